Source: an optimization exercise on an open RTL-to-GDS flow (aim: small area). Production flows keep margins and buffers that such runs may drop. The RTL was checked by simulation tests, not by an equivalence proof against the original design. Order is by start time. A run may have started before the one above it ended, and the first run may already hold edits. Some runs may be left out. An edit can pass the tests and still lose a function that they never use. The clock cells of runs 6 to 11 come from the design's own scripts or RTL, not from TritonCTS. The clock port is modelled as an ideal driver, which makes a skipped or thinned clock tree look cheaper than it is; a real chip needs a root buffer or a tree.

[design/flow/design.v]
`timescale 1ns / 1ps
module XMLDecoder(
    input CLOCK,
    input rst,           
    input inValid,
    input inEop,
    input [7:0] in,
    output reg outValid,
    output reg outEop,
    output reg [7:0] out,
    output isData,
    output isTag,
    output reg isTagName,
    output reg isTagKey,
    output reg isTagValue,
    output reg isComment,
    output reg [3:0] tagDepth,
    output reg depthPush,
    output reg depthPop,
    output [7:0] s0,
    output [7:0] s1,
    output [7:0] s2,
    output [7:0] s3,
    output [7:0] s4,
    output [7:0] s5,
    output [7:0] s6,
    output [7:0] s7
    );
	reg eopn;
	reg eopnn;
	reg eopnnn;
	reg vnnn;
 	reg vnn;
	reg vn;
	reg [7:0] snnn;
	reg [7:0] snn;
	reg [7:0] sn;
	reg [7:0] sp;
	reg [7:0] spp;
	reg isClosingTag;
	reg isSelfClosingTag;
	reg intag;   
	reg [7:0] tagno [0:7];   
	wire onTagStartNext = sn == "<" && !(snn=="!" && snnn=="-");   
	wire onTagClose = (out == ">");		    
	wire onSelfCloseTag = (out =="/" || out == "?") && sn == ">";    
	wire onCloseThenData = onTagClose && sn != "<";
	wire isOpeningTag = intag && !isSelfClosingTag && !isClosingTag;
	wire _isData = outValid && !intag && !isComment;
	wire _isTag  = intag && !isComment;
	assign s0 = tagno[0];
	assign s1 = tagno[1];
	assign s2 = tagno[2];
	assign s3 = tagno[3];
	assign s4 = tagno[4];
	assign s5 = tagno[5];
	assign s6 = tagno[6];
	assign s7 = tagno[7];
	always @(posedge CLOCK) begin
		if (rst) begin
			eopnnn <= 1; eopnn <= 1; eopn <= 1; outEop <= 0;
			vnnn <= 0; vnn <= 0; vn <= 0; outValid <= 0;
			snnn <= 0; snn <= 0; sn <= 0; out <= 0; sp <= 0; spp <= 0;
			intag <= 0; isClosingTag <= 0; isSelfClosingTag <= 0;
			isTagName <= 0; isTagKey <= 0; isTagValue <= 0; isComment <= 0;
			tagDepth <= 0; depthPush <= 0; depthPop <= 0;
			tagno[0] <= 0; tagno[1] <= 0; tagno[2] <= 0; tagno[3] <= 0;
			tagno[4] <= 0; tagno[5] <= 0; tagno[6] <= 0; tagno[7] <= 0;
		end else begin
		eopnnn    <= inEop;
		eopnn     <= eopnnn;
		eopn      <= eopnn;
		outEop    <= eopn;
		if (inValid || eopn || eopnn || eopnnn || inEop) begin
			vnnn      <= inValid;
			vnn       <= vnnn;
			vn        <= vnn;
			outValid  <= vn;
			snnn      <= in;
			snn       <= snnn;
			sn        <= snn;
			out       <= sn;
			sp        <= out;
			spp       <= sp;
		end else begin
			outValid  <= 0;
		end
		if (outEop) begin	 
			tagDepth 		<= 0;
			tagno[0]		<= 0;
			tagno[1]		<= 0;
			tagno[2]		<= 0;
			tagno[3]		<= 0;
			tagno[4]		<= 0;
			tagno[5] 		<= 0;
			tagno[6] 		<= 0;
			intag            <= 0;
			isClosingTag     <= 0;
			isSelfClosingTag <= 0;
			isTagName        <= 0;
			isTagKey         <= 0;
			isTagValue       <= 0;
			isComment        <= 0;
			depthPush        <= 0;
			depthPop         <= 0;
		end else if (vn || eopn || eopnn || eopnnn) begin	 
			isComment <=  (( (sn == "<" && !eopn) && (snn == "!" && !eopnn) && (snnn == "-" && !eopnnn) && (in == "-" && !inEop)) || isComment )
						&& !(out == ">" && sp == "-" && spp == "-");
			if (!isComment) begin
				intag <= (intag || onTagStartNext) && !(onTagClose && !onTagStartNext);
				isTagName <= ((out == "<" && sn != "/") || (out=="/" && sp == "<") || isTagName)
				               && !(sn == " " || sn == ">");
				isTagKey <= (intag && out==" " || isTagKey) && sn!="=";
				isTagValue <= (intag && out=="=" || isTagValue) && !(sn == " " || sn == ">");
				isClosingTag <= (out != ">" && isClosingTag) || (out == "<" && sn == "/");
				isSelfClosingTag <= (isSelfClosingTag || onSelfCloseTag) && !onTagStartNext;
				if (onTagClose && isOpeningTag) begin
					tagDepth <= tagDepth + 8'h1;
				end else if (onTagClose && isClosingTag) begin
					tagDepth <= tagDepth - 8'h1;
				end else begin
					tagDepth <= tagDepth;
				end
				depthPush <= onTagClose && isOpeningTag;
				depthPop  <= onTagClose && isClosingTag;
				if (onTagClose) begin
					if (isClosingTag || isSelfClosingTag) begin
						if (tagDepth < 4'd8)
							tagno[tagDepth[2:0]] <= tagno[tagDepth[2:0]] + 8'h1;
						if (tagDepth < 4'd7)
							tagno[tagDepth[2:0] + 3'd1] <= 0;
					end
				end
			end
		end
		end  
	end
	assign isTag      = _isTag;
	assign isData     = _isData;
endmodule
[design/flow/run.sh]
#!/bin/bash
# synth_recipe.tcl (not shown) runs the flow's synth.tcl, then flattens the netlist and writes it again
# the make line also repeats each setting of config.mk as NAME=value (left out here)
make -C /OpenROAD-flow-scripts/flow DESIGN_CONFIG=/design/flow/config.mk WORK_HOME=/design/flow/orfs CLKGATE_MAP_FILE= SYNTH_SCRIPT=/design/flow/synth_recipe.tcl finish
[design/flow/config.mk]
export PLATFORM = sky130hd
export DESIGN_NAME = XMLDecoder
export DESIGN_NICKNAME = XMLDecoder
export VERILOG_FILES = /design/flow/design.v
export SDC_FILE = /design/flow/constraint.sdc
export NUM_CORES = 4
export LEC_CHECK = 0
export CAP_MARGIN = 20
export CORE_MARGIN = 2
export CORE_UTILIZATION = 40
export SLEW_MARGIN = 20
[design/flow/constraint.sdc]
create_clock -name core_clock -period 5.0 [get_ports {CLOCK}]
set_input_delay 1.0000 -clock core_clock [delete_from_list [all_inputs] [get_ports {CLOCK}]]
set_output_delay 1.0000 -clock core_clock [all_outputs]
set_load 0.01 [all_outputs]
==> results of run 1 <==
-- sequential cells by signal (all words and copies together), names as in the netlist, 4 cells and up, named ones only --
register / count
tagDepth: 4
spp: 8
out: 8
snnn: 8
snn: 8
sn: 8
tagno: 64
sp: 8
-- final cells by class --
class	count	area [sq um]
Sequential cell	136	2720
Multi-Input combinational cell	517	3140
Clock inverter	13	178
Fill cell	1428	7270
Inverter	4	15.0
Tap cell	188	235
Timing Repair Buffer	106	1030
Clock buffer	19	443
-- tightest hold or removal path, stage by stage (launching register included) --
cell and delay (ns):
dfxtp_1 0.31, nand2_1 0.05, a21oi_1 0.05
-- stage by stage --
step / std cells / worst slack (ns)
2_1_floorplan: 703 / 2.07
3_3_place_gp: 951 / 1.60
3_5_place_dp: 951 / 1.54
4_1_cts: 983 / 1.75
5_1_grt: 983 / 1.52
6_report: 983 / 1.74
-- cell families (layout without fill, tap and decap cells) --
group           after synthesis  count (layout)  share of synthesized area, %
mux                          26              26                          7.64
buf+inv                      50             142                          3.69
xor+xnor                      9               9                          1.54
fa+ha+maj                     5               5                          1.15
flops                       136             136                          44.8
compound gates              141             141                          13.7
simple gates                336             336                          27.4
-- cells in the mapped netlist, types with 3 or more instances --
cell type,instances
a31oi_1,15
xnor2_1,5
a21oi_1,84
nor2_1,66
mux4_2,16
nor4_1,13
or2_2,4
dfxtp_1,136
mux2_2,3
o2bb2ai_1,3
nor3_1,10
nor3b_1,5
nand3_1,28
nand4b_1,9
nand4_1,17
nand2b_1,4
o21ai_0,13
buf_2,8
a22o_1,9
and3_1,17
or3_1,7
ha_1,4
mux2i_1,7
nor4b_1,4
o31ai_1,3
or4_1,3
nand2_1,124
nand3b_1,3
a311oi_1,3
clkbuf_1,33
nor2b_1,8
inv_1,4
-- worst min-delay path by stage --
stage                  end  slack (ns)  cells past startpoint
floorplan           spp[1]        0.43                      2
global placement    spp[7]        0.43                      2
detailed placement     vnn        0.45                      2
CTS                    vnn        0.46                      2
global route        spp[1]        0.47                      2
finish              spp[5]        0.45                      2
-- cells in the final DEF, fill, tap and decap left out, types with 10 or more instances in the layout --
master and n:
a21oi_1 84, clkdlybuf4s50_1 96, nor2_1 65, and3_1 17, dfxtp_1 136, clkbuf_16 17, nand2_1 124, o21ai_0 13
nand3_1 28, nor3_1 10, nor4_1 12, nand4_1 17, a31oi_1 15, mux4_2 16
-- routing by layer --
layer	vias up	wire length, um	share of wire [%]	GRT usage, %
met5	-	0	0	0
met4	0	422	2.2	9.18
met3	31	1200	6.3	4.86
met2	218	8780	46	37.4
met1	2809	8640	45	33.6
li1	2698	-	-	-
==> reports/results.tsv, run 1 <==
stage	metric	value	unit
floorplanning	chip width	127	um
clock_network	# clock sinks	136	
sta	Tightest Pin Transition	1.05	ns
sta	crit share post-route	65.1	%
setup_path	critical path type	reg2reg	
setup_path	Crit. path cell count	8	
logic_synthesis	Synthesis Warnings	1	
finish	Layout Utilization	51.7	%
global_routing	GR Overflow Total	0	
placed_design	Port Buffers	97	
floorplanning	Core Region	0.0150	sq mm
floorplanning	initial core utilization	40.4	%
floorplanning	die height	127	um
global_routing	largest net degree at the start of global routing	57	
clock_network	CTS root buf	clkbuf_16	
sta	Setup TNS	0	ns
setup_path	crit path to	tagno[7][4]	
finish	nets@finish	799	
worst_hold_path	worst hold path type	reg2reg	
logic_synthesis	syn avg cell area	8.64	sq um
detailed_routing	1st-pass router iterations	5	
clock_network	Setup Buffers After CTS	0	
sta	Slew HR	29.8	%
detailed_routing	post-route ant nets	0	
logic_synthesis	Cells after Synth	703	
clock_network	PostCTS Resize Cnt	0	
clock_network	Num CTS Buffers	17	
setup_path	r2r worst-path depth	8	
sta	clk_skew	0.00659	ns
global_routing	number of global-route vias before repair	5468	
logic_synthesis	Netlist cell types	59	
sta	final slew viol count	0	
placed_design	placed cell area	0.00715	sq mm
outcome	status	timing/DRC/antenna clean	
setup_path	crit path cell chain	mux4_2 -> mux2_2 -> ha_1 -> inv_1 -> nor3_1 -> xor2_1 -> nor2_1 -> o21ba_2	
clock_network	CTS tree	yes	
logic_synthesis	Mapped Area	0.00607	sq mm
finish	share of layout cells above drive strength 1	9.81	%
clock_network	hold buffer count at CTS	0	
setup_path	Worst R2R End	tagno[7][4]	
logic_synthesis	Primary FF master, synth	dfxtp_1	
setup_path	Worst setup SP type	register	
setup_path	endpoint class of the critical path	register	
sta	f_max	0.307	GHz
clock_network	clock slew at the register clock pins of the worst setup and hold paths	0.06	ns
worst_hold_path	Hold Startpoint	spp[5]	
finish	Layout area overhead	27.8	%
logic_synthesis	register area share after synthesis	44.8	%
setup_path	Req. time, crit path	5.31	ns
finish	final instance area	0.00777	sq mm
global_routing	initial antenna violation count	0	
clock_network	Clock Tree Buf Depth	2	
setup_path	Critical-path top delay cell	dfxtp_1	
logic_synthesis	Post-synth EDFFs	0	
detailed_routing	Routed WL per cell	19.4	um
setup_path	Arr. time, crit path	3.57	ns
setup_path	CP delay by family, top	multiplexers	
global_routing	Total Routing Usage GR	24.2	%
detailed_routing	DRC Markers	0	
placed_design	RePlAce Congestion	0.878	
sta	RSZ-0062 raised after global routing	false	
clock_network	clk latency of the worst-skew pair	0.42	ns
floorplanning	row cnt	45	
setup_path	slowest stage delay, CP	0.69	ns
setup_path	r2r setup slk	1.74	ns
logic_synthesis	Synth async-reset ratio	0	%
logic_synthesis	Mapped Nets	720	
logic_synthesis	most area-hungry cell type in the Yosys netlist	dfxtp_1	
sta	Final Hold Fails	0	
sta	clock period minus worst slack	3.26	ns
floorplanning	Boundary Pins	98	
sta	final setup violation count	0	
flow_run	Max Cap Viol	0	
logic_synthesis	post-synth top area share	44.8	%
detailed_routing	Routed WL	19000	um
logic_synthesis	Synth area leaders	dfxtp_1 45%, nand2_1 7.7%, a21oi_1 6.9%	
detailed_routing	Avg Vias per Cell	5.86	
floorplanning	DIE AREA	0.0162	sq mm
global_routing	first-pass GRT wire length	30600	um
finish	ANT cells	0	
sta	Fin Hold WS	0.455	ns
clock_network	Max H-tree Level	4	
detailed_routing	1st-iter DRT viols	424	
setup_path	Buf+Inv Stages, Crit Path	1	
detailed_routing	via count	5756	
setup_path	critical path fanouts, max	9	
logic_synthesis	Synth Register Bits	136	
placed_design	post-DP HPWL	13900	um
Power of run 1 is not shown: the default activity estimate is doubtful for this run.
==> run 2, diff against run 1 <==
==> design/flow/design.v (replaced) <==
`timescale 1ns / 1ps
module XMLDecoder(
    input CLOCK,
    input rst,           
    input inValid,
    input inEop,
    input [7:0] in,
    output reg outValid,
    output reg outEop,
    output reg [7:0] out,
    output isData,
    output isTag,
    output reg isTagName,
    output reg isTagKey,
    output reg isTagValue,
    output reg isComment,
    output reg [3:0] tagDepth,
    output reg depthPush,
    output reg depthPop,
    output [7:0] s0,
    output [7:0] s1,
    output [7:0] s2,
    output [7:0] s3,
    output [7:0] s4,
    output [7:0] s5,
    output [7:0] s6,
    output [7:0] s7
    );
	reg eopn, eopnn, eopnnn;
	reg vnnn, vnn, vn;
	reg [7:0] snnn, snn, sn;
	reg spLt, spDash, spDash2;
	reg isClosingTag;
	reg isSelfClosingTag;
	reg intag;
	reg [7:0] tagno [0:7];
	wire outLt   = out == "<";
	wire outGt   = out == ">";
	wire outDash = out == "-";
	wire outSl   = out == "/";
	wire snLt    = sn == "<";
	wire snGt    = sn == ">";
	wire snSp    = sn == " ";
	wire onTagStartNext = snLt && !(snn == "!" && snnn == "-");
	wire onSelfCloseTag = (outSl || out == "?") && snGt;
	wire isOpeningTag   = intag && !isSelfClosingTag && !isClosingTag;
	wire eopAny = eopn || eopnn || eopnnn;
	wire shift  = inValid || inEop || eopAny;
	wire step   = !outEop && (vn || eopAny) && !isComment;
	wire bump   = step && outGt && (isClosingTag || isSelfClosingTag);
	assign s0 = tagno[0];
	assign s1 = tagno[1];
	assign s2 = tagno[2];
	assign s3 = tagno[3];
	assign s4 = tagno[4];
	assign s5 = tagno[5];
	assign s6 = tagno[6];
	assign s7 = tagno[7];
	assign isTag  = intag && !isComment;
	assign isData = outValid && !intag && !isComment;
	always @(posedge CLOCK) begin
		if (rst) begin
			eopnnn <= 1; eopnn <= 1; eopn <= 1; outEop <= 0;
		end else begin
			eopnnn <= inEop;
			eopnn  <= eopnnn;
			eopn   <= eopnn;
			outEop <= eopn;
		end
	end
	always @(posedge CLOCK) begin
		if (rst) begin
			vnnn <= 0; vnn <= 0; vn <= 0; outValid <= 0;
			snnn <= 0; snn <= 0; sn <= 0; out <= 0;
			spLt <= 0; spDash <= 0; spDash2 <= 0;
		end else if (shift) begin
			vnnn <= inValid; vnn <= vnnn; vn <= vnn; outValid <= vn;
			snnn <= in; snn <= snnn; sn <= snn; out <= sn;
			spLt <= outLt; spDash <= outDash; spDash2 <= outDash && spDash;
		end else begin
			outValid <= 0;
		end
	end
	always @(posedge CLOCK) begin
		if (rst || outEop) begin
			isComment <= 0;
		end else if (vn || eopAny) begin
			isComment <= ((snLt && !eopn) && (snn == "!" && !eopnn) && (snnn == "-" && !eopnnn) && (in == "-" && !inEop) || isComment)
			             && !(outGt && spDash2);
		end
	end
	always @(posedge CLOCK) begin
		if (rst || outEop) begin
			intag <= 0; isClosingTag <= 0; isSelfClosingTag <= 0;
			isTagName <= 0; isTagKey <= 0; isTagValue <= 0;
			tagDepth <= 0; depthPush <= 0; depthPop <= 0;
		end else if (step) begin
			intag <= (intag || onTagStartNext) && !(outGt && !onTagStartNext);
			isTagName <= ((outLt && sn != "/") || (outSl && spLt) || isTagName) && !(snSp || snGt);
			isTagKey <= (intag && out == " " || isTagKey) && sn != "=";
			isTagValue <= (intag && out == "=" || isTagValue) && !(snSp || snGt);
			isClosingTag <= (!outGt && isClosingTag) || (outLt && sn == "/");
			isSelfClosingTag <= (isSelfClosingTag || onSelfCloseTag) && !onTagStartNext;
			if (outGt && isOpeningTag)
				tagDepth <= tagDepth + 4'd1;
			else if (outGt && isClosingTag)
				tagDepth <= tagDepth - 4'd1;
			depthPush <= outGt && isOpeningTag;
			depthPop  <= outGt && isClosingTag;
		end
	end
	wire [7:0] cur = tagno[tagDepth[2:0]];
	wire [7:0] nxt = cur + 8'd1;
	wire live = !rst && !outEop;
	wire [7:0] busEven = (live && !tagDepth[0]) ? nxt : 8'd0;
	wire [7:0] busOdd  = (live &&  tagDepth[0]) ? nxt : 8'd0;
	genvar i;
	generate for (i = 0; i < 8; i = i + 1) begin : g_tag
		wire load = rst || (outEop && i != 7) || (bump && (tagDepth == i || (i != 0 && tagDepth == i - 1)));
		always @(posedge CLOCK)
			if (load) tagno[i] <= (i % 2) ? busOdd : busEven;
	end endgenerate
endmodule
==> run 2 against run 1 <==
  * Die area shrank 16%
  * Flip-flop and latch count shrank 16
  * Cell count decreased by 23%
  * Worst hold slack gained 0.0011 ns
  * Global-route usage shrank 2.9 points
  * Critical path depth grew 2
  * Clock skew rose by 0.0014 ns
  * Synthesized cell count down 32%
  * Routed wire length decreased by 25%
  * Design area decreased by 12%
  * Critical endpoint is now tagno[6][6]
  * Largest cell class is now flip-flops and latches
==> reports/results.tsv, run 2 <==
stage	metric	value	unit	change
outcome	status	timing/DRC/antenna clean		unchanged
clock_network	# clock sinks	120		was 136
logic_synthesis	Post-synth top cells	88 x nand2_1, 64 x edfxtp_1, 56 x dfxtp_1		was 136 x dfxtp_1, 124 x nand2_1, 84 x a21oi_1
clock_network	Setup Buffers After CTS	0		unchanged
clock_network	clock slew at the register clock pins of the worst setup and hold paths	0.05	ns	was 0.06 ns
detailed_routing	Met3 Wirelength	701	um	was 1200 um
finish	share of layout cells above drive strength 1	10.5	%	was 9.81%
detailed_routing	1st-iter DRT viols	255		was 424
detailed_routing	met2 wire length	7200	um	was 8780 um
setup_path	Arr. time, crit path	3.53	ns	was 3.57 ns
clock_network	Clock Tree Buf Depth	2		unchanged
logic_synthesis	Synth Register Bits	120		was 136
finish	ANT cells	0		unchanged
detailed_routing	uppermost layer routed	met4		unchanged
detailed_routing	post-route ant nets	0		unchanged
worst_hold_path	worst hold path type	reg2reg		unchanged
finish	nets@finish	596		was 799
global_routing	largest net degree at the start of global routing	47		was 57
flow_run	Max Cap Viol	0		unchanged
sta	crit share post-route	67.9	%	was 65.1%
logic_synthesis	Post-synth EDFFs	64		was 0
logic_synthesis	post-synth top area share	37.7	%	was 44.8%
clock_network	hold buffer count at CTS	0		unchanged
floorplanning	Boundary Pins	98		unchanged
floorplanning	chip width	117	um	was 127 um
setup_path	endpoint class of the critical path	register		unchanged
clock_network	CTS root buf	clkbuf_16		unchanged
clock_network	PostCTS Resize Cnt	0		unchanged
setup_path	critical path fanouts, max	12		was 9
clock_network	CTS tree	yes		unchanged
logic_synthesis	Mapped Nets	497		was 720
sta	f_max	0.294	GHz	was 0.307 GHz
detailed_routing	Avg Vias per Cell	5.35		was 5.86
detailed_routing	DRC Markers	0		unchanged
logic_synthesis	Mapped Area	0.00509	sq mm	was 0.00607 sq mm
placed_design	Port Buffers	97		unchanged
global_routing	initial antenna violation count	0		unchanged
logic_synthesis	Synth async-reset ratio	0	%	unchanged
sta	Setup TNS	0	ns	unchanged
logic_synthesis	syn avg cell area	10.7	sq um	was 8.64 sq um
finish	Largest Register	tagno		unchanged
global_routing	number of global-route vias before repair	3972		was 5,468
detailed_routing	Routed WL	14200	um	was 19,000 um
sta	Tightest Pin Transition	0.987	ns	was 1.05 ns
logic_synthesis	Netlist cell types	61		was 59
finish	Layout area overhead	33.7	%	was 27.8%
setup_path	critical path type	reg2reg		unchanged
logic_synthesis	register area share after synthesis	59.8	%	was 44.8%
placed_design	post-DP HPWL	10100	um	was 13,900 um
floorplanning	initial core utilization	40.7	%	was 40.4%
setup_path	Req. time, crit path	5.13	ns	was 5.31 ns
global_routing	first-pass GRT wire length	21600	um	was 30,600 um
logic_synthesis	Primary FF master, synth	edfxtp_1		was dfxtp_1
sta	Final Hold Fails	0		unchanged
setup_path	Worst setup SP type	register		unchanged
clock_network	clk latency of the worst-skew pair	0.41	ns	was 0.42 ns
finish	commonest non-fill, non-tap cell in the layout	clkdlybuf4s50_1		was dfxtp_1
clock_network	Max H-tree Level	4		unchanged
placed_design	RePlAce Congestion	0.879		was 0.878
detailed_routing	wl on met1	6040	um	was 8640 um
detailed_routing	Routed WL per cell	18.7	um	was 19.4 um
floorplanning	row cnt	41		was 45
logic_synthesis	Synth area leaders	edfxtp_1 38%, dfxtp_1 22%, nand2_1 6.5%		was dfxtp_1 45%, nand2_1 7.7%, a21oi_1 6.9%
sta	clock period minus worst slack	3.40	ns	was 3.26 ns
global_routing	GR Overflow Total	0		unchanged
logic_synthesis	Cells after Synth	477		was 703
floorplanning	Core Region	0.0125	sq mm	was 0.0150 sq mm
clock_network	Num CTS Buffers	17		unchanged
sta	clk_skew	0.00800	ns	was 0.00659 ns
finish	most frequent cells in the layout	97 x clkdlybuf4s50_1, 88 x nand2_1, 64 x edfxtp_1		was 136 x dfxtp_1, 124 x nand2_1, 96 x clkdlybuf4s50_1
sta	final setup violation count	0		unchanged
sta	RSZ-0062 raised after global routing	false		unchanged
floorplanning	die height	117	um	was 127 um
logic_synthesis	Synthesis Warnings	2		was 1
floorplanning	DIE AREA	0.0136	sq mm	was 0.0162 sq mm
detailed_routing	via count	4068		was 5,756
sta	Slew HR	34.1	%	was 29.8%
detailed_routing	1st-pass router iterations	5		unchanged
logic_synthesis	most area-hungry cell type in the Yosys netlist	edfxtp_1		was dfxtp_1
global_routing	Total Routing Usage GR	21.3	%	was 24.2%
finish	Largest register FFs	64		unchanged
sta	final slew viol count	0		unchanged
logic_synthesis	most numerous cell in the Yosys netlist	nand2_1		was dfxtp_1
-- run 2: final timing paths --
| path | from | end | slack [ns] | depth (start not counted) |
|---|---|---|---|---|
| worst max-delay path | tagDepth[0] | tagno[6][6] | 1.60 | 10 |
| worst max register to register | tagDepth[0] | tagno[6][6] | 1.60 | 10 |
| worst min-delay path | spLt | spLt | 0.46 | 2 |
| worst min register to register | spLt | spLt | 0.46 | 2 |
-- run 2: cell type report --
cell class	instances	area [sq um]
multi-input combinational	323	1880
timing repair buffer	106	1040
sequential	120	3040
fill	1180	5710
inverter	8	30.0
clock inverter	9	85.1
tap	172	215
clock buffer	23	519
-- run 2: worst max-delay path: stages, from the launching register on --
cell      delay (ns)
dfxtp_1         0.44
inv_1           0.17
ha_1            0.41
a211o_4         0.44
or2_4           0.29
a31oi_2         0.33
ha_1            0.29
o221ai_1        0.13
nor4_1          0.25
xnor2_1         0.22
nor2_1          0.13
-- run 2: layer usage --
metal  GRT usage, %  up-vias
met5              0        -
met4           6.90        0
met3           5.05       27
met2           36.6      136
met1           26.6     1963
li1               -     1942
-- run 2: kinds of logic (layout without fill, tap and decap cells) --
| family | Yosys count | in the layout | share of synthesized area [%] |
|---|---|---|---|
| fa+ha+maj | 8 | 8 | 1.97 |
| simple gates | 194 | 194 | 18.3 |
| xor+xnor | 7 | 7 | 1.20 |
| mux | 6 | 6 | 1.30 |
| compound gates | 108 | 108 | 14.1 |
| buf+inv | 34 | 146 | 3.42 |
| flops | 120 | 120 | 59.8 |
-- run 2: metrics by stage --
step	cells	cell area [sq um]	worst slack, ns	hold WS (ns)	util (%)
after floorplan	477	5090	1.85	0.427	-
after global placement	729	6200	1.77	0.437	49.6
after detailed placement	729	6200	1.65	0.449	49.6
after CTS	761	6810	1.63	0.456	54.4
after global routing	761	6810	1.36	0.480	54.4
final	761	6810	1.60	0.456	54.4
Power of run 2 is not shown: the default activity estimate is doubtful for this run.
==> run 3, diff against run 2 <==
==> design/flow/flow/run.sh (new file) <==
#!/bin/bash
# Own layout flow: the standard ORFS flow (standard.sh) with
#  - an area-oriented abc script in synthesis (flow/synth.tcl, flow/area.abc),
#  - the smallest buffer (buf_1) on every input and output port,
#  - CTS without dummy load cells, using small clock buffers.
# The full make output goes to run.log in the work folder; each ORFS tool's log
# is under orfs/logs/.
set -euo pipefail
WORK=$(pwd)
export FLOW_SYNTH_TCL=$WORK/synth_recipe.tcl
export AREA_ABC_SCRIPT=$WORK/flow/area.abc
bash standard.sh \
  "SYNTH_SCRIPT=$WORK/flow/synth.tcl" \
  "BUFFER_PORTS_ARGS=-buffer_cell sky130_fd_sc_hd__buf_1" \
  "CTS_ARGS=-sink_clustering_enable -repair_clock_nets -dont_use_dummy_load -buf_list sky130_fd_sc_hd__clkbuf_4" \
  finish > "$WORK/run.log" 2>&1
==> design/flow/flow/area.abc (new file) <==
&get -n
&st
&dc2
&dch
&nf -R 1000 -p -a -C 32
&put
==> design/flow/flow/synth.tcl (new file) <==
# The standard synthesis (synth_recipe.tcl) with one change: the combinational
# mapping step (abc) runs an area-oriented script, flow/area.abc, in place of the
# ORFS speed script. Flip-flop mapping and register names are untouched.
proc abc {args} {
  set i [lsearch -exact $args -script]
  if { $i >= 0 } { lset args [expr {$i + 1}] $::env(AREA_ABC_SCRIPT) }
  yosys abc {*}$args
}
source $::env(FLOW_SYNTH_TCL)
==> design/flow/standard.sh (new file) <==
#!/bin/bash
# synth_recipe.tcl (not shown) runs the flow's synth.tcl, then flattens the netlist and writes it again
# the make line also repeats each setting of config.mk as NAME=value (left out here)
make -C /OpenROAD-flow-scripts/flow DESIGN_CONFIG=/design/flow/config.mk WORK_HOME=/design/flow/orfs CLKGATE_MAP_FILE= SYNTH_SCRIPT=/design/flow/synth_recipe.tcl "${@:-finish}"
--- a/design/flow/config.mk
+++ b/design/flow/config.mk
@@ -8,4 +8,4 @@
 export CAP_MARGIN = 20
 export CORE_MARGIN = 2
-export CORE_UTILIZATION = 40
+export CORE_UTILIZATION = 30
 export SLEW_MARGIN = 20
removed: design/flow/run.sh
==> run 3 against run 2 <==
  * Global-route usage down 5.3 points
  * Synthesized area down 6.6%
  * Die area up 24%
  * Cell count up 0.92%
  * Largest cell class unchanged
==> reports/results.tsv, run 3 <==
stage	metric	value	unit	change
sta	final setup violation count	0		unchanged
sta	worst setup margin	1.35	ns	was 1.60 ns
logic_synthesis	Primary FF master, synth	edfxtp_1		unchanged
setup_path	Arr. time, crit path	3.88	ns	was 3.53 ns
sta	clk_skew	0.0477	ns	was 0.00800 ns
global_routing	number of global-route vias before repair	3716		was 3,972
floorplanning	chip width	130	um	was 117 um
sta	RSZ-0062 raised after global routing	false		unchanged
global_routing	grt peak-use layer	met2		unchanged
logic_synthesis	Synth async-reset ratio	0	%	unchanged
finish	fillcell total	1622		was 1,180
logic_synthesis	Synthesis Warnings	2		unchanged
logic_synthesis	Mapped Area	0.00476	sq mm	was 0.00509 sq mm
detailed_routing	DRC Markers	0		unchanged
setup_path	critical path type	reg2reg		unchanged
clock_network	Setup Buffers After CTS	0		unchanged
worst_hold_path	Hold Startpoint	depthPop		was spLt
finish	Largest register FFs	64		unchanged
clock_network	CTS root buf	clkbuf_4		was clkbuf_16
global_routing	largest net degree at the start of global routing	45		was 47
finish	commonest non-fill, non-tap cell in the layout	nor2_1		was clkdlybuf4s50_1
logic_synthesis	register area share after synthesis	64.0	%	was 59.8%
worst_hold_path	worst hold path type	reg2reg		unchanged
floorplanning	die height	130	um	was 117 um
floorplanning	row cnt	46		was 41
floorplanning	Boundary Pins	98		unchanged
setup_path	Setup crit start	tagDepth[0]		unchanged
logic_synthesis	Cells after Synth	432		was 477
setup_path	endpoint class of the critical path	register		unchanged
clock_network	Max H-tree Level	4		unchanged
clock_network	Clock Tree Buf Depth	2		unchanged
logic_synthesis	most area-hungry cell type in the Yosys netlist	edfxtp_1		unchanged
logic_synthesis	Synth Register Bits	120		unchanged
detailed_routing	1st-iter DRT viols	478		was 255
finish	share of layout cells above drive strength 1	4.53	%	was 10.5%
floorplanning	DIE AREA	0.0169	sq mm	was 0.0136 sq mm
finish	ANT cells	0		unchanged
detailed_routing	Routed WL	13200	um	was 14,200 um
global_routing	first-pass GRT wire length	20400	um	was 21,600 um
detailed_routing	1st-pass router iterations	9		was 5
global_routing	M1 GR Usage	20.2	%	was 26.6%
sta	f_max	0.274	GHz	was 0.294 GHz
clock_network	PostCTS Resize Cnt	0		unchanged
logic_synthesis	Post-synth top cells	103 x nor2_1, 64 x edfxtp_1, 56 x dfxtp_1		was 88 x nand2_1, 64 x edfxtp_1, 56 x dfxtp_1
clock_network	clock slew at the register clock pins of the worst setup and hold paths	0.09	ns	was 0.05 ns
sta	Final Hold Fails	0		unchanged
logic_synthesis	Netlist cell types	38		was 61
detailed_routing	Routed WL per cell	17.2	um	was 18.7 um
flow_run	Max Cap Viol	0		unchanged
placed_design	worst slack at placement	1.39	ns	was 1.65 ns
detailed_routing	via count	3962		was 4,068
finish	Layout area overhead	17.0	%	was 33.7%
sta	Setup TNS	0	ns	unchanged
outcome	status	timing/DRC/antenna clean		unchanged
placed_design	Port Buffers	97		unchanged
setup_path	Req. time, crit path	5.23	ns	was 5.13 ns
detailed_routing	post-route ant nets	0		unchanged
clock_network	CTS tree	yes		unchanged
logic_synthesis	Mapped Nets	452		was 497
detailed_routing	Avg Vias per Cell	5.16		was 5.35
global_routing	Total Routing Usage GR	16.0	%	was 21.3%
setup_path	Worst setup SP type	register		unchanged
sta	final slew viol count	0		unchanged
global_routing	met2 Use GR	26.6	%	was 36.6%
floorplanning	initial core utilization	30.3	%	was 40.7%
logic_synthesis	most numerous cell in the Yosys netlist	nor2_1		was nand2_1
sta	Slew HR	36.1	%	was 34.1%
logic_synthesis	syn avg cell area	11.0	sq um	was 10.7 sq um
clock_network	hold buffer count at CTS	0		unchanged
placed_design	RePlAce Congestion	0.892		was 0.879
placed_design	post-DP HPWL	9460	um	was 10,100 um
finish	most frequent cells in the layout	103 x nor2_1, 96 x buf_1, 64 x edfxtp_1		was 97 x clkdlybuf4s50_1, 88 x nand2_1, 64 x edfxtp_1
global_routing	initial antenna violation count	0		unchanged
finish	Largest Register	tagno		unchanged
logic_synthesis	Synth area leaders	edfxtp_1 40%, dfxtp_1 24%, nor2_1 8.1%		was edfxtp_1 38%, dfxtp_1 22%, nand2_1 6.5%
floorplanning	Core Region	0.0157	sq mm	was 0.0125 sq mm
clock_network	clk latency of the worst-skew pair	0.52	ns	was 0.41 ns
finish	nets@finish	574		was 596
logic_synthesis	post-synth top area share	40.4	%	was 37.7%
setup_path	critical path fanouts, max	16		was 12
clock_network	# clock sinks	120		unchanged
setup_path	reg2reg start	tagDepth[0]		unchanged
logic_synthesis	Post-synth EDFFs	64		unchanged
sta	Tightest Pin Transition	0.951	ns	was 0.987 ns
sta	clock period minus worst slack	3.65	ns	was 3.40 ns
global_routing	routing usage on met3	4.51	%	was 5.05%
global_routing	GR Overflow Total	0		unchanged
clock_network	Num CTS Buffers	17		unchanged
sta	crit share post-route	73.1	%	was 67.9%
==> run 3: area by class of cell <==
type / instances / area (sq um) / share of cell area [%]
sequential: 120 / 3040 / 54.7
timing repair buffer: 103 / 410 / 7.37
inverter: 4 / 15.0 / 0.270
tap: 216 / 270 / 4.86
clock buffer: 17 / 128 / 2.29
multi-input combinational: 308 / 1700 / 30.5
==> run 3: cells by family after synthesis <==
| kind of cell | after synthesis | synth area share [%] |
|---|---|---|
| fa+ha+maj | 8 | 2.10 |
| compound gates | 61 | 9.02 |
| simple gates | 231 | 23.1 |
| xor+xnor | 8 | 1.47 |
| flops | 120 | 64.0 |
| buf+inv | 4 | 0.316 |
==> run 3: per-layer routing <==
layer | vias up | part of all wire (%) | wire length [um]
met5 | - | 0 | 0
met4 | 0 | 1.4 | 186
met3 | 21 | 9.1 | 1210
met2 | 223 | 48 | 6340
met1 | 1856 | 42 | 5510
li1 | 1862 | - | -
==> run 3: through the flow <==
| stage | cells | utilization (%) | hold slack, ns | cell area [sq um] |
|---|---|---|---|---|
| floorplan | 432 | - | 0.423 | 4760 |
| global placement | 750 | 34.6 | 0.447 | 5430 |
| detailed placement | 750 | 34.6 | 0.441 | 5430 |
| CTS | 767 | 35.4 | 0.459 | 5560 |
| global route | 768 | 35.4 | 0.476 | 5570 |
| finish | 768 | 35.4 | 0.457 | 5570 |
==> run 3: worst max-delay path, cell delays in order, from the launching register on <==
cell and delay, ns:
dfxtp_1 0.52, clkinv_1 0.24, ha_1 0.28, and2_0 0.42, nor3_1 0.25, nand2_1 0.33, a31oi_1 0.41, nand3_1 0.20
nor4_1 0.39, xor2_1 0.24, nor2_1 0.10
==> run 3: worst paths after layout <==
path                  to  slack, ns  depth (start not counted)
max reg2reg  tagno[2][7]       1.35                         10
max          tagno[2][7]       1.35                         10
min reg2reg     depthPop       0.46                          2
min             depthPop       0.46                          2
Power of run 3 is not shown: the default activity estimate is doubtful for this run.
==> run 4, diff against run 3 <==
--- a/design/flow/design.v
+++ b/design/flow/design.v
@@ -110,5 +110,8 @@
 		end
 	end
-	wire [7:0] cur = tagno[tagDepth[2:0]];
+	wire [7:0] cur = ({8{tagDepth[2:0]==3'd0}} & tagno[0]) | ({8{tagDepth[2:0]==3'd1}} & tagno[1])
+	                | ({8{tagDepth[2:0]==3'd2}} & tagno[2]) | ({8{tagDepth[2:0]==3'd3}} & tagno[3])
+	                | ({8{tagDepth[2:0]==3'd4}} & tagno[4]) | ({8{tagDepth[2:0]==3'd5}} & tagno[5])
+	                | ({8{tagDepth[2:0]==3'd6}} & tagno[6]) | ({8{tagDepth[2:0]==3'd7}} & tagno[7]);
 	wire [7:0] nxt = cur + 8'd1;
 	wire live = !rst && !outEop;
==> design/flow/flow/area.abc (replaced) <==
&get -n
&st
&deepsyn -T 60
&dch
&nf -R 1000 -p -a -C 32
&put
==> design/flow/flow/synth.tcl (replaced) <==
# The standard synthesis (synth_recipe.tcl) with one change: the combinational
# mapping step (abc) runs an area-oriented script, flow/area.abc (a 60 s
# &deepsyn restructuring, then area-recovering &nf mapping), in place of the
# ORFS speed script. Flip-flop mapping and register names are untouched.
proc abc {args} {
  set i [lsearch -exact $args -script]
  if { $i >= 0 } { lset args [expr {$i + 1}] $::env(AREA_ABC_SCRIPT) }
  yosys abc {*}$args
}
source $::env(FLOW_SYNTH_TCL)
==> run 4 against run 3 <==
  * Maximum frequency grew 6.9%
  * Global-route usage shrank 0.28 points
  * Non-clock buffer count is the same
  * Critical endpoint is now tagno[1][7]
  * Routed wire length shrank 3.4%
  * First-iteration DRC count shrank 26%
  * Largest cell class unchanged
==> reports/results.tsv, run 4 <==
stage	metric	value	unit	change
outcome	status	timing/DRC/antenna clean		unchanged
setup_path	slowest stage delay, CP	0.56	ns	was 0.52 ns
sta	final slew viol count	0		unchanged
logic_synthesis	most area-hungry cell type in the Yosys netlist	edfxtp_1		unchanged
placed_design	RePlAce Congestion	0.870		was 0.892
floorplanning	DIE AREA	0.0163	sq mm	was 0.0169 sq mm
sta	Tightest Pin Transition	0.904	ns	was 0.951 ns
global_routing	largest net degree at the start of global routing	38		was 45
global_routing	GR Overflow Total	0		unchanged
clock_network	Num CTS Buffers	17		unchanged
logic_synthesis	Post-synth EDFFs	64		unchanged
global_routing	initial antenna violation count	0		unchanged
detailed_routing	via count	3635		was 3,962
clock_network	hold buffer count at CTS	0		unchanged
detailed_routing	post-route ant nets	0		unchanged
detailed_routing	wl on met1	5520	um	was 5510 um
finish	ANT cells	0		unchanged
setup_path	endpoint class of the critical path	register		unchanged
setup_path	reg2reg start	out[5]		was tagDepth[0]
global_routing	number of global-route vias before repair	3447		was 3,716
logic_synthesis	syn avg cell area	13.2	sq um	was 11.0 sq um
sta	crit share post-route	68.3	%	was 73.1%
detailed_routing	Avg Vias per Cell	5.53		was 5.16
setup_path	critical path fanouts, max	9		was 16
setup_path	Setup crit start	out[5]		was tagDepth[0]
clock_network	CTS root buf	clkbuf_4		unchanged
finish	most frequent cells in the layout	97 x buf_1, 64 x edfxtp_1, 56 x dfxtp_1		was 103 x nor2_1, 96 x buf_1, 64 x edfxtp_1
detailed_routing	Routed WL per cell	19.5	um	was 17.2 um
logic_synthesis	Primary FF master, synth	edfxtp_1		unchanged
clock_network	Setup Buffers After CTS	0		unchanged
setup_path	Worst setup SP type	register		unchanged
clock_network	clk latency of the worst-skew pair	0.52	ns	about the same
flow_run	Max Cap Viol	0		unchanged
finish	Layout area overhead	17.0	%	about the same
worst_hold_path	worst hold path type	reg2reg		unchanged
logic_synthesis	post-synth top area share	41.9	%	was 40.4%
sta	Slew HR	39.3	%	was 36.1%
detailed_routing	Routed WL	12800	um	was 13,200 um
clock_network	clock slew at the register clock pins of the worst setup and hold paths	0.08	ns	was 0.09 ns
placed_design	worst slack at placement	1.67	ns	was 1.39 ns
floorplanning	Core Region	0.0151	sq mm	was 0.0157 sq mm
placed_design	Port Buffers	97		unchanged
sta	worst setup margin	1.58	ns	was 1.35 ns
setup_path	critical path type	reg2reg		unchanged
detailed_routing	uppermost layer routed	met4		unchanged
clock_network	# clock sinks	120		unchanged
finish	share of layout cells above drive strength 1	5.33	%	was 4.53%
detailed_routing	Met3 Wirelength	1010	um	was 1210 um
setup_path	most used cell, CP	nand2_1		
detailed_routing	met2 wire length	6070	um	was 6340 um
setup_path	Req. time, crit path	5.13	ns	was 5.23 ns
logic_synthesis	Cells after Synth	349		was 432
finish	nets@finish	491		was 574
floorplanning	initial core utilization	30.4	%	was 30.3%
sta	final setup violation count	0		unchanged
finish	Largest register FFs	64		unchanged
clock_network	Clock Tree Buf Depth	2		unchanged
worst_hold_path	Hold Startpoint	eopnn		was depthPop
finish	fillcell total	1523		was 1,622
setup_path	crit path cell chain	nor3b_1 -> nor2b_1 -> nand4_1 -> nor2_1 -> nand2_1 -> nor3_1 -> nand2_1 -> nand2_1 -> a21o_1		was clkinv_1 -> ha_1 -> and2_0 -> nor3_1 -> nand2_1 -> a31oi_1 -> nand3_1 -> nor4_1 -> xor2_1 -> nor2_1
finish	Largest Register	tagno		unchanged
clock_network	PostCTS Resize Cnt	0		unchanged
logic_synthesis	most numerous cell in the Yosys netlist	edfxtp_1		was nor2_1
detailed_routing	DRC Markers	0		unchanged
sta	Final Hold Fails	0		unchanged
clock_network	Max H-tree Level	4		unchanged
logic_synthesis	Netlist cell types	38		unchanged
detailed_routing	1st-iter DRT viols	354		was 478
logic_synthesis	Mapped Nets	369		was 452
logic_synthesis	Synth Register Bits	120		unchanged
logic_synthesis	Synthesis Warnings	2		unchanged
logic_synthesis	Synth async-reset ratio	0	%	unchanged
finish	Layout Utilization	35.6	%	was 35.4%
floorplanning	Boundary Pins	98		unchanged
logic_synthesis	register area share after synthesis	66.3	%	was 64.0%
global_routing	first-pass GRT wire length	19200	um	was 20,400 um
global_routing	Total Routing Usage GR	15.7	%	was 16.0%
setup_path	Arr. time, crit path	3.55	ns	was 3.88 ns
floorplanning	row cnt	45		was 46
logic_synthesis	Mapped Area	0.00459	sq mm	was 0.00476 sq mm
sta	Setup TNS	0	ns	unchanged
floorplanning	die height	128	um	was 130 um
floorplanning	chip width	128	um	was 130 um
sta	f_max	0.293	GHz	was 0.274 GHz
detailed_routing	1st-pass router iterations	5		was 9
placed_design	post-DP HPWL	9170	um	was 9460 um
sta	clk_skew	0.0479	ns	was 0.0477 ns
setup_path	Critical-path top delay cell	nor3_1		was dfxtp_1
logic_synthesis	Synth area leaders	edfxtp_1 42%, dfxtp_1 24%, a22o_1 6.7%		was edfxtp_1 40%, dfxtp_1 24%, nor2_1 8.1%
sta	clock period minus worst slack	3.42	ns	was 3.65 ns
logic_synthesis	Post-synth top cells	64 x edfxtp_1, 56 x dfxtp_1, 35 x a22o_1		was 103 x nor2_1, 64 x edfxtp_1, 56 x dfxtp_1
clock_network	CTS tree	yes		unchanged
finish	commonest non-fill, non-tap cell in the layout	buf_1		was nor2_1
sta	RSZ-0062 raised after global routing	false		unchanged
run 4: changes by cell type after synthesis, moves of 3 or more:
cell / before / now
nor2_1: 103 / 32
nor3_1: 42 / 8
a22o_1: 4 / 35
a222oi_1: 8 / 16
a21oi_1: 14 / 7
nand2_1: 25 / 19
nand3_1: 9 / 5
nor4_1: 9 / 5
a22oi_1: 9 / 6
and3_1: 4 / 7
nor2b_1: 6 / 9
nor3b_1: 3 / 6
run 4: critical path: cells and delay by family, from the launching register on:
kind | cells | cell delay (ns)
simple gates | 8 | 2.25
compound gates | 1 | 0.45
flops | 1 | 0.36
run 4: cell type report:
type	instances	area (sq um)	area share [%]
inverter	6	22.5	0.419
tap	188	235	4.38
sequential	120	3040	56.7
multi-input combinational	223	1530	28.5
timing repair buffer	103	409	7.62
clock buffer	17	128	2.38
run 4: cell families after synthesis:
family	count (synthesis)	share of synthesized area (%)
compound gates	85	15.0
xor+xnor	6	1.15
fa+ha+maj	8	2.18
buf+inv	6	0.491
flops	120	66.3
mux	2	0.436
simple gates	122	14.4
run 4: stage by stage:
| step | hold slack [ns] | cells | instance area [sq um] |
|---|---|---|---|
| after floorplan | 0.419 | 349 | 4590 |
| after global placement | 0.438 | 638 | 5230 |
| after detailed placement | 0.443 | 640 | 5240 |
| after CTS | 0.455 | 657 | 5370 |
| after global routing | 0.483 | 657 | 5370 |
| final | 0.454 | 657 | 5370 |
run 4: final timing paths:
check,end,slack (ns),cells after the start
setup / recovery,tagno[1][7],1.58,9
hold / removal,eopn,0.45,1
setup reg to reg,tagno[1][7],1.58,9
hold reg to reg,eopn,0.45,1
run 4: per-layer routing:
layer / up-vias / track usage (%)
li1: 1637 / -
met1: 1780 / 20.3
met2: 201 / 25.2
met3: 17 / 4.59
met4: 0 / 5.88
met5: - / 0
Power of run 4 is not shown: the default activity estimate is doubtful for this run.
==> run 5, diff against run 4 <==
--- a/design/flow/design.v
+++ b/design/flow/design.v
@@ -115,12 +115,11 @@
 	                | ({8{tagDepth[2:0]==3'd6}} & tagno[6]) | ({8{tagDepth[2:0]==3'd7}} & tagno[7]);
 	wire [7:0] nxt = cur + 8'd1;
-	wire live = !rst && !outEop;
-	wire [7:0] busEven = (live && !tagDepth[0]) ? nxt : 8'd0;
-	wire [7:0] busOdd  = (live &&  tagDepth[0]) ? nxt : 8'd0;
 	genvar i;
 	generate for (i = 0; i < 8; i = i + 1) begin : g_tag
-		wire load = rst || (outEop && i != 7) || (bump && (tagDepth == i || (i != 0 && tagDepth == i - 1)));
+		wire clr  = rst || (outEop && i != 7);
+		wire inc  = !rst && bump && tagDepth == i;
+		wire keep = !clr && !(bump && (tagDepth == i || (i != 0 && tagDepth == i - 1)));
 		always @(posedge CLOCK)
-			if (load) tagno[i] <= (i % 2) ? busOdd : busEven;
+			tagno[i] <= ({8{inc}} & nxt) | ({8{keep}} & tagno[i]);
 	end endgenerate
 endmodule
==> run 5 against run 4 <==
  * Register-to-register slack worse by 0.58 ns
  * Clock-buffer cell count unchanged
  * Via count grew 18%
  * Flip-flop and latch count did not move
  * Critical endpoint is now tagno[1][4]
  * Largest cell class unchanged
  * Utilization grew 0.41 points
  * Highest routed layer unchanged
  * Still clean on timing, DRC and antenna
  * First-iteration DRC count is 15% higher
==> reports/results.tsv, run 5 <==
stage	metric	value	unit	change
clock_network	Clock Tree Buf Depth	2		unchanged
logic_synthesis	Synth Register Bits	120		unchanged
clock_network	Num CTS Buffers	17		unchanged
floorplanning	die height	127	um	was 128 um
sta	RSZ-0062 raised after global routing	false		unchanged
logic_synthesis	Post-synth EDFFs	0		was 64
sta	Setup TNS	0	ns	unchanged
finish	most frequent cells in the layout	120 x dfxtp_1, 97 x buf_1, 70 x a22o_1		was 97 x buf_1, 64 x edfxtp_1, 56 x dfxtp_1
clock_network	# clock sinks	120		unchanged
setup_path	Arr. time, crit path	4.43	ns	was 3.55 ns
logic_synthesis	Netlist cell types	33		was 38
floorplanning	Boundary Pins	98		unchanged
placed_design	Port Buffers	97		unchanged
sta	Tightest Pin Transition	1.08	ns	was 0.904 ns
clock_network	hold buffer count at CTS	0		unchanged
sta	Slew HR	27.8	%	was 39.3%
sta	clock period minus worst slack	4.00	ns	was 3.42 ns
detailed_routing	Routed WL per cell	19.2	um	was 19.5 um
logic_synthesis	register area share after synthesis	53.2	%	was 66.3%
placed_design	post-DP HPWL	10300	um	was 9170 um
floorplanning	row cnt	44		was 45
logic_synthesis	post-synth top area share	53.2	%	was 41.9%
sta	final setup violation count	0		unchanged
logic_synthesis	Cells after Synth	446		was 349
setup_path	critical path type	reg2reg		unchanged
logic_synthesis	syn avg cell area	10.1	sq um	was 13.2 sq um
logic_synthesis	Primary FF master, synth	dfxtp_1		was edfxtp_1
detailed_routing	post-route ant nets	0		unchanged
worst_hold_path	worst hold path type	reg2reg		unchanged
finish	Largest register FFs	64		unchanged
detailed_routing	via count	4275		was 3,635
global_routing	largest net degree at the start of global routing	22		was 38
global_routing	first-pass GRT wire length	22600	um	was 19,200 um
finish	commonest non-fill, non-tap cell in the layout	dfxtp_1		was buf_1
clock_network	clk latency of the worst-skew pair	0.53	ns	was 0.52 ns
setup_path	critical path fanouts, max	12		was 9
logic_synthesis	most area-hungry cell type in the Yosys netlist	dfxtp_1		was edfxtp_1
setup_path	Req. time, crit path	5.44	ns	was 5.13 ns
outcome	status	timing/DRC/antenna clean		unchanged
floorplanning	initial core utilization	30.8	%	was 30.4%
floorplanning	chip width	127	um	was 128 um
flow_run	Max Cap Viol	0		unchanged
logic_synthesis	most numerous cell in the Yosys netlist	dfxtp_1		was edfxtp_1
logic_synthesis	Synthesis Warnings	2		unchanged
global_routing	Total Routing Usage GR	18.1	%	was 15.7%
sta	clk_skew	0.0381	ns	was 0.0479 ns
sta	Final Hold Fails	0		unchanged
sta	final slew viol count	0		unchanged
finish	nets@finish	584		was 491
placed_design	RePlAce Congestion	0.925		was 0.870
finish	Largest Register	tagno		unchanged
sta	crit share post-route	80.0	%	was 68.3%
clock_network	CTS root buf	clkbuf_4		unchanged
clock_network	clock slew at the register clock pins of the worst setup and hold paths	0.09	ns	was 0.08 ns
global_routing	number of global-route vias before repair	4158		was 3,447
finish	fillcell total	1540		was 1,523
finish	Layout area overhead	16.7	%	was 17.0%
logic_synthesis	Synth area leaders	dfxtp_1 53%, a22o_1 14%, nand2_1 4.2%		was edfxtp_1 42%, dfxtp_1 24%, a22o_1 6.7%
detailed_routing	DRC Markers	0		unchanged
detailed_routing	Avg Vias per Cell	5.72		was 5.53
detailed_routing	Routed WL	14300	um	was 12,800 um
clock_network	Setup Buffers After CTS	0		unchanged
global_routing	GR Overflow Total	0		unchanged
detailed_routing	1st-pass router iterations	5		unchanged
floorplanning	DIE AREA	0.0161	sq mm	was 0.0163 sq mm
logic_synthesis	Post-synth top cells	120 x dfxtp_1, 70 x a22o_1, 51 x nand2_1		was 64 x edfxtp_1, 56 x dfxtp_1, 35 x a22o_1
clock_network	CTS tree	yes		unchanged
setup_path	Worst setup SP type	register		unchanged
logic_synthesis	Synth async-reset ratio	0	%	unchanged
finish	share of layout cells above drive strength 1	3.74	%	was 5.33%
logic_synthesis	Mapped Nets	466		was 369
global_routing	initial antenna violation count	0		unchanged
floorplanning	Core Region	0.0146	sq mm	was 0.0151 sq mm
setup_path	endpoint class of the critical path	register		unchanged
clock_network	Max H-tree Level	4		unchanged
detailed_routing	1st-iter DRT viols	408		was 354
sta	f_max	0.250	GHz	was 0.293 GHz
logic_synthesis	Mapped Area	0.00452	sq mm	was 0.00459 sq mm
clock_network	PostCTS Resize Cnt	0		unchanged
[run 5: cell types whose count changed after synthesis, moves of 9 or more]
cell,previous run,this run
edfxtp_1,64,0
dfxtp_1,56,120
nand2_1,19,51
o21ai_0,8,36
nor2_1,32,23
a22o_1,35,70
[run 5: worst max-delay path: stages (launching register included)]
cell	delay [ns]
dfxtp_1	0.53
clkinv_1	0.29
ha_1	0.44
a222oi_1	0.32
nand2_1	0.10
a211oi_1	0.51
clkinv_1	0.32
ha_1	0.33
nor3b_1	0.17
xnor2_1	0.50
clkinv_1	0.23
o21ai_0	0.21
[run 5: layout make-up]
class                   instances  area [sq um]  area share [%]
well taps                     184           230            4.37
repair buffers                 99           379            7.19
diodes                          1          2.50          0.0475
inverters                       9          33.8           0.641
clock buffers                  17           128            2.42
flip-flops and latches        120          2400            45.6
multi-input cells             317          2090            39.7
[run 5: layer usage]
| metal | vias up | global-route usage (%) | part of all wire, % |
|---|---|---|---|
| met5 | - | 0 | 0 |
| met4 | 0 | 6.66 | 2.3 |
| met3 | 34 | 6.41 | 9.7 |
| met2 | 250 | 29.3 | 46 |
| met1 | 2027 | 22.3 | 42 |
| li1 | 1964 | - | - |
[run 5: final timing paths]
| path | start | end | slack (ns) | cells after the start |
|---|---|---|---|---|
| setup / recovery | tagDepth[2] | tagno[1][4] | 1.00 | 11 |
| hold / removal | eopnn | eopn | 0.45 | 1 |
| setup reg to reg | tagDepth[2] | tagno[1][4] | 1.00 | 11 |
| hold reg to reg | eopnn | eopn | 0.45 | 1 |
[run 5: logic make-up after synthesis]
| family | after synthesis | share of synthesized area [%] |
|---|---|---|
| compound gates | 152 | 25.5 |
| simple gates | 148 | 16.6 |
| flops | 120 | 53.2 |
| xor+xnor | 9 | 1.75 |
| buf+inv | 9 | 0.748 |
| fa+ha+maj | 8 | 2.22 |
[run 5: metrics by stage]
stage               instance area (sq um)  hold WS [ns]  instances  setup WS [ns]  utilization, %
global placement                     5130         0.435        729           1.40            35.1
global route                         5270         0.470        746          0.573            36.0
floorplan                            4520         0.427        446           1.12               -
detailed placement                   5130         0.444        729           1.09            35.1
finish                               5270         0.451        747           1.00            36.0
CTS                                  5260         0.450        746           1.09            35.9
Power of run 5 is not shown: the default activity estimate is doubtful for this run.
==> run 6, diff against run 5 <==
==> design/flow/flow/run.sh (replaced) <==
#!/bin/bash
# Own layout flow: the standard ORFS flow (standard.sh) with
#  - an area-oriented abc script in synthesis (flow/synth.tcl, flow/area.abc),
#  - the smallest buffer (buf_1) on every input and output port,
#  - a hand-built two-level clock tree in place of TritonCTS (flow/cts_hook.tcl,
#    flow/manual_cts.tcl): CLOCK -> clkinv_8 -> 10 clkinv_4 -> flip-flops.
# The full make output goes to run.log in the work folder; each ORFS tool's log
# is under orfs/logs/.
set -euo pipefail
WORK=$(pwd)
export FLOW_SYNTH_TCL=$WORK/synth_recipe.tcl
export AREA_ABC_SCRIPT=$WORK/flow/area.abc
export MCTS_ROOT=sky130_fd_sc_hd__clkinv_8
export MCTS_LEAF=sky130_fd_sc_hd__clkinv_4
export MCTS_NLEAF=10
bash standard.sh \
  "SYNTH_SCRIPT=$WORK/flow/synth.tcl" \
  "BUFFER_PORTS_ARGS=-buffer_cell sky130_fd_sc_hd__buf_1" \
  "PRE_CTS_TCL=$WORK/flow/cts_hook.tcl" \
  finish > "$WORK/run.log" 2>&1
==> design/flow/flow/cts_hook.tcl (new file) <==
# PRE_CTS_TCL hook: ORFS's cts.tcl calls clock_tree_synthesis right after this
# file is sourced; this replaces that call with the two-level clock tree of
# manual_cts.tcl (inverter root, inverter leaves). Everything else in cts.tcl
# (placement legalisation, timing repair) runs as usual.
source [file join [file dirname [info script]] manual_cts.tcl]
proc clock_tree_synthesis {args} {
  manual_clock_tree $::env(MCTS_ROOT) $::env(MCTS_LEAF) $::env(MCTS_NLEAF)
  set_propagated_clock [all_clocks]
}
==> design/flow/flow/manual_cts.tcl (new file) <==
# Two-level clock tree built by hand: CLOCK -> one root cell -> NLEAF leaf cells
# -> flip-flops. Sinks are split into NLEAF clusters of (nearly) equal size by
# a capacity-limited k-means on their placed locations; each leaf sits at its
# cluster's centroid and the root at the centroid of the leaves. Root and leaf
# cells are both buffers or both inverters, so the flip-flops see CLOCK's own
# polarity.
proc mcts_out_iterm {inst} {
  foreach it [$inst getITerms] {
    if {[$it isOutputSignal]} { return $it }
  }
  error "no output on [$inst getName]"
}
proc mcts_in_iterm {inst} {
  foreach it [$inst getITerms] {
    if {[$it isInputSignal]} { return $it }
  }
  error "no input on [$inst getName]"
}
proc manual_clock_tree {root_cell leaf_cell nleaf} {
  set db [ord::get_db]
  set block [ord::get_db_block]
  set clknet [$block findNet CLOCK]
  set sinks {}
  set pts {}
  foreach it [$clknet getITerms] {
    lappend sinks $it
    set bb [[$it getInst] getBBox]
    lappend pts [list [expr {([$bb xMin] + [$bb xMax]) / 2.0}] [expr {([$bb yMin] + [$bb yMax]) / 2.0}]]
  }
  set n [llength $sinks]
  set cap [expr {int(ceil(double($n) / $nleaf))}]
  # initial centres: spread along x then y
  set order [lsort -real -index 0 $pts]
  set cents {}
  for {set k 0} {$k < $nleaf} {incr k} {
    lappend cents [lindex $order [expr {int(($k + 0.5) * $n / $nleaf)}]]
  }
  for {set iter 0} {$iter < 40} {incr iter} {
    # all (distance, sink, centre) pairs, nearest first; fill each centre up to cap
    set pairs {}
    for {set s 0} {$s < $n} {incr s} {
      set p [lindex $pts $s]
      for {set k 0} {$k < $nleaf} {incr k} {
        set c [lindex $cents $k]
        lappend pairs [list [expr {abs([lindex $p 0] - [lindex $c 0]) + abs([lindex $p 1] - [lindex $c 1])}] $s $k]
      }
    }
    set pairs [lsort -real -index 0 $pairs]
    set assign [lrepeat $n -1]
    set fill [lrepeat $nleaf 0]
    foreach pr $pairs {
      lassign $pr d s k
      if {[lindex $assign $s] >= 0 || [lindex $fill $k] >= $cap} continue
      lset assign $s $k
      lset fill $k [expr {[lindex $fill $k] + 1}]
    }
    set newc {}
    for {set k 0} {$k < $nleaf} {incr k} {
      set sx 0.0; set sy 0.0; set cnt 0
      foreach p $pts a $assign {
        if {$a == $k} { set sx [expr {$sx + [lindex $p 0]}]; set sy [expr {$sy + [lindex $p 1]}]; incr cnt }
      }
      if {$cnt > 0} { lappend newc [list [expr {$sx / $cnt}] [expr {$sy / $cnt}]] } else { lappend newc [lindex $cents $k] }
    }
    set cents $newc
  }
  set sx 0.0; set sy 0.0
  foreach c $cents { set sx [expr {$sx + [lindex $c 0]}]; set sy [expr {$sy + [lindex $c 1]}] }
  foreach it $sinks { $it disconnect }
  set root [odb::dbInst_create $block [$db findMaster $root_cell] clkroot_CLOCK]
  $root setLocation [expr {int($sx / $nleaf)}] [expr {int($sy / $nleaf)}]
  $root setPlacementStatus PLACED
  set rnet [odb::dbNet_create $block clknet_root_CLOCK]
  $rnet setSigType CLOCK
  [mcts_in_iterm $root] connect $clknet
  [mcts_out_iterm $root] connect $rnet
  set leafm [$db findMaster $leaf_cell]
  for {set k 0} {$k < $nleaf} {incr k} {
    set c [lindex $cents $k]
    set leaf [odb::dbInst_create $block $leafm clkleaf_${k}_CLOCK]
    $leaf setLocation [expr {int([lindex $c 0])}] [expr {int([lindex $c 1])}]
    $leaf setPlacementStatus PLACED
    set lnet [odb::dbNet_create $block clknet_leaf_${k}_CLOCK]
    $lnet setSigType CLOCK
    [mcts_in_iterm $leaf] connect $rnet
    [mcts_out_iterm $leaf] connect $lnet
    foreach it $sinks a $assign { if {$a == $k} { $it connect $lnet } }
  }
  global_connect
}
==> run 6 against run 5 <==
  * Routed wire length up 0.46%
  * Design area down 0.50%
  * Utilization down 0.18 points
  * Critical path depth unchanged
  * First-iteration DRC count up 1.5%
  * Critical path type unchanged
  * Critical endpoint unchanged
  * Largest cell class unchanged
  * Highest routed layer unchanged
==> reports/results.tsv, run 6 <==
stage	metric	value	unit	change
outcome	status	timing/DRC/antenna clean		unchanged
sta	f_max	0.246	GHz	was 0.250 GHz
finish	share of layout cells above drive strength 1	2.70	%	was 3.74%
sta	crit share post-route	81.2	%	was 80.0%
setup_path	critical path type	reg2reg		unchanged
clock_network	PostCTS Resize Cnt	0		unchanged
finish	Largest Register	tagno		unchanged
finish	ANT cells	0		was 1
detailed_routing	1st-pass router iterations	9		was 5
floorplanning	Core Region	0.0146	sq mm	unchanged
detailed_routing	via count	4211		was 4,275
logic_synthesis	most area-hungry cell type in the Yosys netlist	dfxtp_1		unchanged
logic_synthesis	Synth area leaders	dfxtp_1 53%, a22o_1 14%, nand2_1 4.2%		unchanged
logic_synthesis	Post-synth top cells	120 x dfxtp_1, 70 x a22o_1, 51 x nand2_1		unchanged
worst_hold_path	worst hold path type	reg2reg		unchanged
global_routing	largest net degree at the start of global routing	22		unchanged
global_routing	number of global-route vias before repair	4115		was 4,158
logic_synthesis	Netlist cell types	33		unchanged
clock_network	clock slew at the register clock pins of the worst setup and hold paths	0.09	ns	about the same
setup_path	crit path cell chain	clkinv_1 -> ha_1 -> a222oi_1 -> nand2_1 -> a211oi_1 -> clkinv_1 -> ha_1 -> nor3b_1 -> xnor2_1 -> clkinv_1 -> o21ai_0		unchanged
detailed_routing	Routed WL	14400	um	was 14,300 um
logic_synthesis	syn avg cell area	10.1	sq um	unchanged
setup_path	Req. time, crit path	5.18	ns	was 5.44 ns
placed_design	RePlAce Congestion	0.925		unchanged
logic_synthesis	Synthesis Warnings	2		unchanged
sta	Slew HR	28.3	%	was 27.8%
floorplanning	initial core utilization	30.8	%	unchanged
global_routing	GR Overflow Total	0		unchanged
setup_path	endpoint class of the critical path	register		unchanged
global_routing	initial antenna violation count	0		unchanged
sta	final setup violation count	0		unchanged
detailed_routing	Avg Vias per Cell	5.69		was 5.72
sta	Tightest Pin Transition	1.07	ns	was 1.08 ns
logic_synthesis	Mapped Area	0.00452	sq mm	unchanged
clock_network	Setup Buffers After CTS	0		unchanged
sta	final slew viol count	0		unchanged
detailed_routing	Routed WL per cell	19.5	um	was 19.2 um
finish	Largest register FFs	64		unchanged
finish	commonest non-fill, non-tap cell in the layout	dfxtp_1		unchanged
setup_path	slowest stage delay, CP	0.54	ns	was 0.53 ns
floorplanning	die height	127	um	unchanged
global_routing	first-pass GRT wire length	22700	um	was 22,600 um
finish	nets@finish	578		was 584
clock_network	clk latency of the worst-skew pair	0.27	ns	was 0.53 ns
logic_synthesis	post-synth top area share	53.2	%	unchanged
floorplanning	DIE AREA	0.0161	sq mm	unchanged
sta	clock period minus worst slack	4.06	ns	was 4.00 ns
logic_synthesis	Primary FF master, synth	dfxtp_1		unchanged
global_routing	Total Routing Usage GR	17.3	%	was 18.1%
floorplanning	chip width	127	um	unchanged
logic_synthesis	Mapped Nets	466		unchanged
finish	most frequent cells in the layout	120 x dfxtp_1, 97 x buf_1, 70 x a22o_1		unchanged
setup_path	Buf+Inv Stages, Crit Path	3		unchanged
logic_synthesis	Synth async-reset ratio	0	%	unchanged
sta	RSZ-0062 raised after global routing	false		unchanged
detailed_routing	post-route ant nets	0		unchanged
clock_network	hold buffer count at CTS	0		unchanged
logic_synthesis	most numerous cell in the Yosys netlist	dfxtp_1		unchanged
placed_design	Port Buffers	97		unchanged
floorplanning	Boundary Pins	98		unchanged
setup_path	Worst setup SP type	register		unchanged
sta	clk_skew	0.0216	ns	was 0.0381 ns
setup_path	most used cell, CP	clkinv_1		unchanged
flow_run	Max Cap Viol	0		unchanged
detailed_routing	1st-iter DRT viols	414		was 408
placed_design	post-DP HPWL	10300	um	unchanged
sta	Setup TNS	0	ns	unchanged
detailed_routing	DRC Markers	0		unchanged
floorplanning	row cnt	44		unchanged
logic_synthesis	Synth Register Bits	120		unchanged
setup_path	Arr. time, crit path	4.24	ns	was 4.43 ns
sta	Final Hold Fails	0		unchanged
finish	Layout area overhead	16.1	%	was 16.7%
setup_path	Critical-path top delay cell	dfxtp_1		unchanged
logic_synthesis	Post-synth EDFFs	0		unchanged
logic_synthesis	Cells after Synth	446		unchanged
logic_synthesis	register area share after synthesis	53.2	%	unchanged
setup_path	CP delay by family, top	compound AO/OA/AOI/OAI gates		unchanged
setup_path	critical path fanouts, max	12		unchanged
==> run 6: cell counts after synthesis <==
Identical to the previous run, type by type.
==> run 6: worst paths after layout <==
path / startpoint / end / slack, ns / cells after the start
setup / recovery: tagDepth[2] / tagno[1][4] / 0.94 / 11
hold reg to reg: spDash / spDash / 0.46 / 1
hold / removal: spDash / spDash / 0.46 / 1
setup reg to reg: tagDepth[2] / tagno[1][4] / 0.94 / 11
==> run 6: worst reg2reg max path, cell delays in order (launching register included) <==
cell and delay, ns:
dfxtp_1 0.54, clkinv_1 0.29, ha_1 0.44, a222oi_1 0.32, nand2_1 0.09, a211oi_1 0.52, clkinv_1 0.32, ha_1 0.33
nor3b_1 0.17, xnor2_1 0.51, clkinv_1 0.23, o21ai_0 0.21
==> run 6: cell families after synthesis <==
| kind of cell | count (synthesis) | share of synthesized area [%] |
|---|---|---|
| compound gates | 152 | 25.5 |
| xor+xnor | 9 | 1.75 |
| fa+ha+maj | 8 | 2.22 |
| buf+inv | 9 | 0.748 |
| flops | 120 | 53.2 |
| simple gates | 148 | 16.6 |
==> run 6: layer usage <==
layer | global-route usage (%) | vias up | share of wire [%]
li1 | - | 1950 | -
met2 | 29.5 | 214 | 46
met3 | 3.54 | 26 | 9.2
met5 | 0 | - | 0
met4 | 3.75 | 0 | 2.0
met1 | 22.6 | 2021 | 42
==> run 6: layout make-up <==
| type | instances | area, sq um |
|---|---|---|
| Sequential cell | 120 | 2400 |
| Tap cell | 184 | 230 |
| Fill cell | 1538 | 9400 |
| Multi-Input combinational cell | 317 | 2090 |
| Timing Repair Buffer | 99 | 379 |
| Inverter | 20 | 138 |
==> run 6: metrics by stage <==
stage / worst slack [ns] / util (%) / hold slack (ns) / area, sq um / std cells
global placement: 1.40 / 35.1 / 0.435 / 5130 / 729
detailed placement: 1.09 / 35.1 / 0.444 / 5130 / 729
global route: 0.521 / 35.8 / 0.499 / 5240 / 740
floorplan: 1.12 / - / 0.427 / 4520 / 446
finish: 0.938 / 35.8 / 0.465 / 5240 / 740
CTS: 1.05 / 35.8 / 0.465 / 5240 / 740
Power of run 6 is not shown: the default activity estimate is doubtful for this run.
==> run 7, diff against run 6 <==
--- a/design/flow/flow/run.sh
+++ b/design/flow/flow/run.sh
@@ -2,4 +2,5 @@
 # Own layout flow: the standard ORFS flow (standard.sh) with
 #  - an area-oriented abc script in synthesis (flow/synth.tcl, flow/area.abc),
+#    run with four &deepsyn seeds, keeping the smallest netlist,
 #  - the smallest buffer (buf_1) on every input and output port,
 #  - a hand-built two-level clock tree in place of TritonCTS (flow/cts_hook.tcl,
@@ -14,4 +15,5 @@
 export MCTS_LEAF=sky130_fd_sc_hd__clkinv_4
 export MCTS_NLEAF=10
+export AREA_ABC_SEEDS="1 2 3 4"
 bash standard.sh \
   "SYNTH_SCRIPT=$WORK/flow/synth.tcl" \
==> design/flow/flow/area.abc (replaced) <==
&get -n
&st
&deepsyn -T 40 -S @SEED@
&dch
&nf -R 1000 -p -a -C 32
&put
==> design/flow/flow/synth.tcl (replaced) <==
# The standard synthesis (synth_recipe.tcl) with one change: the combinational
# mapping step (abc) runs an area-oriented script in place of the ORFS speed
# script: a time-limited &deepsyn restructuring then area-recovering &nf
# mapping. It is run with several deepsyn seeds and the smallest result kept.
# Flip-flop mapping and register names are untouched.
proc abc {args} {
  set i [lsearch -exact $args -script]
  if { $i < 0 } { yosys abc {*}$args; return }
  set libs {}
  foreach lib $::env(LIB_FILES) { lappend libs -liberty $lib }
  yosys design -save pre_abc
  set best_area 1e30
  set best_seed -1
  foreach seed $::env(AREA_ABC_SEEDS) {
    yosys design -load pre_abc
    set script $::env(OBJECTS_DIR)/area_abc_$seed.script
    set f [open $script w]
    puts $f [string map [list @SEED@ $seed] [read [set g [open $::env(AREA_ABC_SCRIPT)]]]]
    close $g
    close $f
    lset args [expr {$i + 1}] $script
    yosys abc {*}$args
    yosys tee -q -o $::env(OBJECTS_DIR)/area_abc_$seed.stat stat {*}$libs
    set fh [open $::env(OBJECTS_DIR)/area_abc_$seed.stat]
    set txt [read $fh]
    close $fh
    regexp {Chip area for module[^:]*:\s*([0-9.]+)} $txt -> area
    puts "area_abc seed $seed: chip area $area"
    if { $area < $best_area } {
      set best_area $area
      set best_seed $seed
      yosys design -save abc_best
    }
  }
  puts "area_abc: keeping seed $best_seed, chip area $best_area"
  yosys design -load abc_best
}
source $::env(FLOW_SYNTH_TCL)
==> run 7 against run 6 <==
  * Still clean on timing, DRC and antenna
  * Setup slack improved by 0.47 ns
  * Design area down 1.5%
  * Cell count up 2.2%
  * Critical path type is now in2reg
  * Worst hold slack worse by 0.0027 ns
==> reports/results.tsv, run 7 <==
stage	metric	value	unit	change
finish	nets@finish	594		was 578
setup_path	Req. time, crit path	5.20	ns	was 5.18 ns
finish	commonest non-fill, non-tap cell in the layout	dfxtp_1		unchanged
finish	Largest register FFs	64		unchanged
floorplanning	DIE AREA	0.0158	sq mm	was 0.0161 sq mm
worst_hold_path	worst hold path type	reg2reg		unchanged
placed_design	RePlAce Congestion	0.939		was 0.925
finish	most frequent cells in the layout	120 x dfxtp_1, 97 x buf_1, 83 x nand2_1		was 120 x dfxtp_1, 97 x buf_1, 70 x a22o_1
finish	Largest Register	tagno		unchanged
outcome	status	timing/DRC/antenna clean		unchanged
global_routing	initial antenna violation count	0		unchanged
logic_synthesis	syn avg cell area	9.63	sq um	was 10.1 sq um
setup_path	crit path cell chain	buf_1 -> or2_0 -> nor4_1 -> buf_4 -> a21oi_1 -> and2_0 -> nand2_1 -> o21ai_0		was clkinv_1 -> ha_1 -> a222oi_1 -> nand2_1 -> a211oi_1 -> clkinv_1 -> ha_1 -> nor3b_1 -> xnor2_1 -> clkinv_1 -> o21ai_0
sta	Fin Hold WS	0.462	ns	was 0.465 ns
sta	Setup TNS	0	ns	unchanged
global_routing	GR Overflow Total	0		unchanged
sta	Tightest Pin Transition	0.928	ns	was 1.07 ns
finish	share of layout cells above drive strength 1	2.97	%	was 2.70%
setup_path	Worst setup SP type	input port		was register
detailed_routing	met2 wire length	6400	um	was 6670 um
placed_design	Port Buffers	97		unchanged
logic_synthesis	Synth area leaders	dfxtp_1 54%, o21ai_0 7.7%, a22o_1 7.1%		was dfxtp_1 53%, a22o_1 14%, nand2_1 4.2%
finish	Layout area overhead	16.6	%	was 16.1%
detailed_routing	via count	4239		was 4,211
logic_synthesis	Mapped Nets	480		was 466
floorplanning	Core Region	0.0145	sq mm	was 0.0146 sq mm
sta	clk_skew	0.0179	ns	was 0.0216 ns
logic_synthesis	register area share after synthesis	54.2	%	was 53.2%
global_routing	first-pass GRT wire length	21400	um	was 22,700 um
logic_synthesis	Synthesis Warnings	2		unchanged
setup_path	Critical-path top delay cell	a21oi_1		was dfxtp_1
detailed_routing	Avg Vias per Cell	5.61		was 5.69
logic_synthesis	Synth async-reset ratio	0	%	unchanged
detailed_routing	uppermost layer routed	met4		unchanged
logic_synthesis	Synth Register Bits	120		unchanged
global_routing	number of global-route vias before repair	3968		was 4,115
detailed_routing	post-route ant nets	0		unchanged
placed_design	post-DP HPWL	9780	um	was 10,300 um
floorplanning	die height	126	um	was 127 um
setup_path	critical path type	in2reg		was reg2reg
setup_path	Arr. time, crit path	3.79	ns	was 4.24 ns
floorplanning	initial core utilization	30.6	%	was 30.8%
detailed_routing	1st-pass router iterations	6		was 9
detailed_routing	1st-iter DRT viols	544		was 414
detailed_routing	Routed WL per cell	18.1	um	was 19.5 um
setup_path	critical path fanouts, max	11		was 12
setup_path	slowest stage delay, CP	0.74	ns	was 0.54 ns
sta	final setup violation count	0		unchanged
clock_network	PostCTS Resize Cnt	0		unchanged
logic_synthesis	Post-synth EDFFs	0		unchanged
sta	Final Hold Fails	0		unchanged
finish	ANT cells	0		unchanged
clock_network	clk latency of the worst-skew pair	0.27	ns	about the same
detailed_routing	Met3 Wirelength	1220	um	was 1320 um
detailed_routing	wl on met1	5690	um	was 6120 um
setup_path	r2r worst-path depth	10		was 11
logic_synthesis	most numerous cell in the Yosys netlist	dfxtp_1		unchanged
logic_synthesis	post-synth top area share	54.2	%	was 53.2%
logic_synthesis	Mapped Area	0.00443	sq mm	was 0.00452 sq mm
clock_network	hold buffer count at CTS	0		unchanged
floorplanning	Boundary Pins	98		unchanged
detailed_routing	DRC Markers	0		unchanged
sta	f_max	0.278	GHz	was 0.246 GHz
logic_synthesis	Netlist cell types	40		was 33
clock_network	Setup Buffers After CTS	0		unchanged
detailed_routing	Routed WL	13700	um	was 14,400 um
global_routing	Total Routing Usage GR	16.2	%	was 17.3%
sta	RSZ-0062 raised after global routing	false		unchanged
logic_synthesis	Post-synth top cells	120 x dfxtp_1, 83 x nand2_1, 68 x o21ai_0		was 120 x dfxtp_1, 70 x a22o_1, 51 x nand2_1
finish	fillcell total	1538		unchanged
sta	final slew viol count	0		unchanged
setup_path	endpoint class of the critical path	register		unchanged
floorplanning	row cnt	44		unchanged
sta	clock period minus worst slack	3.60	ns	was 4.06 ns
floorplanning	chip width	126	um	was 127 um
logic_synthesis	Cells after Synth	460		was 446
logic_synthesis	Primary FF master, synth	dfxtp_1		unchanged
sta	Slew HR	38.1	%	was 28.3%
logic_synthesis	most area-hungry cell type in the Yosys netlist	dfxtp_1		unchanged
sta	crit share post-route	71.9	%	was 81.2%
global_routing	largest net degree at the start of global routing	38		was 22
clock_network	clock slew at the register clock pins of the worst setup and hold paths	0.10	ns	was 0.09 ns
worst_hold_path	Hold Path Cell Cnt	2		was 1
flow_run	Max Cap Viol	0		unchanged
[run 7: cell count changes in the layout (fill, tap and decap cells not counted), moves of 4 or more]
cell and change:
a22o_1 -34, nor2_1 -7, nand2_1 +32, nor3_1 -9, o21ai_0 +32, nand3_1 +4
[run 7: routing by layer]
metal / up-vias / track usage, %
met5: - / 0
met4: 0 / 5.16
met3: 30 / 2.18
met2: 210 / 26.9
met1: 2026 / 22.0
li1: 1973 / -
[run 7: worst paths after layout]
kind	startpoint	endpoint	slack, ns
worst max-delay path	rst	tagno[1][6]	1.40
worst min-delay path	depthPop	depthPop	0.46
worst max register to register	tagDepth[0]	tagno[3][6]	1.62
worst min register to register	depthPop	depthPop	0.46
[run 7: stage by stage]
| stage | util (%) | instance area [sq um] | worst slack, ns | std cells |
|---|---|---|---|---|
| after floorplan | - | 4430 | 1.12 | 460 |
| after global placement | 35.0 | 5060 | 1.17 | 745 |
| after detailed placement | 35.0 | 5060 | 1.15 | 745 |
| after CTS | 35.7 | 5170 | 1.44 | 756 |
| after global routing | 35.7 | 5170 | 1.19 | 756 |
| final | 35.7 | 5170 | 1.40 | 756 |
[run 7: worst max-delay path: cells and delay by family]
kind                   cells  cell delay [ns]
buffers and inverters      2             0.54
AOI/OAI and AO/OA          2             0.82
and+or+nand+nor            4             1.42
[run 7: cell type report]
| cell class | count | area [sq um] | area share (%) |
|---|---|---|---|
| Inverter | 17 | 126 | 2.45 |
| Timing Repair Buffer | 101 | 394 | 7.63 |
| Multi-Input combinational cell | 334 | 2010 | 39.0 |
| Tap cell | 184 | 230 | 4.46 |
| Sequential cell | 120 | 2400 | 46.5 |
[run 7: cells by family (layout without fill, tap and decap cells)]
| logic type | after synthesis | count (layout) | synth area share, % |
|---|---|---|---|
| fa+ha+maj | 8 | 8 | 2.26 |
| buf+inv | 6 | 118 | 0.508 |
| compound gates | 148 | 148 | 22.7 |
| simple gates | 172 | 172 | 19.1 |
| flops | 120 | 120 | 54.2 |
| xor+xnor | 6 | 6 | 1.19 |
Power of run 7 is not shown: the default activity estimate is doubtful for this run.
==> run 8, diff against run 7 <==
--- a/design/flow/flow/run.sh
+++ b/design/flow/flow/run.sh
@@ -2,5 +2,5 @@
 # Own layout flow: the standard ORFS flow (standard.sh) with
 #  - an area-oriented abc script in synthesis (flow/synth.tcl, flow/area.abc),
-#    run with four &deepsyn seeds, keeping the smallest netlist,
+#    run with eight &deepsyn seeds, keeping the smallest netlist,
 #  - the smallest buffer (buf_1) on every input and output port,
 #  - a hand-built two-level clock tree in place of TritonCTS (flow/cts_hook.tcl,
@@ -15,5 +15,5 @@
 export MCTS_LEAF=sky130_fd_sc_hd__clkinv_4
 export MCTS_NLEAF=10
-export AREA_ABC_SEEDS="1 2 3 4"
+export AREA_ABC_SEEDS="1 2 3 4 5 6 7 8"
 bash standard.sh \
   "SYNTH_SCRIPT=$WORK/flow/synth.tcl" \
==> design/flow/flow/area.abc (replaced) <==
&get -n
&st
&deepsyn -T 30 -S @SEED@
&dch
&nf -R 1000 -p -a -C 32
&put
==> run 8 against run 7 <==
  * Worst hold slack unchanged
  * Synthesized area unchanged
  * Design area unchanged
  * Via count unchanged
  * Largest cell class unchanged
==> reports/results.tsv, run 8 <==
stage	metric	value	unit	change
floorplanning	DIE AREA	0.0158	sq mm	unchanged
logic_synthesis	Synthesis Warnings	2		unchanged
setup_path	Arr. time, crit path	3.79	ns	about the same
finish	nets@finish	594		unchanged
global_routing	grt peak-use layer	met2		unchanged
clock_network	PostCTS Resize Cnt	0		unchanged
sta	final slew viol count	0		unchanged
global_routing	number of global-route vias before repair	3968		unchanged
sta	clock period minus worst slack	3.60	ns	unchanged
sta	Setup TNS	0	ns	unchanged
global_routing	Total Routing Usage GR	16.2	%	unchanged
floorplanning	Core Region	0.0145	sq mm	unchanged
worst_hold_path	worst hold path type	reg2reg		unchanged
detailed_routing	post-route ant nets	0		unchanged
sta	Slew HR	38.1	%	unchanged
floorplanning	Boundary Pins	98		unchanged
setup_path	CP delay by family, top	simple AND/OR/NAND/NOR gates		unchanged
floorplanning	row cnt	44		unchanged
global_routing	largest net degree at the start of global routing	38		unchanged
global_routing	initial antenna violation count	0		unchanged
floorplanning	chip width	126	um	unchanged
setup_path	Critical-path top delay cell	a21oi_1		unchanged
setup_path	Worst setup SP type	input port		unchanged
global_routing	met2 Use GR	26.9	%	unchanged
setup_path	critical path fanouts, max	11		unchanged
sta	worst setup margin	1.40	ns	unchanged
sta	f_max	0.278	GHz	unchanged
logic_synthesis	Netlist cell types	40		unchanged
finish	commonest non-fill, non-tap cell in the layout	dfxtp_1		unchanged
outcome	status	timing/DRC/antenna clean		unchanged
sta	clk_skew	0.0179	ns	unchanged
floorplanning	initial core utilization	30.6	%	unchanged
finish	share of layout cells above drive strength 1	2.97	%	unchanged
sta	Tightest Pin Transition	0.928	ns	unchanged
logic_synthesis	Synth area leaders	dfxtp_1 54%, o21ai_0 7.7%, a22o_1 7.1%		unchanged
global_routing	first-pass GRT wire length	21400	um	unchanged
logic_synthesis	Post-synth EDFFs	0		unchanged
placed_design	RePlAce Congestion	0.939		unchanged
sta	RSZ-0062 raised after global routing	false		unchanged
logic_synthesis	most numerous cell in the Yosys netlist	dfxtp_1		unchanged
placed_design	Port Buffers	97		unchanged
logic_synthesis	register area share after synthesis	54.2	%	unchanged
sta	Final Hold Fails	0		unchanged
finish	Largest Register	tagno		unchanged
logic_synthesis	Primary FF master, synth	dfxtp_1		unchanged
global_routing	routing usage on met3	2.18	%	unchanged
setup_path	Buf+Inv Stages, Crit Path	2		unchanged
setup_path	endpoint class of the critical path	register		unchanged
clock_network	Setup Buffers After CTS	0		unchanged
logic_synthesis	Post-synth top cells	120 x dfxtp_1, 83 x nand2_1, 68 x o21ai_0		unchanged
clock_network	hold buffer count at CTS	0		unchanged
finish	most frequent cells in the layout	120 x dfxtp_1, 97 x buf_1, 83 x nand2_1		unchanged
flow_run	Max Cap Viol	0		unchanged
logic_synthesis	Synth Register Bits	120		unchanged
logic_synthesis	Cells after Synth	460		unchanged
detailed_routing	Routed WL	13700	um	unchanged
finish	Layout area overhead	16.6	%	unchanged
detailed_routing	1st-iter DRT viols	544		unchanged
logic_synthesis	post-synth top area share	54.2	%	unchanged
setup_path	critical path type	in2reg		unchanged
placed_design	post-DP HPWL	9780	um	unchanged
floorplanning	die height	126	um	unchanged
global_routing	M1 GR Usage	22.0	%	unchanged
logic_synthesis	Synth async-reset ratio	0	%	unchanged
setup_path	r2r setup slk	1.62	ns	about the same
logic_synthesis	Mapped Area	0.00443	sq mm	unchanged
detailed_routing	1st-pass router iterations	6		unchanged
detailed_routing	DRC Markers	0		unchanged
clock_network	clk latency of the worst-skew pair	0.27	ns	about the same
finish	ANT cells	0		unchanged
detailed_routing	via count	4239		unchanged
setup_path	slowest stage delay, CP	0.74	ns	about the same
sta	Fin Hold WS	0.462	ns	unchanged
detailed_routing	Avg Vias per Cell	5.61		unchanged
detailed_routing	Routed WL per cell	18.1	um	unchanged
setup_path	crit path cell chain	buf_1 -> or2_0 -> nor4_1 -> buf_4 -> a21oi_1 -> and2_0 -> nand2_1 -> o21ai_0		unchanged
global_routing	GR Overflow Total	0		unchanged
sta	crit share post-route	71.9	%	unchanged
clock_network	clock slew at the register clock pins of the worst setup and hold paths	0.10	ns	about the same
finish	Largest register FFs	64		unchanged
setup_path	Req. time, crit path	5.20	ns	about the same
sta	final setup violation count	0		unchanged
logic_synthesis	Mapped Nets	480		unchanged
placed_design	worst slack at placement	1.15	ns	unchanged
logic_synthesis	most area-hungry cell type in the Yosys netlist	dfxtp_1		unchanged
logic_synthesis	syn avg cell area	9.63	sq um	unchanged
-- run 8: worst paths after layout --
| kind | start | endpoint | cells past startpoint |
|---|---|---|---|
| setup / recovery | rst | tagno[1][6] | 8 |
| hold / removal | depthPop | depthPop | 2 |
| setup reg to reg | tagDepth[0] | tagno[3][6] | 10 |
| hold reg to reg | depthPop | depthPop | 2 |
-- run 8: area by class of cell --
| cell class | count | area, sq um |
|---|---|---|
| fill | 1538 | 9310 |
| inverter | 17 | 126 |
| multi-input combinational | 334 | 2010 |
| sequential | 120 | 2400 |
| tap | 184 | 230 |
| timing repair buffer | 101 | 394 |
-- run 8: tightest hold or removal path: stages (launching register included) --
cell,delay (ns)
dfxtp_1,0.32
nand2_1,0.05
a21oi_1,0.05
-- run 8: logic make-up after synthesis --
group	Yosys count	synth area share [%]
AO/OA/AOI/OAI	148	22.7
XOR/XNOR	6	1.19
adder cells (fa/ha/maj)	8	2.26
buffers and inverters	6	0.508
flip-flops	120	54.2
AND/OR/NAND/NOR	172	19.1
-- run 8: stage by stage --
stage | utilization, % | cells | area (sq um)
finish | 35.7 | 756 | 5170
global route | 35.7 | 756 | 5170
CTS | 35.7 | 756 | 5170
detailed placement | 35.0 | 745 | 5060
global placement | 35.0 | 745 | 5060
floorplan | - | 460 | 4430
-- run 8: metal layers --
metal / share of wire [%] / vias to the layer above
met4: 2.9 / 0
met1: 41 / 2026
met3: 8.9 / 30
met5: 0 / -
met2: 47 / 210
li1: - / 1973
Power of run 8 is not shown: the default activity estimate is doubtful for this run.
==> run 9, diff against run 8 <==
--- a/design/flow/flow/run.sh
+++ b/design/flow/flow/run.sh
@@ -2,5 +2,6 @@
 # Own layout flow: the standard ORFS flow (standard.sh) with
 #  - an area-oriented abc script in synthesis (flow/synth.tcl, flow/area.abc),
-#    run with eight &deepsyn seeds, keeping the smallest netlist,
+#    run with eight &deepsyn seeds, keeping the smallest netlist, and with
+#    no adder extraction (ADDER_MAP_FILE empty), so abc maps the adders too,
 #  - the smallest buffer (buf_1) on every input and output port,
 #  - a hand-built two-level clock tree in place of TritonCTS (flow/cts_hook.tcl,
@@ -18,4 +19,5 @@
 bash standard.sh \
   "SYNTH_SCRIPT=$WORK/flow/synth.tcl" \
+  "ADDER_MAP_FILE=" \
   "BUFFER_PORTS_ARGS=-buffer_cell sky130_fd_sc_hd__buf_1" \
   "PRE_CTS_TCL=$WORK/flow/cts_hook.tcl" \
==> run 9 against run 8 <==
  * Design area increased by 0.12%
  * Synthesized cell count is 1.5% higher
  * Maximum frequency up 4.8%
  * Synthesized area fell by 0.51%
  * Global-route usage up 0.20 points
  * Cell count is 1.3% higher
  * Register-to-register slack worse by 0.05 ns
  * Clock skew is 0.017 ns higher
  * Routed wire length decreased by 1.5%
  * Setup slack gained 0.17 ns
  * Critical path depth grew 4
  * Utilization grew 0.18 points
  * Critical endpoint is now tagno[2][7]
==> reports/results.tsv, run 9 <==
stage	metric	value	unit	change
setup_path	slowest stage delay, CP	0.50	ns	was 0.74 ns
logic_synthesis	post-synth top area share	54.5	%	was 54.2%
setup_path	Req. time, crit path	5.13	ns	was 5.20 ns
sta	Tightest Pin Transition	0.970	ns	was 0.928 ns
setup_path	CP delay by family, top	simple AND/OR/NAND/NOR gates		unchanged
finish	most frequent cells in the layout	120 x dfxtp_1, 97 x buf_1, 90 x nand2_1		was 120 x dfxtp_1, 97 x buf_1, 83 x nand2_1
global_routing	first-pass GRT wire length	21500	um	was 21,400 um
floorplanning	initial core utilization	30.6	%	about the same
logic_synthesis	Synth Register Bits	120		unchanged
setup_path	crit path cell chain	clkinv_1 -> nor3_1 -> buf_4 -> a22oi_1 -> and4_1 -> or2_0 -> nor3_1 -> nand2b_1 -> or2_0 -> nand2b_1 -> xor2_1 -> o21ai_0		was buf_1 -> or2_0 -> nor4_1 -> buf_4 -> a21oi_1 -> and2_0 -> nand2_1 -> o21ai_0
detailed_routing	Routed WL	13500	um	was 13,700 um
placed_design	RePlAce Congestion	0.905		was 0.939
global_routing	initial antenna violation count	0		unchanged
logic_synthesis	most area-hungry cell type in the Yosys netlist	dfxtp_1		unchanged
setup_path	Arr. time, crit path	3.56	ns	was 3.79 ns
logic_synthesis	Mapped Area	0.00441	sq mm	was 0.00443 sq mm
floorplanning	row cnt	44		unchanged
logic_synthesis	Synth async-reset ratio	0	%	unchanged
finish	ANT cells	0		unchanged
placed_design	Port Buffers	97		unchanged
logic_synthesis	Post-synth EDFFs	0		unchanged
finish	post-route non-filler standard cell count	766		was 756
worst_hold_path	worst hold path type	reg2reg		unchanged
setup_path	critical path fanouts, max	11		unchanged
logic_synthesis	Cells after Synth	467		was 460
finish	share of layout cells above drive strength 1	3.61	%	was 2.97%
sta	clk_skew	0.0344	ns	was 0.0179 ns
floorplanning	Boundary Pins	98		unchanged
finish	commonest non-fill, non-tap cell in the layout	dfxtp_1		unchanged
outcome	status	timing/DRC/antenna clean		unchanged
clock_network	hold buffer count at CTS	0		unchanged
floorplanning	Core Region	0.0144	sq mm	was 0.0145 sq mm
detailed_routing	1st-pass router iterations	7		was 6
detailed_routing	DRC Markers	0		unchanged
logic_synthesis	Synthesis Warnings	2		unchanged
logic_synthesis	Mapped Nets	479		was 480
sta	Slew HR	35.0	%	was 38.1%
setup_path	Buf+Inv Stages, Crit Path	2		unchanged
setup_path	Critical-path top delay cell	dfxtp_1		was a21oi_1
logic_synthesis	register area share after synthesis	54.5	%	was 54.2%
global_routing	largest net degree at the start of global routing	36		was 38
logic_synthesis	Primary FF master, synth	dfxtp_1		unchanged
sta	RSZ-0062 raised after global routing	false		unchanged
global_routing	Total Routing Usage GR	16.4	%	was 16.2%
placed_design	post-DP HPWL	9950	um	was 9780 um
sta	final slew viol count	0		unchanged
logic_synthesis	Netlist cell types	38		was 40
sta	final setup violation count	0		unchanged
setup_path	Worst setup SP type	register		was input port
sta	Final Hold Fails	0		unchanged
finish	fillcell total	1547		was 1,538
logic_synthesis	most numerous cell in the Yosys netlist	dfxtp_1		unchanged
floorplanning	chip width	125	um	was 126 um
detailed_routing	Avg Vias per Cell	5.48		was 5.61
floorplanning	die height	125	um	was 126 um
detailed_routing	via count	4197		was 4,239
sta	clock period minus worst slack	3.43	ns	was 3.60 ns
sta	Setup TNS	0	ns	unchanged
clock_network	clk latency of the worst-skew pair	0.29	ns	was 0.27 ns
finish	Layout area overhead	17.3	%	was 16.6%
setup_path	endpoint class of the critical path	register		unchanged
sta	crit share post-route	68.6	%	was 71.9%
setup_path	critical path type	reg2reg		was in2reg
placed_design	placed cell count	755		was 745
global_routing	number of global-route vias before repair	3880		was 3,968
sta	f_max	0.291	GHz	was 0.278 GHz
logic_synthesis	syn avg cell area	9.44	sq um	was 9.63 sq um
detailed_routing	post-route ant nets	0		unchanged
finish	Largest register FFs	64		unchanged
finish	nets@finish	596		was 594
logic_synthesis	Synth area leaders	dfxtp_1 54%, o21ai_0 7.7%, nand2_1 7.7%		was dfxtp_1 54%, o21ai_0 7.7%, a22o_1 7.1%
setup_path	r2r setup slk	1.57	ns	was 1.62 ns
clock_network	Setup Buffers After CTS	0		unchanged
detailed_routing	1st-iter DRT viols	412		was 544
finish	Largest Register	tagno		unchanged
detailed_routing	Routed WL per cell	17.6	um	was 18.1 um
floorplanning	DIE AREA	0.0157	sq mm	was 0.0158 sq mm
flow_run	Max Cap Viol	0		unchanged
global_routing	GR Overflow Total	0		unchanged
clock_network	clock slew at the register clock pins of the worst setup and hold paths	0.10	ns	about the same
logic_synthesis	Post-synth top cells	120 x dfxtp_1, 90 x nand2_1, 68 x o21ai_0		was 120 x dfxtp_1, 83 x nand2_1, 68 x o21ai_0
clock_network	PostCTS Resize Cnt	0		unchanged
==> run 9: changes by cell type in the layout (fill, tap and decap cells not counted), sizes merged, moves of 4 or more <==
cell    before  now
and3        11    6
or2          4    9
nor3         5   12
a22oi        7   17
and2         5    1
nor2b        8    4
nand2       83   90
and4         0    4
ha           8    0
a222oi      16   10
==> run 9: layout make-up <==
class	count	area, sq um	share of cell area [%]
flip-flops and latches	120	2400	46.4
repair buffers	104	417	8.06
inverters	14	115	2.23
well taps	184	230	4.45
multi-input cells	344	2010	38.8
==> run 9: cells by family (layout without fill, tap and decap cells) <==
kind of cell / count (synthesis) / count (layout) / share of synthesized area [%]
compound gates: 155 / 155 / 23.6
mux: 1 / 1 / 0.227
flops: 120 / 120 / 54.5
simple gates: 182 / 182 / 20.3
buf+inv: 3 / 118 / 0.255
xor+xnor: 6 / 6 / 1.19
==> run 9: worst reg2reg max path, cell delays in order, from the launching register on <==
cell      delay (ns)
dfxtp_1         0.50
clkinv_1        0.22
nor3_1          0.21
buf_4           0.21
a22oi_1         0.10
and4_1          0.21
or2_0           0.29
nor3_1          0.33
nand2b_1        0.14
or2_0           0.28
nand2b_1        0.17
xor2_1          0.48
o21ai_0         0.15
==> run 9: worst paths after layout <==
path | from | endpoint | cells past startpoint
hold reg to reg | depthPush | depthPush | 2
hold / removal | depthPush | depthPush | 2
setup / recovery | tagDepth[1] | tagno[2][7] | 12
setup reg to reg | tagDepth[1] | tagno[2][7] | 12
==> run 9: metrics by stage <==
step,instance area [sq um],setup WS (ns),hold slack [ns],util [%]
2_1_floorplan,4410,1.09,0.430,-
3_3_place_gp,5060,1.76,0.445,35.1
3_5_place_dp,5060,1.63,0.452,35.1
4_1_cts,5170,1.60,0.467,35.8
5_1_grt,5170,1.20,0.481,35.9
6_report,5170,1.57,0.461,35.9
==> run 9: metal layers <==
| layer | up-vias | track usage (%) | part of all wire (%) |
|---|---|---|---|
| li1 | 2008 | - | - |
| met1 | 2000 | 23.1 | 43 |
| met2 | 169 | 27.0 | 47 |
| met3 | 20 | 2.52 | 7.8 |
| met4 | 0 | 3.27 | 1.9 |
| met5 | - | 0 | 0 |
Power of run 9 is not shown: the default activity estimate is doubtful for this run.
==> run 10, diff against run 9 <==
--- a/design/flow/flow/run.sh
+++ b/design/flow/flow/run.sh
@@ -6,5 +6,5 @@
 #  - the smallest buffer (buf_1) on every input and output port,
 #  - a hand-built two-level clock tree in place of TritonCTS (flow/cts_hook.tcl,
-#    flow/manual_cts.tcl): CLOCK -> clkinv_8 -> 10 clkinv_4 -> flip-flops.
+#    flow/manual_cts.tcl): CLOCK -> clkinv_8 -> 9 clkinv_4 -> flip-flops.
 # The full make output goes to run.log in the work folder; each ORFS tool's log
 # is under orfs/logs/.
@@ -15,5 +15,5 @@
 export MCTS_ROOT=sky130_fd_sc_hd__clkinv_8
 export MCTS_LEAF=sky130_fd_sc_hd__clkinv_4
-export MCTS_NLEAF=10
+export MCTS_NLEAF=9
 export AREA_ABC_SEEDS="1 2 3 4 5 6 7 8"
 bash standard.sh \
==> run 10 against run 9 <==
  * Cell count fell by 0.13%
  * Critical path depth fell by 2
  * Maximum frequency fell by 1.0%
  * Synthesized cell count did not move
  * Via count rose by 0.29%
  * Clock skew fell by 0.014 ns
  * Routed wire length fell by 0.55%
  * Die area did not move
  * First-iteration DRC count rose by 13%
  * Utilization fell by 0.061 points
  * Sequential share of layout area rose by 0.079 points
  * Synthesized area did not move
==> reports/results.tsv, run 10 <==
stage	metric	value	unit	change
setup_path	crit path cell chain	and3_1 -> a22oi_1 -> and4_1 -> or2_0 -> nor3_1 -> nand2b_1 -> or2_0 -> nand2b_1 -> xor2_1 -> o21ai_0		was clkinv_1 -> nor3_1 -> buf_4 -> a22oi_1 -> and4_1 -> or2_0 -> nor3_1 -> nand2b_1 -> or2_0 -> nand2b_1 -> xor2_1 -> o21ai_0
finish	Layout area overhead	17.1	%	was 17.3%
logic_synthesis	most area-hungry cell type in the Yosys netlist	dfxtp_1		unchanged
sta	worst setup margin	1.53	ns	was 1.57 ns
setup_path	critical path fanouts, max	12		was 11
finish	nets@finish	595		was 596
detailed_routing	1st-iter DRT viols	464		was 412
global_routing	number of global-route vias before repair	3868		was 3,880
setup_path	Req. time, crit path	5.13	ns	about the same
setup_path	Worst R2R End	tagno[2][7]		unchanged
floorplanning	Core Region	0.0144	sq mm	unchanged
floorplanning	row cnt	44		unchanged
finish	Largest register FFs	64		unchanged
detailed_routing	Avg Vias per Cell	5.50		was 5.48
global_routing	first-pass GRT wire length	21300	um	was 21,500 um
floorplanning	DIE AREA	0.0157	sq mm	unchanged
sta	Tightest Pin Transition	0.958	ns	was 0.970 ns
finish	commonest non-fill, non-tap cell in the layout	dfxtp_1		unchanged
placed_design	worst slack at placement	1.63	ns	unchanged
logic_synthesis	post-synth top area share	54.5	%	unchanged
finish	share of layout cells above drive strength 1	3.44	%	was 3.61%
logic_synthesis	Primary FF master, synth	dfxtp_1		unchanged
setup_path	Buf+Inv Stages, Crit Path	0		was 2
worst_hold_path	hold endpoint	depthPush		unchanged
finish	ANT cells	0		unchanged
sta	final slew viol count	0		unchanged
setup_path	Arr. time, crit path	3.60	ns	was 3.56 ns
sta	clock period minus worst slack	3.47	ns	was 3.43 ns
detailed_routing	via count	4209		was 4,197
setup_path	critical path type	reg2reg		unchanged
sta	Setup TNS	0	ns	unchanged
detailed_routing	met2 wire length	6320	um	was 6390 um
setup_path	reg2reg start	tagDepth[0]		was tagDepth[1]
placed_design	Port Buffers	97		unchanged
floorplanning	Boundary Pins	98		unchanged
sta	clk_skew	0.0206	ns	was 0.0344 ns
clock_network	hold buffer count at CTS	0		unchanged
setup_path	Crit. path cell count	10		was 12
sta	crit share post-route	69.3	%	was 68.6%
logic_synthesis	Synth Register Bits	120		unchanged
flow_run	Max Cap Viol	0		unchanged
clock_network	Setup Buffers After CTS	0		unchanged
finish	Layout Utilization	35.8	%	was 35.9%
setup_path	CP delay by family, top	simple AND/OR/NAND/NOR gates		unchanged
sta	Fin Hold WS	0.460	ns	was 0.461 ns
global_routing	GR Overflow Total	0		unchanged
setup_path	r2r setup slk	1.53	ns	was 1.57 ns
detailed_routing	Routed WL per cell	17.6	um	about the same
outcome	status	timing/DRC/antenna clean		unchanged
setup_path	endpoint class of the critical path	register		unchanged
logic_synthesis	Mapped Nets	479		unchanged
logic_synthesis	most numerous cell in the Yosys netlist	dfxtp_1		unchanged
detailed_routing	wl on met1	5780	um	was 5820 um
sta	RSZ-0062 raised after global routing	false		unchanged
logic_synthesis	Cells after Synth	467		unchanged
setup_path	r2r worst-path depth	10		was 12
worst_hold_path	Hold Startpoint	depthPush		unchanged
finish	most frequent cells in the layout	120 x dfxtp_1, 97 x buf_1, 90 x nand2_1		unchanged
global_routing	Total Routing Usage GR	16.2	%	was 16.4%
logic_synthesis	Post-synth EDFFs	0		unchanged
clock_network	clock slew at the register clock pins of the worst setup and hold paths	0.10	ns	about the same
sta	Slew HR	35.8	%	was 35.0%
floorplanning	initial core utilization	30.6	%	unchanged
worst_hold_path	worst hold path type	reg2reg		unchanged
clock_network	clk latency of the worst-skew pair	0.26	ns	was 0.29 ns
floorplanning	chip width	125	um	unchanged
finish	Largest Register	tagno		unchanged
global_routing	largest net degree at the start of global routing	36		unchanged
detailed_routing	DRC Markers	0		unchanged
placed_design	RePlAce Congestion	0.905		unchanged
setup_path	slowest stage delay, CP	0.54	ns	was 0.50 ns
detailed_routing	Met3 Wirelength	1050	um	was 1060 um
clock_network	PostCTS Resize Cnt	0		unchanged
worst_hold_path	Hold Path Cell Cnt	2		unchanged
floorplanning	die height	125	um	unchanged
logic_synthesis	Synth async-reset ratio	0	%	unchanged
detailed_routing	uppermost layer routed	met4		unchanged
logic_synthesis	Mapped Area	0.00441	sq mm	unchanged
setup_path	Worst setup SP type	register		unchanged
logic_synthesis	register area share after synthesis	54.5	%	unchanged
global_routing	initial antenna violation count	0		unchanged
sta	f_max	0.288	GHz	was 0.291 GHz
setup_path	Critical-path top delay cell	dfxtp_1		unchanged
sta	final setup violation count	0		unchanged
detailed_routing	post-route ant nets	0		unchanged
logic_synthesis	Synthesis Warnings	2		unchanged
sta	Final Hold Fails	0		unchanged
logic_synthesis	Post-synth top cells	120 x dfxtp_1, 90 x nand2_1, 68 x o21ai_0		unchanged
logic_synthesis	Synth area leaders	dfxtp_1 54%, o21ai_0 7.7%, nand2_1 7.7%		unchanged
detailed_routing	Routed WL	13400	um	was 13,500 um
detailed_routing	1st-pass router iterations	6		was 7
placed_design	post-DP HPWL	9950	um	unchanged
logic_synthesis	Netlist cell types	38		unchanged
logic_synthesis	syn avg cell area	9.44	sq um	unchanged
## run 10: worst min-delay path: stages, from the launching register on
cell	delay, ns
dfxtp_1	0.32
nand2_1	0.05
a21oi_1	0.05
## run 10: kinds of logic (layout without fill, tap and decap cells)
group	count (synthesis)	count (layout)	share of synthesized area [%]
AND/OR/NAND/NOR	182	182	20.3
AO/OA/AOI/OAI	155	155	23.6
flip-flops	120	120	54.5
XOR/XNOR	6	6	1.19
buffers and inverters	3	117	0.255
multiplexers	1	1	0.227
## run 10: layer usage
layer	global-route usage [%]	vias to the layer above
li1	-	2001
met1	22.8	2008
met2	26.6	173
met3	2.48	27
met4	3.33	0
met5	0	-
## run 10: cell type report
type                       instances  area, sq um
inverter                          13          106
sequential                       120         2400
tap                              184          230
timing repair buffer             104          417
multi-input combinational        344         2010
fill                            1542         9260
## run 10: metrics by stage
step | instance area, sq um | cells
global route | 5160 | 765
CTS | 5160 | 765
finish | 5160 | 765
detailed placement | 5060 | 755
global placement | 5060 | 755
floorplan | 4410 | 467
## run 10: worst max path at each step
stage	startpoint	end	slack, ns
final	tagDepth[0]	tagno[2][7]	1.53
after CTS	tagDepth[1]	tagno[2][7]	1.61
after floorplan	inEop	out[0]	1.09
after global routing	tagDepth[1]	tagno[5][7]	1.21
after global placement	tagDepth[0]	tagno[0][7]	1.76
after detailed placement	tagDepth[1]	tagno[2][7]	1.63
Power of run 10 is not shown: the default activity estimate is doubtful for this run.
==> run 11, diff against run 10 <==
--- a/design/flow/flow/run.sh
+++ b/design/flow/flow/run.sh
@@ -2,6 +2,5 @@
 # Own layout flow: the standard ORFS flow (standard.sh) with
 #  - an area-oriented abc script in synthesis (flow/synth.tcl, flow/area.abc),
-#    run with eight &deepsyn seeds, keeping the smallest netlist, and with
-#    no adder extraction (ADDER_MAP_FILE empty), so abc maps the adders too,
+#    run with eight &deepsyn seeds, keeping the smallest netlist,
 #  - the smallest buffer (buf_1) on every input and output port,
 #  - a hand-built two-level clock tree in place of TritonCTS (flow/cts_hook.tcl,
@@ -19,5 +18,4 @@
 bash standard.sh \
   "SYNTH_SCRIPT=$WORK/flow/synth.tcl" \
-  "ADDER_MAP_FILE=" \
   "BUFFER_PORTS_ARGS=-buffer_cell sky130_fd_sc_hd__buf_1" \
   "PRE_CTS_TCL=$WORK/flow/cts_hook.tcl" \
==> run 11 against run 10 <==
  * Synthesized area increased by 0.88%
  * Utilization decreased by 0.082 points
  * Critical path depth shrank 1
  * Sequential share of layout area down 0.25 points
  * Largest cell class unchanged
==> reports/results.tsv, run 11 <==
stage	metric	value	unit	change
detailed_routing	1st-pass router iterations	7		was 6
finish	most frequent cells in the layout	120 x dfxtp_1, 97 x buf_1, 84 x nand2_1		was 120 x dfxtp_1, 97 x buf_1, 90 x nand2_1
global_routing	number of global-route vias before repair	4019		was 3,868
setup_path	Req. time, crit path	5.11	ns	was 5.13 ns
floorplanning	chip width	126	um	was 125 um
finish	Largest Register	tagno		unchanged
finish	Largest register FFs	64		unchanged
placed_design	RePlAce Congestion	0.899		was 0.905
outcome	status	timing/DRC/antenna clean		unchanged
global_routing	Total Routing Usage GR	16.5	%	was 16.2%
floorplanning	die height	126	um	was 125 um
worst_hold_path	worst hold path type	reg2reg		unchanged
finish	share of layout cells above drive strength 1	3.29	%	was 3.44%
detailed_routing	Routed WL per cell	18.2	um	was 17.6 um
logic_synthesis	Synth async-reset ratio	0	%	unchanged
sta	clock period minus worst slack	3.96	ns	was 3.47 ns
setup_path	Buf+Inv Stages, Crit Path	1		was 0
sta	clk_skew	0.0398	ns	was 0.0206 ns
global_routing	routing usage on met3	3.74	%	was 2.48%
logic_synthesis	complex-gate fraction of the synthesized area	23.1	%	was 23.6%
worst_hold_path	Hold Startpoint	spDash		was depthPush
clock_network	hold buffer count at CTS	0		unchanged
placed_design	post-DP HPWL	10000	um	was 9950 um
worst_hold_path	hold endpoint	spDash2		was depthPush
setup_path	Worst R2R End	tagno[6][6]		was tagno[2][7]
setup_path	CP delay by family, top	simple AND/OR/NAND/NOR gates		unchanged
sta	crit share post-route	79.3	%	was 69.3%
floorplanning	Boundary Pins	98		unchanged
logic_synthesis	Synth Area in Adders	2.25	%	was 0%
logic_synthesis	Netlist cell types	36		was 38
floorplanning	row cnt	44		unchanged
clock_network	clock slew at the register clock pins of the worst setup and hold paths	0.12	ns	was 0.10 ns
logic_synthesis	Post-synth EDFFs	0		unchanged
setup_path	Arr. time, crit path	4.08	ns	was 3.60 ns
sta	Final Hold Fails	0		unchanged
logic_synthesis	Synth area leaders	dfxtp_1 54%, o21ai_0 7.7%, a22o_1 7.1%		was dfxtp_1 54%, o21ai_0 7.7%, nand2_1 7.7%
logic_synthesis	register area share after synthesis	54.0	%	was 54.5%
global_routing	GR Overflow Total	0		unchanged
logic_synthesis	xor and xnor fraction of the mapped netlist area	1.38	%	was 1.19%
logic_synthesis	most numerous cell in the Yosys netlist	dfxtp_1		unchanged
detailed_routing	Avg Vias per Cell	5.45		was 5.50
global_routing	met2 Use GR	28.2	%	was 26.6%
floorplanning	Core Region	0.0145	sq mm	was 0.0144 sq mm
detailed_routing	Routed WL	13900	um	was 13,400 um
logic_synthesis	multiplexer share of the synthesized area	0	%	was 0.227%
sta	final slew viol count	0		unchanged
finish	nets@finish	600		was 595
sta	RSZ-0062 raised after global routing	false		unchanged
logic_synthesis	largest family of logic cells by synthesized area	compound AO/OA/AOI/OAI gates		unchanged
global_routing	initial antenna violation count	0		unchanged
global_routing	first-pass GRT wire length	21700	um	was 21,300 um
setup_path	r2r worst-path depth	9		was 10
sta	Slew HR	36.8	%	was 35.8%
sta	Tightest Pin Transition	0.945	ns	was 0.958 ns
placed_design	Port Buffers	97		unchanged
finish	Layout area overhead	16.7	%	was 17.1%
global_routing	M1 GR Usage	21.2	%	was 22.8%
logic_synthesis	syn avg cell area	9.54	sq um	was 9.44 sq um
logic_synthesis	Synthesis Warnings	2		unchanged
clock_network	PostCTS Resize Cnt	0		unchanged
detailed_routing	1st-iter DRT viols	336		was 464
logic_synthesis	Post-synth top cells	120 x dfxtp_1, 84 x nand2_1, 68 x o21ai_0		was 120 x dfxtp_1, 90 x nand2_1, 68 x o21ai_0
detailed_routing	post-route ant nets	0		unchanged
logic_synthesis	Synth Register Bits	120		unchanged
clock_network	Setup Buffers After CTS	0		unchanged
floorplanning	initial core utilization	30.6	%	about the same
flow_run	Max Cap Viol	0		unchanged
setup_path	r2r setup slk	1.04	ns	was 1.53 ns
detailed_routing	via count	4154		was 4,209
logic_synthesis	Mapped Nets	486		was 479
sta	f_max	0.252	GHz	was 0.288 GHz
sta	final setup violation count	0		unchanged
setup_path	crit path cell chain	clkinv_1 -> ha_1 -> a222oi_1 -> nand3_1 -> ha_1 -> nor3b_1 -> nor3b_1 -> xor2_1 -> o21ai_0		was and3_1 -> a22oi_1 -> and4_1 -> or2_0 -> nor3_1 -> nand2b_1 -> or2_0 -> nand2b_1 -> xor2_1 -> o21ai_0
logic_synthesis	Mapped Area	0.00445	sq mm	was 0.00441 sq mm
floorplanning	DIE AREA	0.0158	sq mm	was 0.0157 sq mm
logic_synthesis	post-synth top area share	54.0	%	was 54.5%
finish	ANT cells	0		unchanged
clock_network	clk latency of the worst-skew pair	0.27	ns	was 0.26 ns
setup_path	Critical-path top delay cell	dfxtp_1		unchanged
global_routing	largest net degree at the start of global routing	22		was 36
global_routing	grt peak-use layer	met2		unchanged
setup_path	critical path type	reg2reg		unchanged
worst_hold_path	Hold Path Cell Cnt	1		was 2
logic_synthesis	Primary FF master, synth	dfxtp_1		unchanged
logic_synthesis	Synth Area in Simple Gates	18.6	%	was 20.3%
setup_path	critical path fanouts, max	14		was 12
sta	Setup TNS	0	ns	unchanged
logic_synthesis	most area-hungry cell type in the Yosys netlist	dfxtp_1		unchanged
setup_path	endpoint class of the critical path	register		unchanged
detailed_routing	DRC Markers	0		unchanged
setup_path	slowest stage delay, CP	0.63	ns	was 0.54 ns
finish	commonest non-fill, non-tap cell in the layout	dfxtp_1		unchanged
logic_synthesis	Cells after Synth	466		was 467
setup_path	Worst setup SP type	register		unchanged
setup_path	reg2reg start	tagDepth[2]		was tagDepth[0]
-- run 11: cell count changes after synthesis, sizes merged, moves of 5 or more --
cell | before | now
a22oi | 17 | 5
nand2 | 90 | 84
clkinv | 3 | 8
nand3 | 7 | 14
ha | 0 | 8
and2 | 1 | 7
a222oi | 10 | 16
-- run 11: worst register-to-register path, stage by stage, from the launching register on --
cell and delay [ns]:
dfxtp_1 0.63, clkinv_1 0.22, ha_1 0.41, a222oi_1 0.53, nand3_1 0.48, ha_1 0.40
nor3b_1 0.17, nor3b_1 0.19, xor2_1 0.57, o21ai_0 0.22
-- run 11: logic make-up (layout without fill, tap and decap cells) --
| group | after synthesis | count (layout) |
|---|---|---|
| AOI/OAI and AO/OA | 151 | 151 |
| xor gates and xnor gates | 7 | 7 |
| adders and majority gates | 8 | 8 |
| buffers and inverters | 8 | 120 |
| DFF | 120 | 120 |
| and+or+nand+nor | 172 | 172 |
-- run 11: how the worst max path moves through the flow --
| stage | start | end | slack (ns) | depth (start not counted) |
|---|---|---|---|---|
| CTS | tagDepth[2] | tagno[6][6] | 1.11 | 9 |
| floorplan | inEop | out[0] | 1.13 | 3 |
| global placement | rst | tagno[1][2] | 1.20 | 8 |
| detailed placement | rst | tagno[1][3] | 0.93 | 8 |
| global route | tagDepth[2] | tagno[6][6] | 0.82 | 9 |
| finish | tagDepth[2] | tagno[6][6] | 1.04 | 9 |
-- run 11: metrics by stage --
step | worst slack, ns | hold WS (ns) | instances | instance area, sq um | util, %
floorplan | 1.13 | 0.415 | 466 | 4450 | -
global placement | 1.20 | 0.436 | 752 | 5090 | 35.0
detailed placement | 0.935 | 0.442 | 752 | 5090 | 35.0
CTS | 1.11 | 0.457 | 762 | 5190 | 35.7
global route | 0.819 | 0.459 | 762 | 5190 | 35.7
finish | 1.04 | 0.459 | 762 | 5190 | 35.7
-- run 11: cell type report --
cell class	instances	area (sq um)
Fill cell	1527	9340
Timing Repair Buffer	102	402
Multi-Input combinational cell	338	2030
Inverter	18	125
Tap cell	184	230
Sequential cell	120	2400
-- run 11: layer usage --
layer,up-vias,wire [um],share of wire (%)
met5,-,0,0
met4,0,280,2.0
met3,21,1180,8.5
met2,187,6570,47
met1,1983,5850,42
li1,1963,-,-
Power of run 11 is not shown: the default activity estimate is doubtful for this run.

[separate check: timing with driven ports]
The flow's constraints put no driver on any port. The routed layouts listed below were extracted and timed again, unchanged, in two steps. Step 1 (the two cells are an assumption about what drives the block):
set clk [get_ports {CLOCK}]
set_driving_cell -lib_cell sky130_fd_sc_hd__clkbuf_16 $clk
set_driving_cell -lib_cell sky130_fd_sc_hd__buf_2 [delete_from_list [all_inputs] $clk]
Step 2 also shifts input and output timing later by t, the mid clock arrival at the registers, as if the neighbouring blocks saw the same clock. Three values: ideal ports, drivers, drivers and shift; two values: the first two.
run	shift t [ns]	setup slack, ns	clock arrival spread, ns
run 1	0.461	1.745 / 1.745 / 1.454	0.006 / 0.007
run 2	0.445	1.604 / 1.604 / 1.604	0.009 / 0.008
run 3	0.525	1.346 / 1.346 / 1.346	0.048 / 0.048
run 4	0.525	1.583 / 1.583 / 1.583	0.048 / 0.048
run 5	0.545	1.001 / 1.001 / 1.001	0.044 / 0.044
run 6	0.317	0.938 / 0.938 / 0.938	0.022 / 0.022
run 7	0.315	1.403 / 1.429 / 1.114	0.018 / 0.018
run 8	0.315	1.403 / 1.429 / 1.114	0.018 / 0.018
run 9	0.323	1.568 / 1.568 / 1.568	0.034 / 0.035
run 10	0.302	1.534 / 1.534 / 1.534	0.021 / 0.021
run 11	0.307	1.036 / 1.036 / 0.891	0.039 / 0.040
After both steps setup and hold are still met in every run listed. For run 1, which loses most, drivers alone change the setup slack by 0.000 ns; drivers and shift together by -0.291 ns.
